This is an optimization exercise on Yosys and OpenROAD, whose aim is small area and a short achievable clock period, not a production implementation.
RTL that was checked went through simulation tests only; none was proved equivalent to the original.
Order is by start time. A run may have started before the one above it ended, and the first run may already hold edits.
Some runs may be left out. An edit can pass the tests and still lose a function that they never use.
The RTL of run 2 was laid out without a check of its function.
Power and IR drop assume default switching activity.

==> flow/design.v <==
module ALU(
    input [31:0] a,
    input [31:0] b,
    input [3:0] func,
    output reg [31:0] res,
    output isZero
);
    assign isZero = ~|res;
    wire mmode = (func == 4'd2);
    wire dmode = (func == 4'd3) | (func == 4'd4);
    wire amode = (func == 4'd0) | (func == 4'd1) | (func == 4'd11) | (func == 4'd12);
    wire sub   = ~mmode & (func != 4'd0);
    wire [31:0] am = a & {32{mmode}};
    wire [31:0] bx = (b ^ {32{sub}}) & {32{~mmode}};
    wire [31:0] q;
    wire [31:0] x [0:32];
    wire        co0;
    assign x[32] = mmode ? 32'd0 : a;
    genvar k;
    generate
        for (k = 31; k >= 0; k = k - 1) begin : row
            localparam W = 32 - k;
            wire        hz;
            if (k == 0) begin : nz
                assign hz = 1'b1;
            end else begin : z
                assign hz = ~|b[31:W];
            end
            wire [W-1:0] y = (am[W-1:0] & {W{b[k]}}) | bx[W-1:0];
            wire [W:0]   s = {1'b0, x[k+1][31:k]} + {1'b0, y} + {{W{1'b0}}, sub};
            assign q[k] = hz & s[W];
            wire sel;
            if (k == 0) begin : lo
                assign sel = mmode | amode | (dmode & q[k]);
                assign x[k] = sel ? s[W-1:0] : x[k+1];
                assign co0 = s[W];
            end else begin : hi
                assign sel = mmode | (dmode & q[k]);
                assign x[k] = {sel ? s[W-1:0] : x[k+1][31:k], x[k+1][k-1:0]};
            end
        end
    endgenerate
    wire ltu = ~co0;
    wire lts = (a[31] ^ b[31]) ? a[31] : ltu;
    wire        bigsh = |b[31:5];
    reg  [31:0] a_rev;
    integer i;
    always @(*) for (i = 0; i < 32; i = i + 1) a_rev[i] = a[31 - i];
    wire [31:0] sh_in  = (func == 4'd9) ? a_rev : a;
    wire [31:0] sh_out = sh_in >> b[4:0];
    reg  [31:0] sh_rev;
    always @(*) for (i = 0; i < 32; i = i + 1) sh_rev[i] = sh_out[31 - i];
    always @ (*) begin
    case (func)
        4'd0: res = x[0];
        4'd1: res = x[0];
        4'd2: res = x[0];
        4'd3: res = q;
        4'd4: res = x[0];
        4'd5: res = a & b;
        4'd6: res = a | b;
        4'd7: res = a ^ b;
        4'd8: res = ~a;
        4'd9: res = bigsh ? 32'd0 : sh_rev;
        4'd10: res = bigsh ? 32'd0 : sh_out;
        4'd11: res = {31'h0, lts};
        4'd12: res = {31'h0, ltu};
        default:
            res = 32'h0;
    endcase
end
endmodule
module RegFile(
    input clk,
    input [3:0] raddr1,
    input [3:0] raddr2,
    input wen,
    input [3:0] waddr,
    input [31:0] wdata,
    output [31:0] rdata1,
    output [31:0] rdata2
);
    reg [31:0] memory [0:15];
    assign rdata1 = memory[raddr1];
    assign rdata2 = memory[raddr2];
    always @ (posedge clk) begin
        if (wen)
            memory[waddr] <= wdata;
    end
endmodule
module GPPM(
    input clk,
    input [3:0] raddr1,
    input [3:0] raddr2,
    input wen,
    input [3:0] waddr,
    input wdsrc,
    input [3:0] func,
    input [31:0] constant,
    input alusrc,
    input [31:0] aluconst,
    output [31:0] outrdata1,
    output isZero
);
    wire [31:0] rdata1;
    wire [31:0] rdata2;
    wire [31:0] wdata;
    wire [31:0] ares;
    wire [31:0] alu_op2;
    assign wdata = (wdsrc)? ares : constant;
    assign outrdata1 = rdata1;
    assign alu_op2 = alusrc? aluconst : rdata2;
    RegFile rf (
        .clk (clk),
        .raddr1 (raddr1),
        .raddr2 (raddr2),
        .wen (wen),
        .waddr (waddr),
        .wdata (wdata),
        .rdata1 (rdata1),
        .rdata2 (rdata2)
    );
    ALU alu (
        .a (rdata1),
        .b (alu_op2),
        .func (func),
        .res (ares),
        .isZero (isZero)
    );
endmodule
==> flow/run.sh <==
#!/bin/bash
# synth_recipe.tcl (not shown) runs the flow's synth.tcl, then flattens the netlist and writes it again
# the make line also repeats each setting of config.mk as NAME=value (left out here)
make -C /OpenROAD-flow-scripts/flow DESIGN_CONFIG=/design/flow/config.mk WORK_HOME=/design/flow/orfs CLKGATE_MAP_FILE= SYNTH_SCRIPT=/design/flow/synth_recipe.tcl finish
==> flow/config.mk <==
export PLATFORM = sky130hd
export DESIGN_NAME = GPPM
export DESIGN_NICKNAME = GPPM
export VERILOG_FILES = /design/flow/design.v
export SDC_FILE = /design/flow/constraint.sdc
export NUM_CORES = 4
export LEC_CHECK = 0
export CAP_MARGIN = 20
export CORE_MARGIN = 2
export CORE_UTILIZATION = 40
export SLEW_MARGIN = 20
==> flow/constraint.sdc <==
create_clock -name core_clock -period 140.0 [get_ports {clk}]
set_input_delay 28.0000 -clock core_clock [delete_from_list [all_inputs] [get_ports {clk}]]
set_output_delay 28.0000 -clock core_clock [all_outputs]
set_load 0.01 [all_outputs]
==> run summary, run 1 <==
# TYPE chip_impl_metric gauge
chip_impl_metric{name="drtPass1Iterations",unit=""} 9
chip_impl_info{name="critical_path.endpoint_type",value="output port"} 1
chip_impl_metric{name="setup_viol",unit=""} 0
chip_impl_metric{name="timing.hold.ws",unit="ns"} 2.34
chip_impl_metric{name="routed_via_count_divided_by_cell_count",unit=""} 6.33
chip_impl_metric{name="crit_arrival",unit="ns"} 109.13
chip_impl_metric{name="ys_seq_area_frac",unit=""} 0.234
chip_impl_metric{name="final_antenna_net_count",unit=""} 0
chip_impl_metric{name="first_pass_grt_wire_length",unit="mm"} 461
chip_impl_metric{name="synth_async_sr_flop_share",unit=""} 0
chip_impl_info{name="cts.root.buffer_cell",value="clkbuf_16"} 1
chip_impl_metric{name="netSwitchingPower",unit="mW"} 0.810
chip_impl_metric{name="dp_hpwl",unit="mm"} 240
chip_impl_metric{name="ioPinCount",unit=""} 117
chip_impl_metric{name="largest_register_ffs",unit=""} 512
chip_impl_metric{name="globalRoute.totalOverflow",unit=""} 0
chip_impl_info{name="outcome",value="finished clean"} 1
chip_impl_metric{name="flow.area_growth_from_synthesis",unit="%"} 34.5
chip_impl_metric{name="globalRouteMet2Util",unit=""} 0.578
chip_impl_metric{name="via_count_of_the_first_global_routing_pass",unit=""} 68900
chip_impl_metric{name="routed_wl",unit="mm"} 329
chip_impl_metric{name="post_route_cells_drive_above_1_share",unit=""} 0.339
chip_impl_info{name="top_flip_flop_cell_by_instance_count_after_synthesis",value="edfxtp_1"} 1
chip_impl_metric{name="cts.htree.levels",unit=""} 2
chip_impl_metric{name="worstMarginPinSlew",unit="ns"} 1.33
chip_impl_metric{name="required",unit="ns"} 112.00
chip_impl_metric{name="synth_edf_count",unit=""} 512
chip_impl_metric{name="max-vdd-ir-drop",unit="mV"} 0.0127
chip_impl_metric{name="clock_insertion_delay_worst_skew",unit="ns"} 0.59
chip_impl_info{name="worst_hold_path_type",value="flop to flop"} 1
chip_impl_metric{name="max_slew_margin",unit=""} 0.102
chip_impl_metric{name="cts_buffers",unit=""} 47
chip_impl_metric{name="cp_max_fo",unit=""} 8
chip_impl_metric{name="die_width",unit="um"} 410
chip_impl_metric{name="grt_util_all_layers",unit=""} 0.371
chip_impl_metric{name="route.detailed.drc",unit=""} 0
chip_impl_metric{name="netlist-cell-type-count",unit=""} 138
chip_impl_metric{name="syn_avg_cell_area",unit="um^2"} 8.76
chip_impl_metric{name="static-leakage-power",unit="nW"} 37.3
chip_impl_metric{name="comb_power_share",unit=""} 0.827
chip_impl_metric{name="switching_share",unit=""} 0.462
chip_impl_info{name="grt_busiest_layer",value="met2"} 1
chip_impl_metric{name="synth_seq_cells",unit=""} 512
chip_impl_metric{name="postCtsHoldBufs",unit=""} 0
chip_impl_metric{name="floorplan.initialDensity",unit=""} 0.403
chip_impl_info{name="clock_tree_from_tritoncts",value="built"} 1
chip_impl_metric{name="mappedNetlistArea",unit="mm^2"} 0.0658
chip_impl_metric{name="place_congestion",unit=""} 1.06
chip_impl_metric{name="clkTransAtPathRegs",unit="ns"} 0.07
chip_impl_metric{name="grt_start_max_net_pins",unit=""} 94
chip_impl_metric{name="grt_antenna_before_repair",unit=""} 27
chip_impl_metric{name="layout_min_cycle_time",unit="ns"} 137.13
chip_impl_info{name="reg.largest.list",value="rf.memory (512)"} 1
chip_impl_metric{name="floorplan.rows",unit=""} 148
chip_impl_metric{name="avgRoutedWirePerCell",unit="um"} 28.5
chip_impl_metric{name="power_frac_seq",unit=""} 0.104
chip_impl_metric{name="maxCapViolations",unit=""} 0
chip_impl_metric{name="final_slew_viol_count",unit=""} 0
chip_impl_metric{name="final-hold-violation-count",unit=""} 0
chip_impl_metric{name="tns",unit="ns"} 0
chip_impl_metric{name="detailedRoute.firstIterationViolations",unit=""} 9532
chip_impl_info{name="registers.top_by_ff_count",value="rf.memory"} 1
chip_impl_info{name="critical_setup_path_class",value="primary input to output port"} 1
chip_impl_metric{name="synthesis.instances",unit=""} 7513
chip_impl_metric{name="clk_path_buf_depth",unit=""} 3
chip_impl_metric{name="synth_nets",unit=""} 8159
chip_impl_metric{name="grtUsageMet1",unit=""} 0.494
chip_impl_metric{name="layout.core_utilization",unit=""} 0.543
chip_impl_info{name="slowest_stage",value="or4_4"} 1
chip_impl_metric{name="num-fill-cells",unit=""} 14800
chip_impl_metric{name="synth-warning-count",unit=""} 2
chip_impl_metric{name="die-height",unit="um"} 410
chip_impl_metric{name="buffer_ports.inserted",unit=""} 116
chip_impl_metric{name="p_int",unit="mW"} 0.943
chip_impl_metric{name="core_area",unit="mm^2"} 0.163
chip_impl_metric{name="clock_power_frac",unit=""} 0.069
chip_impl_metric{name="fmaxAchievable",unit="MHz"} 7.29
chip_impl_metric{name="nNetsFinal",unit=""} 9961
chip_impl_metric{name="finalCritPeriodShare",unit=""} 0.980
chip_impl_metric{name="gr-usage-met3",unit=""} 0.0715
chip_impl_info{name="worstSetupStartpointType",value="primary input"} 1
chip_impl_metric{name="worst_path_largest_cell_delay",unit="ns"} 0.60
chip_impl_metric{name="power_density",unit="mW/mm^2"} 19.8
chip_impl_metric{name="floorplan.die_area",unit="mm^2"} 0.168
chip_impl_metric{name="numClockSinks",unit=""} 512
chip_impl_metric{name="fin_skew",unit="ns"} 0.0258
chip_impl_metric{name="vias",unit=""} 73100
## layer usage
| metal | up-vias | share of wire |
|---|---|---|
| li1 | 32000 | - |
| met4 | 20 | 0.060 |
| met5 | - | 0.00041 |
| met3 | 941 | 0.12 |
| met2 | 4534 | 0.44 |
| met1 | 35600 | 0.39 |
## power groups by stage
stage	Sequential (mW)	Combinational, mW	Clock, mW
global placement	0.185	1.30	0
detailed placement	0.185	1.31	0
global route	0.182	1.55	0.127
floorplan	0.184	0.723	0
CTS	0.182	1.33	0.122
finish	0.182	1.45	0.121
## placed cells by master (no fill, tap or decap), drive strengths merged, types with 55 or more instances in the layout
master,Yosys,routed
buf,143,2050
o21ai,836,836
a21oi,732,732
nor2,658,658
nand2,583,583
edfxtp,512,512
ha,506,506
xnor2,360,360
inv,313,314
a21o,260,260
mux4,257,257
mux2i,225,225
xor2,133,133
o21bai,124,124
nor3,117,117
nand3,112,112
mux2,108,108
clkdlybuf4s50,0,105
o21a,86,86
nand2b,81,81
nor2b,67,67
a31oi,67,67
a22oi,65,65
o221ai,64,64
clkbuf,266,60
fa,56,56
and3,55,55
## synthesized netlist by cell type, types with 103 or more instances
cell | instances | area (um^2)
o21ai_0 | 767 | 3840
a21oi_1 | 723 | 3620
nor2_1 | 655 | 2460
nand2_1 | 582 | 2180
edfxtp_1 | 512 | 15400
ha_1 | 506 | 6330
xnor2_1 | 359 | 3140
inv_1 | 302 | 1130
clkbuf_1 | 262 | 983
a21o_1 | 259 | 1940
mux4_2 | 252 | 5680
mux2i_1 | 222 | 2220
xor2_1 | 132 | 1160
o21bai_1 | 124 | 931
nor3_1 | 116 | 581
nand3_1 | 110 | 551
mux2_2 | 103 | 1160
## repair_timing
item                       4_1_cts  5_1_grt
setup endpoints to repair        1        1
gates resized for setup         61      637
cloned                           0        4
buffers inserted                 5      151
pin swaps                       11      522
## cells by family (layout without fill, tap and decap cells)
kind of cell,count (synthesis),in the layout,synth area share
AO/OA/AOI/OAI,2670,2670,0.258
other,0,12,0
XOR/XNOR,499,499,0.0679
multiplexers,590,590,0.141
AND/OR/NAND/NOR,1931,1931,0.136
adder cells (fa/ha/maj),588,588,0.117
flip-flops,512,512,0.234
buffers and inverters,723,2559,0.0467
## final timing paths
path                                       start               end  slack (ns)  depth (start not counted)
worst max register to register  rf.memory[15][0]  rf.memory[1][27]       58.54                        463
worst min-delay path             rf.memory[2][2]   rf.memory[0][2]        2.34                          9
worst max-delay path                   raddr2[0]            isZero        2.87                        465
worst min register to register   rf.memory[2][2]   rf.memory[0][2]        2.34                          9
## worst max-delay path, delay by kind of cell
| family | cells | cell delay, ns |
|---|---|---|
| AO/OA/AOI/OAI | 261 | 42.74 |
| AND/OR/NAND/NOR | 105 | 16.20 |
| adder cells (fa/ha/maj) | 35 | 9.71 |
| multiplexers | 24 | 7.42 |
| buffers and inverters | 29 | 3.60 |
| XOR/XNOR | 11 | 1.33 |
## cell type report
type	count	area (um^2)	area share
Clock inverter	28	193	0.00218
Timing Repair Buffer	2162	17000	0.192
Tap cell	2175	2720	0.0307
Multi-Input combinational cell	6278	50800	0.574
Antenna cell	12	30.0	0.000339
Clock buffer	55	1230	0.0139
Inverter	314	1180	0.0133
Sequential cell	512	15400	0.174
## stage by stage
stage,power (mW),std cells,setup slack [ns],instance area (um^2)
finish,1.75,11500,2.87,88500
global placement,1.49,11300,-1.51,82800
detailed placement,1.50,11300,-2.53,82800
floorplan,0.907,7513,0.000455,66500
CTS,1.63,11400,0.00918,84500
global route,1.86,11500,-1.07,88500
==> run 2, diff against run 1 <==
==> flow/design.v (replaced) <==
module ALU(
    input [31:0] a,
    input [31:0] b,
    input [3:0] func,
    output reg [31:0] res,
    output isZero
);
    assign isZero = ~|res;
    always @ (*) begin
    case (func)
        4'd0: res = a + b;
        4'd1: res = a - b;
        4'd2: res = a * b;
        4'd3: res = (b == 32'd0) ? 32'hFFFFFFFF : a / b;
        4'd4: res = (b == 32'd0) ? a : a % b;
        4'd5: res = a & b;
        4'd6: res = a | b;
        4'd7: res = a ^ b;
        4'd8: res = ~a;
        4'd9: res = a << b;
        4'd10: res = a >> b;
        4'd11: res = {31'h0, $signed(a) < $signed(b)};
        4'd12: res = {31'h0, a < b};
        default:
            res = 32'h0;
    endcase
end
endmodule
module RegFile(
    input clk,
    input [3:0] raddr1,
    input [3:0] raddr2,
    input wen,
    input [3:0] waddr,
    input [31:0] wdata,
    output [31:0] rdata1,
    output [31:0] rdata2
);
    reg [31:0] memory [0:15];
    assign rdata1 = memory[raddr1];
    assign rdata2 = memory[raddr2];
    always @ (posedge clk) begin
        if (wen)
            memory[waddr] <= wdata;
    end
endmodule
module GPPM(
    input clk,
    input [3:0] raddr1,
    input [3:0] raddr2,
    input wen,
    input [3:0] waddr,
    input wdsrc,
    input [3:0] func,
    input [31:0] constant,
    input alusrc,
    input [31:0] aluconst,
    output [31:0] outrdata1,
    output isZero
);
    wire [31:0] rdata1;
    wire [31:0] rdata2;
    wire [31:0] wdata;
    wire [31:0] ares;
    wire [31:0] alu_op2;
    assign wdata = (wdsrc)? ares : constant;
    assign outrdata1 = rdata1;
    assign alu_op2 = alusrc? aluconst : rdata2;
    RegFile rf (
        .clk (clk),
        .raddr1 (raddr1),
        .raddr2 (raddr2),
        .wen (wen),
        .waddr (waddr),
        .wdata (wdata),
        .rdata1 (rdata1),
        .rdata2 (rdata2)
    );
    ALU alu (
        .a (rdata1),
        .b (alu_op2),
        .func (func),
        .res (ares),
        .isZero (isZero)
    );
endmodule
==> run summary, run 2 <==
# TYPE chip_impl_metric gauge
chip_impl_info{name="outcome",value="finished clean"} 1
chip_impl_metric{name="postCtsHoldBufs",unit=""} 0
chip_impl_metric{name="die-height",unit="um"} 450
chip_impl_metric{name="worst_path_largest_cell_delay",unit="ns"} 0.71
chip_impl_metric{name="layout_min_cycle_time",unit="ns"} 137.03
chip_impl_metric{name="max_slew_margin",unit=""} 0.222
chip_impl_metric{name="grt_start_max_net_pins",unit=""} 91
chip_impl_metric{name="routed_wl",unit="mm"} 440
chip_impl_metric{name="required",unit="ns"} 112.00
chip_impl_info{name="registers.top_by_ff_count",value="rf.memory"} 1
chip_impl_metric{name="netlist-cell-type-count",unit=""} 115
chip_impl_metric{name="clkTransAtPathRegs",unit="ns"} 0.06
chip_impl_metric{name="route.detailed.drc",unit=""} 0
chip_impl_metric{name="grt_util_all_layers",unit=""} 0.418
chip_impl_metric{name="first_pass_grt_wire_length",unit="mm"} 604
chip_impl_metric{name="synth_largest_type_area_fraction",unit=""} 0.194
chip_impl_metric{name="synth_edf_count",unit=""} 512
chip_impl_info{name="top_post_synthesis_cells_by_area",value="edfxtp_1 19%, ha_1 12%, fa_1 10%"} 1
chip_impl_metric{name="ioPinCount",unit=""} 117
chip_impl_metric{name="numPlacedInstances",unit=""} 12100
chip_impl_info{name="worst_hold_path_type",value="flop to flop"} 1
chip_impl_metric{name="stdcell_count",unit=""} 12200
chip_impl_metric{name="via_count_of_the_first_global_routing_pass",unit=""} 77500
chip_impl_metric{name="drtPass1Iterations",unit=""} 6
chip_impl_metric{name="routed_via_count_divided_by_cell_count",unit=""} 6.67
chip_impl_metric{name="core_area",unit="mm^2"} 0.197
chip_impl_metric{name="ys_seq_area_frac",unit=""} 0.194
chip_impl_metric{name="floorplan.rows",unit=""} 163
chip_impl_metric{name="vias",unit=""} 81300
chip_impl_metric{name="finalCritPeriodShare",unit=""} 0.979
chip_impl_info{name="worstSetupStartpointType",value="primary input"} 1
chip_impl_metric{name="final_antenna_net_count",unit=""} 0
chip_impl_info{name="critical_setup_path_class",value="primary input to output port"} 1
chip_impl_metric{name="fmaxAchievable",unit="MHz"} 7.30
chip_impl_metric{name="synthesis.instances",unit=""} 9242
chip_impl_metric{name="largest_register_ffs",unit=""} 512
chip_impl_info{name="yosys.area.top_type",value="edfxtp_1"} 1
chip_impl_info{name="reg.largest.list",value="rf.memory (512)"} 1
chip_impl_metric{name="timing.hold.worst_path_depth",unit=""} 8
chip_impl_metric{name="setup_viol",unit=""} 0
chip_impl_metric{name="synth_nets",unit=""} 10500
chip_impl_info{name="cpMostUsedCell",value="ha_1"} 1
chip_impl_metric{name="synth_seq_cells",unit=""} 512
chip_impl_metric{name="mappedNetlistArea",unit="mm^2"} 0.0794
chip_impl_info{name="yosys-top-cells-count",value="1077 x nand2_1, 884 x nor2_1, 750 x ha_1"} 1
chip_impl_metric{name="place_congestion",unit=""} 1.08
chip_impl_metric{name="avgRoutedWirePerCell",unit="um"} 36.1
chip_impl_metric{name="cts.htree.levels",unit=""} 2
chip_impl_info{name="layout.cells.most_common_list",value="1071 x nand2_1, 858 x nor2_1, 750 x ha_1, 719 x inv_1, 605 x a21oi_1"} 1
chip_impl_metric{name="crit_arrival",unit="ns"} 109.03
chip_impl_metric{name="cp_max_fo",unit=""} 24
chip_impl_metric{name="grt_antenna_before_repair",unit=""} 41
chip_impl_metric{name="clk_path_buf_depth",unit=""} 3
chip_impl_metric{name="fin_skew",unit="ns"} 0.0399
chip_impl_info{name="top_flip_flop_cell_by_instance_count_after_synthesis",value="edfxtp_1"} 1
chip_impl_metric{name="final-hold-violation-count",unit=""} 0
chip_impl_metric{name="worst_r2r_path_depth",unit=""} 328
chip_impl_info{name="clock_tree_from_tritoncts",value="built"} 1
chip_impl_metric{name="die_width",unit="um"} 450
chip_impl_metric{name="synth_async_sr_flop_share",unit=""} 0
chip_impl_metric{name="maxCapViolations",unit=""} 0
chip_impl_metric{name="nNetsFinal",unit=""} 10700
chip_impl_info{name="critical_path.endpoint_type",value="output port"} 1
chip_impl_metric{name="synth-warning-count",unit=""} 2
chip_impl_info{name="layout.cells.most_common",value="nand2_1"} 1
chip_impl_metric{name="post_route_cells_drive_above_1_share",unit=""} 0.134
chip_impl_info{name="cts.root.buffer_cell",value="clkbuf_16"} 1
chip_impl_metric{name="globalRoute.totalOverflow",unit=""} 0
chip_impl_metric{name="detailedRoute.firstIterationViolations",unit=""} 11600
chip_impl_metric{name="buffer_ports.inserted",unit=""} 116
chip_impl_metric{name="final_slew_viol_count",unit=""} 0
chip_impl_metric{name="cts_buffers",unit=""} 48
chip_impl_metric{name="floorplan.die_area",unit="mm^2"} 0.202
chip_impl_metric{name="worstMarginPinSlew",unit="ns"} 1.15
chip_impl_info{name="slowest_stage",value="a2111oi_0"} 1
chip_impl_metric{name="syn_avg_cell_area",unit="um^2"} 8.59
chip_impl_info{name="most_repeated_cell_in_the_gate_level_netlist_after_synthesis",value="nand2_1"} 1
chip_impl_metric{name="floorplan.initialDensity",unit=""} 0.402
chip_impl_metric{name="flow.area_growth_from_synthesis",unit="%"} 12.0
chip_impl_metric{name="clock_insertion_delay_worst_skew",unit="ns"} 0.60
chip_impl_metric{name="numClockSinks",unit=""} 512
chip_impl_metric{name="dp_hpwl",unit="mm"} 339
-- run 2: cell types whose count changed after synthesis, moves of 83 or more --
cell and delta:
nand3_1 +87, o21ai_0 -354, nor2_1 +229, inv_1 +425, a21oi_1 -88, nor3_1 +100
ha_1 +244, nand2_1 +495, xnor2_1 -83, fa_1 +355
-- run 2: critical path, delay by kind of cell --
family	cells	cell delay [ns]
simple gates	102	22.55
fa+ha+maj	31	9.74
compound gates	162	38.62
mux	5	1.88
buf+inv	38	7.92
-- run 2: final timing paths --
| check | startpoint | to | slack (ns) |
|---|---|---|---|
| max | alusrc | isZero | 2.97 |
| min | rf.memory[3][30] | rf.memory[8][0] | 2.49 |
| max reg2reg | rf.memory[11][28] | rf.memory[1][23] | 59.96 |
| min reg2reg | rf.memory[3][30] | rf.memory[8][0] | 2.49 |
-- run 2: area by class of cell --
cell class              count  area, um^2
inverters                 746        2800
repair buffers            657        5410
well taps                2640        3300
diodes                     13        32.5
multi-input cells        7534       60500
clock inverters            32         298
flip-flops and latches    512       15400
clock buffers              56        1230
fillers                 19700      108000
-- run 2: kinds of logic after synthesis --
family	Yosys count	synth area share
AOI/OAI and AO/OA	2409	0.203
xor gates and xnor gates	439	0.0484
adders and majority gates	1161	0.222
buffers and inverters	1197	0.0601
DFF	512	0.194
muxes	498	0.0998
and+or+nand+nor	3026	0.174
-- run 2: what timing repair did --
| action | 4_1_cts | 5_1_grt |
|---|---|---|
| setup endpoints to repair | 1 | 1 |
| cloned | 1 | 1 |
| setup buffers | 1 | 33 |
| pin swaps | 2 | 19 |
| gates resized for setup | 53 | 158 |
-- run 2: per-layer routing --
layer  vias to the layer above  global-route usage  wire length [um]
met5                         -                   0               299
met4                        38               0.258             32600
met3                      1197               0.107             50900
met2                      5378               0.609            182000
met1                     40500               0.554            174000
li1                      34200                   -                 -
-- run 2: per-stage QoR --
| stage | setup WS (ns) | util | hold WS [ns] | setup TNS [ns] | instance area (um^2) |
|---|---|---|---|---|---|
| 5_1_grt | -0.170 | 0.451 | 2.52 | -0.170 | 88900 |
| 6_report | 2.97 | 0.451 | 2.49 | 0 | 89000 |
| 3_3_place_gp | -5.21 | 0.437 | 2.38 | -5.21 | 86200 |
| 2_1_floorplan | 4.90 | - | 1.53 | 0 | 79400 |
| 3_5_place_dp | -4.50 | 0.437 | 2.32 | -4.50 | 86300 |
| 4_1_cts | 0.0291 | 0.446 | 2.35 | 0 | 88100 |
Power of run 2 is not shown: the default activity estimate is doubtful for this run.
==> run 3, diff against run 2 <==
--- a/flow/design.v
+++ b/flow/design.v
@@ -3,28 +3,135 @@
     input [31:0] b,
     input [3:0] func,
     output reg [31:0] res,
-    output isZero
+    output reg isZero
 );
-    assign isZero = ~|res;
+    wire f_add  = (func == 4'd0);
+    wire f_sub  = (func == 4'd1);
+    wire f_mul  = (func == 4'd2);
+    wire f_div  = (func == 4'd3);
+    wire f_mod  = (func == 4'd4);
+    wire f_not  = (func == 4'd8);
+    wire f_shl  = (func == 4'd9);
+    wire f_shr  = (func == 4'd10);
+    wire f_slt  = (func == 4'd11);
+    wire f_sltu = (func == 4'd12);
+    wire acc   = f_mul | f_shl | f_shr;
+    wire dmode = f_div | f_mod;
+    wire sub   = f_sub | dmode | f_slt | f_sltu;
+    reg  [31:0] a_rev;
+    integer i;
+    always @(*) for (i = 0; i < 32; i = i + 1) a_rev[i] = a[31 - i];
+    wire        bigsh = |b[31:5];
+    wire [31:0] oh = bigsh ? 32'd0 : (32'd1 << b[4:0]);
+    wire [31:0] bm = f_mul ? b : oh;
+    wire [31:0] am = acc ? (f_shr ? a_rev : a) : 32'd0;
+    wire [31:0] bx = acc ? 32'd0 : (f_not ? 32'hFFFFFFFF : (b ^ {32{sub}}));
+    wire [31:0] q;
+    wire [31:0] x [0:32];
+    wire [31:0] y0;
+    wire        co0;
+    wire        sel0;
+    assign x[32] = acc ? 32'd0 : a;
+    genvar k;
+    generate
+        for (k = 31; k >= 0; k = k - 1) begin : row
+            localparam W = 32 - k;
+            wire        hz;
+            if (k == 0) begin : nz
+                assign hz = 1'b1;
+            end else begin : z
+                assign hz = ~|b[31:W];
+            end
+            wire [W-1:0] y = (am[W-1:0] & {W{bm[k]}}) | bx[W-1:0];
+            wire [W-1:0] s;
+            wire         co;
+            addrow #(.W(W)) add (.x(x[k+1][31:k]), .y(y), .cin(sub), .s(s), .cout(co));
+            assign q[k] = hz & co;
+            wire sel;
+            if (k == 0) begin : lo
+                assign sel = acc | f_add | f_sub | (dmode & q[k]);
+                assign x[k] = sel ? s : x[k+1];
+                assign co0 = co;
+                assign sel0 = sel;
+                assign y0 = y;
+            end else begin : hi
+                assign sel = acc | (dmode & q[k]);
+                assign x[k] = {sel ? s : x[k+1][31:k], x[k+1][k-1:0]};
+            end
+        end
+    endgenerate
+    wire [31:0] x1 = x[1];
+    wire [31:0] p0 = x1 ^ y0;
+    wire [31:0] g0 = x1 & y0;
+    wire [31:0] t0 = x1 | y0;
+    wire zsum = (p0[0] == sub) & (p0[31:1] == t0[30:0]);
+    wire zx1  = ~|x1;
+    wire z0   = sel0 ? zsum : zx1;
+    reg [31:0] x0_rev;
+    always @(*) for (i = 0; i < 32; i = i + 1) x0_rev[i] = x[0][31 - i];
+    wire ltu = ~co0;
+    wire lts = (a[31] ^ b[31]) ? a[31] : ltu;
     always @ (*) begin
     case (func)
-        4'd0: res = a + b;
-        4'd1: res = a - b;
-        4'd2: res = a * b;
-        4'd3: res = (b == 32'd0) ? 32'hFFFFFFFF : a / b;
-        4'd4: res = (b == 32'd0) ? a : a % b;
-        4'd5: res = a & b;
-        4'd6: res = a | b;
-        4'd7: res = a ^ b;
-        4'd8: res = ~a;
-        4'd9: res = a << b;
-        4'd10: res = a >> b;
-        4'd11: res = {31'h0, $signed(a) < $signed(b)};
-        4'd12: res = {31'h0, a < b};
-        default:
-            res = 32'h0;
+        4'd0:  begin res = x[0];  isZero = z0; end
+        4'd1:  begin res = x[0];  isZero = z0; end
+        4'd2:  begin res = x[0];  isZero = z0; end
+        4'd3:  begin res = q;     isZero = ~|q[31:1] & ~q[0]; end
+        4'd4:  begin res = x[0];  isZero = z0; end
+        4'd5:  begin res = g0;    isZero = ~|g0; end
+        4'd6:   begin res = t0;    isZero = ~|t0; end
+        4'd7:  begin res = p0;    isZero = ~|p0; end
+        4'd8:  begin res = p0;    isZero = ~|p0; end
+        4'd9:  begin res = x[0];  isZero = z0; end
+        4'd10:  begin res = x0_rev; isZero = z0; end
+        4'd11:  begin res = {31'h0, lts};  isZero = ~lts; end
+        4'd12: begin res = {31'h0, ltu};  isZero = ~ltu; end
+        default: begin res = 32'h0; isZero = 1'b1; end
     endcase
-end
+    end
+endmodule
+module addrow #(parameter W = 8, parameter KIND = 0) (
+    input  [W-1:0] x,
+    input  [W-1:0] y,
+    input          cin,
+    output [W-1:0] s,
+    output         cout
+);
+    localparam L = (W <= 2) ? 1 : (W <= 4) ? 2 : (W <= 8) ? 3 : (W <= 16) ? 4 : 5;
+    wire [W-1:0] g0 = x & y;
+    wire [W-1:0] p0 = x ^ y;
+    wire [W-1:0] gg [0:L];
+    wire [W-1:0] pp [0:L];
+    assign gg[0] = {g0[W-1:1], g0[0] | (p0[0] & cin)};
+    assign pp[0] = p0;
+    genvar l, i;
+    generate
+        for (l = 0; l < L; l = l + 1) begin : lev
+            for (i = 0; i < W; i = i + 1) begin : bit_
+                if (KIND == 0) begin : skl
+                    if ((i >> l) & 1) begin : comb
+                        localparam J = ((i >> l) << l) - 1;
+                        assign gg[l+1][i] = gg[l][i] | (pp[l][i] & gg[l][J]);
+                        assign pp[l+1][i] = pp[l][i] & pp[l][J];
+                    end else begin : pass
+                        assign gg[l+1][i] = gg[l][i];
+                        assign pp[l+1][i] = pp[l][i];
+                    end
+                end else begin : ks
+                    if (i >= (1 << l)) begin : comb
+                        assign gg[l+1][i] = gg[l][i] | (pp[l][i] & gg[l][i - (1 << l)]);
+                        assign pp[l+1][i] = pp[l][i] & pp[l][i - (1 << l)];
+                    end else begin : pass
+                        assign gg[l+1][i] = gg[l][i];
+                        assign pp[l+1][i] = pp[l][i];
+                    end
+                end
+            end
+        end
+    endgenerate
+    wire [W:0] c = {gg[L], cin};
+    assign s = p0 ^ c[W-1:0];
+    assign cout = c[W];
 endmodule
 module RegFile(
     input clk,
--- a/flow/config.mk
+++ b/flow/config.mk
@@ -5,6 +5,7 @@
 export SDC_FILE = /design/flow/constraint.sdc
 export NUM_CORES = 4
 export LEC_CHECK = 0
+export ABC_AREA = 1
 export CAP_MARGIN = 20
 export CORE_MARGIN = 2
 export CORE_UTILIZATION = 40
==> run summary, run 3 <==
# TYPE chip_impl_metric gauge
chip_impl_metric{name="setup_viol",unit=""} 0
chip_impl_metric{name="cp_max_fo",unit=""} 61
chip_impl_metric{name="fmaxAchievable",unit="MHz"} 7.52
chip_impl_metric{name="synthesis.instances",unit=""} 8782
chip_impl_metric{name="fin_skew",unit="ns"} 0.0299
chip_impl_metric{name="mappedNetlistArea",unit="mm^2"} 0.0629
chip_impl_metric{name="detailedRoute.firstIterationViolations",unit=""} 7386
chip_impl_metric{name="cts_resized",unit=""} 0
chip_impl_metric{name="route.detailed.drc",unit=""} 0
chip_impl_metric{name="maxCapViolations",unit=""} 0
chip_impl_metric{name="core_area",unit="mm^2"} 0.156
chip_impl_metric{name="die-height",unit="um"} 400
chip_impl_metric{name="cts_buffers",unit=""} 44
chip_impl_metric{name="final_slew_viol_count",unit=""} 0
chip_impl_metric{name="layout_min_cycle_time",unit="ns"} 132.90
chip_impl_metric{name="clkTransAtPathRegs",unit="ns"} 0.07
chip_impl_metric{name="die_width",unit="um"} 400
chip_impl_metric{name="crit_arrival",unit="ns"} 104.90
chip_impl_info{name="top_flip_flop_cell_by_instance_count_after_synthesis",value="edfxtp_1"} 1
chip_impl_metric{name="avgRoutedWirePerCell",unit="um"} 25.1
chip_impl_info{name="most_repeated_cell_in_the_gate_level_netlist_after_synthesis",value="nand2_1"} 1
chip_impl_metric{name="place_congestion",unit=""} 1.05
chip_impl_metric{name="grt_start_max_net_pins",unit=""} 169
chip_impl_info{name="yosys.area.top_type",value="edfxtp_1"} 1
chip_impl_info{name="top_post_synthesis_cells_by_area",value="edfxtp_1 24%, nand2_1 13%, ha_1 9.9%"} 1
chip_impl_info{name="registers.top_by_ff_count",value="rf.memory"} 1
chip_impl_metric{name="clock_insertion_delay_worst_skew",unit="ns"} 0.60
chip_impl_metric{name="synth_async_sr_flop_share",unit=""} 0
chip_impl_metric{name="buffer_ports.inserted",unit=""} 116
chip_impl_metric{name="dp_hpwl",unit="mm"} 192
chip_impl_metric{name="worstMarginPinSlew",unit="ns"} 1.21
chip_impl_metric{name="power_density",unit="mW/mm^2"} 20.7
chip_impl_info{name="cts.root.buffer_cell",value="clkbuf_16"} 1
chip_impl_metric{name="grt_util_all_layers",unit=""} 0.322
chip_impl_info{name="critical_path.endpoint_type",value="output port"} 1
chip_impl_metric{name="tns",unit="ns"} 0
chip_impl_metric{name="routed_via_count_divided_by_cell_count",unit=""} 5.92
chip_impl_metric{name="floorplan.rows",unit=""} 145
chip_impl_metric{name="max-vdd-ir-drop",unit="mV"} 0.0119
chip_impl_info{name="grt_setup_unrepaired",value="false"} 1
chip_impl_metric{name="synth_seq_cells",unit=""} 512
chip_impl_metric{name="ys_seq_area_frac",unit=""} 0.245
chip_impl_metric{name="final-hold-violation-count",unit=""} 0
chip_impl_metric{name="cts.htree.levels",unit=""} 2
chip_impl_metric{name="totalPowerFinal",unit="mW"} 1.38
chip_impl_metric{name="worst_path_largest_cell_delay",unit="ns"} 0.67
chip_impl_info{name="slowest_stage",value="o21ai_0"} 1
chip_impl_metric{name="floorplan.die_area",unit="mm^2"} 0.160
chip_impl_metric{name="routed_wl",unit="mm"} 270
chip_impl_info{name="reg.largest.list",value="rf.memory (512)"} 1
chip_impl_metric{name="largest_register_ffs",unit=""} 512
chip_impl_metric{name="cts_setup_buffers",unit=""} 0
chip_impl_metric{name="postCtsHoldBufs",unit=""} 0
chip_impl_metric{name="finalCritPeriodShare",unit=""} 0.949
chip_impl_metric{name="netlist-cell-type-count",unit=""} 81
chip_impl_metric{name="floorplan.initialDensity",unit=""} 0.402
chip_impl_metric{name="grt_antenna_before_repair",unit=""} 23
chip_impl_metric{name="required",unit="ns"} 112.00
chip_impl_metric{name="max_slew_margin",unit=""} 0.192
chip_impl_metric{name="synth_nets",unit=""} 9494
chip_impl_info{name="layout.cells.most_common_list",value="2103 x nand2_1, 1135 x o21ai_0, 968 x inv_1, 740 x nand3_1, 512 x edfxtp_1"} 1
chip_impl_metric{name="synth_edf_count",unit=""} 512
chip_impl_metric{name="globalRoute.totalOverflow",unit=""} 0
chip_impl_info{name="yosys-top-cells-count",value="2104 x nand2_1, 1157 x o21ai_0, 987 x inv_1"} 1
chip_impl_info{name="worstSetupStartpointType",value="primary input"} 1
chip_impl_metric{name="synth_largest_type_area_fraction",unit=""} 0.245
chip_impl_metric{name="syn_avg_cell_area",unit="um^2"} 7.16
chip_impl_metric{name="clk_path_buf_depth",unit=""} 3
chip_impl_metric{name="final_antenna_net_count",unit=""} 0
chip_impl_info{name="outcome",value="finished clean"} 1
chip_impl_metric{name="nNetsFinal",unit=""} 9353
chip_impl_info{name="worst_hold_path_type",value="flop to flop"} 1
chip_impl_info{name="clock_tree_from_tritoncts",value="built"} 1
chip_impl_metric{name="drtPass1Iterations",unit=""} 6
chip_impl_metric{name="post_route_cells_drive_above_1_share",unit=""} 0.0833
chip_impl_info{name="layout.cells.most_common",value="nand2_1"} 1
chip_impl_metric{name="synth-warning-count",unit=""} 35
chip_impl_metric{name="vias",unit=""} 63500
chip_impl_metric{name="flow.area_growth_from_synthesis",unit="%"} 5.98
chip_impl_metric{name="first_pass_grt_wire_length",unit="mm"} 389
chip_impl_metric{name="via_count_of_the_first_global_routing_pass",unit=""} 59200
chip_impl_metric{name="numClockSinks",unit=""} 512
chip_impl_metric{name="ioPinCount",unit=""} 117
chip_impl_info{name="critical_setup_path_class",value="primary input to output port"} 1
chip_impl_metric{name="static-leakage-power",unit="nW"} 29.5
chip_impl_info{name="cpMostUsedCell",value="nand2_2"} 1
[run 3: changes by cell type in the layout (fill, tap and decap cells not counted), sizes merged, moves of 169 or more]
cell	delta
buf	-391
nand3	+605
fa	-279
ha	-254
inv	+261
nor3	-169
nand2	+1287
nor2	-526
o21ai	+782
mux4	-229
[run 3: metrics by stage]
step / utilization / instances / setup slack (ns) / hold WS, ns / cell area, um^2
final: 0.427 / 10700 / 7.10 / 2.23 / 66600
after global routing: 0.426 / 10700 / 0.134 / 2.34 / 66600
after CTS: 0.426 / 10700 / 3.93 / 2.23 / 66500
after detailed placement: 0.416 / 10600 / 4.24 / 2.22 / 64900
after global placement: 0.416 / 10600 / 5.93 / 2.24 / 64900
after floorplan: - / 8782 / 9.56 / 1.44 / 62900
[run 3: area by class of cell]
cell class / instances / area [um^2]
diodes: 3 / 7.51
flip-flops and latches: 512 / 15400
clock buffers: 48 / 1160
repair inverters: 3 / 20.0
fillers: 16100 / 89600
multi-input cells: 6788 / 40900
inverters: 1027 / 3940
clock inverters: 33 / 373
repair buffers: 265 / 2310
well taps: 2058 / 2570
[run 3: logic make-up (layout without fill, tap and decap cells)]
logic type	after synthesis	count (layout)	synth area share
mux	121	121	0.0193
compound gates	1989	1989	0.172
buf+inv	1482	1376	0.110
other cells	0	3	0
xor+xnor	307	307	0.0428
flops	512	512	0.245
fa+ha+maj	628	628	0.141
simple gates	3743	3743	0.271
[run 3: path summary, 6_finish.rpt]
| kind | from | to | slack (ns) | cells after the start |
|---|---|---|---|---|
| max reg2reg | rf.memory[2][31] | rf.memory[10][7] | 63.54 | 431 |
| min reg2reg | rf.memory[14][31] | rf.memory[4][0] | 2.23 | 13 |
| max | raddr2[1] | isZero | 7.10 | 438 |
| min | rf.memory[14][31] | rf.memory[4][0] | 2.23 | 13 |
[run 3: report_power, final]
part / switching, mW / internal (mW)
registers: 0.00109 / 0.183
logic: 0.698 / 0.368
clock network: 0.0588 / 0.0733
[run 3: metal layers]
metal	global-route usage	vias up	share of wire
li1	-	29300	-
met1	0.417	30100	0.39
met2	0.509	3342	0.44
met3	0.0455	757	0.096
met4	0.195	14	0.070
met5	0	-	0.00038
[run 3: worst max-delay path, delay by kind of cell]
family / cells / cell delay (ns)
compound gates: 96 / 20.07
fa+ha+maj: 36 / 13.72
buf+inv: 51 / 12.82
mux: 2 / 0.84
simple gates: 253 / 28.95
==> run 4, diff against run 3 <==
--- a/flow/config.mk
+++ b/flow/config.mk
@@ -8,5 +8,5 @@
 export ABC_AREA = 1
 export CAP_MARGIN = 20
 export CORE_MARGIN = 2
-export CORE_UTILIZATION = 40
+export CORE_UTILIZATION = 60
 export SLEW_MARGIN = 20
==> run summary, run 4 <==
# TYPE chip_impl_metric gauge
chip_impl_info{name="outcome",value="finished clean"} 1
chip_impl_info{name="yosys.area.top_type",value="edfxtp_1"} 1
chip_impl_metric{name="cts.htree.levels",unit=""} 2
chip_impl_metric{name="postLayoutSetupSlackWorst",unit="ns"} 6.82
chip_impl_metric{name="core_area",unit="mm^2"} 0.104
chip_impl_metric{name="max_slew_margin",unit=""} 0.224
chip_impl_metric{name="ioPinCount",unit=""} 117
chip_impl_metric{name="globalRoute.totalOverflow",unit=""} 0
chip_impl_metric{name="floorplan.rows",unit=""} 118
chip_impl_metric{name="dp_hpwl",unit="mm"} 182
chip_impl_metric{name="synth_largest_type_area_fraction",unit=""} 0.245
chip_impl_metric{name="mappedNetlistArea",unit="mm^2"} 0.0629
chip_impl_metric{name="layout_min_cycle_time",unit="ns"} 133.18
chip_impl_metric{name="die_width",unit="um"} 328
chip_impl_metric{name="layout.core_utilization",unit=""} 0.632
chip_impl_metric{name="pre_cts_slack",unit="ns"} 5.08
chip_impl_metric{name="vias",unit=""} 65300
chip_impl_metric{name="synthesis.instances",unit=""} 8782
chip_impl_info{name="worstSetupStartpointType",value="primary input"} 1
chip_impl_metric{name="nNetsFinal",unit=""} 9332
chip_impl_info{name="most_repeated_cell_in_the_gate_level_netlist_after_synthesis",value="nand2_1"} 1
chip_impl_info{name="layout.cells.most_common",value="nand2_1"} 1
chip_impl_metric{name="routed_wl",unit="mm"} 258
chip_impl_metric{name="required",unit="ns"} 112.00
chip_impl_metric{name="place_congestion",unit=""} 1.08
chip_impl_metric{name="numClockSinks",unit=""} 512
chip_impl_metric{name="postCtsHoldBufs",unit=""} 0
chip_impl_metric{name="grt_util_all_layers",unit=""} 0.464
chip_impl_info{name="slowest_stage",value="buf_4"} 1
chip_impl_metric{name="syn_avg_cell_area",unit="um^2"} 7.16
chip_impl_metric{name="final-hold-violation-count",unit=""} 0
chip_impl_info{name="grt_setup_unrepaired",value="false"} 1
chip_impl_metric{name="crit_arrival",unit="ns"} 105.18
chip_impl_info{name="critical_path.endpoint_type",value="output port"} 1
chip_impl_metric{name="flow.area_growth_from_synthesis",unit="%"} 4.31
chip_impl_metric{name="grt_start_max_net_pins",unit=""} 162
chip_impl_metric{name="synth_async_sr_flop_share",unit=""} 0
chip_impl_info{name="cpMostUsedCell",value="nand2_2"} 1
chip_impl_metric{name="netlist-cell-type-count",unit=""} 81
chip_impl_metric{name="finalCritPeriodShare",unit=""} 0.951
chip_impl_metric{name="synth-warning-count",unit=""} 35
chip_impl_info{name="reg.largest.list",value="rf.memory (512)"} 1
chip_impl_info{name="critical_setup_path_class",value="primary input to output port"} 1
chip_impl_metric{name="power_density",unit="mW/mm^2"} 21.1
chip_impl_metric{name="via_count_of_the_first_global_routing_pass",unit=""} 60500
chip_impl_metric{name="ys_seq_area_frac",unit=""} 0.245
chip_impl_metric{name="detailedRoute.firstIterationViolations",unit=""} 9107
chip_impl_metric{name="floorplan.die_area",unit="mm^2"} 0.107
chip_impl_metric{name="drtPass1Iterations",unit=""} 9
chip_impl_metric{name="tns",unit="ns"} 0
chip_impl_info{name="registers.top_by_ff_count",value="rf.memory"} 1
chip_impl_metric{name="clk_path_buf_depth",unit=""} 3
chip_impl_metric{name="avgRoutedWirePerCell",unit="um"} 25.7
chip_impl_metric{name="die-height",unit="um"} 328
chip_impl_info{name="top_flip_flop_cell_by_instance_count_after_synthesis",value="edfxtp_1"} 1
chip_impl_info{name="yosys-top-cells-count",value="2104 x nand2_1, 1157 x o21ai_0, 987 x inv_1"} 1
chip_impl_metric{name="fmaxAchievable",unit="MHz"} 7.51
chip_impl_metric{name="cts_buffers",unit=""} 40
chip_impl_metric{name="route.detailed.drc",unit=""} 0
chip_impl_metric{name="final_slew_viol_count",unit=""} 0
chip_impl_metric{name="maxCapViolations",unit=""} 0
chip_impl_metric{name="timing.hold.ws",unit="ns"} 2.19
chip_impl_metric{name="fin_skew",unit="ns"} 0.0178
chip_impl_metric{name="worst_path_largest_cell_delay",unit="ns"} 0.74
chip_impl_metric{name="clock_insertion_delay_worst_skew",unit="ns"} 0.57
chip_impl_metric{name="cp_max_fo",unit=""} 51
chip_impl_info{name="clock_tree_from_tritoncts",value="built"} 1
chip_impl_metric{name="largest_register_ffs",unit=""} 512
chip_impl_metric{name="clkTransAtPathRegs",unit="ns"} 0.07
chip_impl_metric{name="grt_antenna_before_repair",unit=""} 8
chip_impl_metric{name="worstMarginPinSlew",unit="ns"} 1.16
chip_impl_metric{name="first_pass_grt_wire_length",unit="mm"} 375
chip_impl_metric{name="buffer_ports.inserted",unit=""} 116
chip_impl_metric{name="setup_viol",unit=""} 0
chip_impl_metric{name="synth_seq_cells",unit=""} 512
chip_impl_metric{name="floorplan.initialDensity",unit=""} 0.606
chip_impl_info{name="layout.cells.most_common_list",value="2103 x nand2_1, 1136 x o21ai_0, 975 x inv_1, 740 x nand3_1, 512 x edfxtp_1"} 1
chip_impl_info{name="top_post_synthesis_cells_by_area",value="edfxtp_1 24%, nand2_1 13%, ha_1 9.9%"} 1
chip_impl_info{name="worst_hold_path_type",value="flop to flop"} 1
chip_impl_metric{name="max-vdd-ir-drop",unit="mV"} 0.0168
chip_impl_info{name="cts.root.buffer_cell",value="clkbuf_16"} 1
chip_impl_metric{name="post_route_cells_drive_above_1_share",unit=""} 0.0794
chip_impl_metric{name="final_antenna_net_count",unit=""} 0
chip_impl_metric{name="synth_nets",unit=""} 9494
chip_impl_metric{name="synth_edf_count",unit=""} 512
chip_impl_metric{name="stdcell_count",unit=""} 10000
chip_impl_metric{name="static-leakage-power",unit="nW"} 29.4
chip_impl_metric{name="routed_via_count_divided_by_cell_count",unit=""} 6.51
chip_impl_metric{name="numPlacedInstances",unit=""} 9953
-- run 4: cell counts after synthesis --
No cell type changed its count.
-- run 4: area by class of cell --
class / instances / area, um^2
multi-input combinational: 6788 / 40900
fill: 9367 / 38200
sequential: 512 / 15400
inverter: 1027 / 3920
timing repair buffer: 248 / 2200
tap: 1380 / 1730
clock buffer: 44 / 1040
clock inverter: 28 / 407
timing repair inverter: 3 / 20.0
antenna: 6 / 15.0
-- run 4: metrics by stage --
stage	total power [mW]	area [um^2]
6_report	1.39	65600
4_1_cts	1.35	65400
5_1_grt	1.49	65600
3_5_place_dp	1.22	64000
2_1_floorplan	0.958	62900
3_3_place_gp	1.21	64000
-- run 4: timing repair --
item                       in CTS  in global routing
gates resized for setup         0                 22
setup endpoints to repair       0                  1
buffers inserted                0                  0
-- run 4: per-layer routing --
layer,wire [um],track usage,vias to the layer above,share of wire
met1,91300,0.574,30100,0.35
met2,110000,0.708,4681,0.43
met4,23000,0.348,8,0.089
li1,-,-,29200,-
met5,58,0,-,0.00023
met3,33400,0.105,1213,0.13
-- run 4: cell families after synthesis --
group           after synthesis  synth area share
xor+xnor                    307            0.0428
compound gates             1989             0.172
buf+inv                    1482             0.110
fa+ha+maj                   628             0.141
mux                         121            0.0193
simple gates               3743             0.271
flops                       512             0.245
-- run 4: final timing paths --
path / end / depth (start not counted) / from / slack (ns)
setup / recovery: isZero / 421 / alusrc / 6.82
setup reg to reg: rf.memory[12][16] / 422 / rf.memory[8][30] / 63.10
hold / removal: rf.memory[5][1] / 13 / rf.memory[14][31] / 2.19
hold reg to reg: rf.memory[5][1] / 13 / rf.memory[14][31] / 2.19
-- run 4: worst max-delay path, delay by kind of cell --
family / cells / cell delay (ns)
AO/OA/AOI/OAI: 90 / 19.30
AND/OR/NAND/NOR: 244 / 29.46
adder cells (fa/ha/maj): 36 / 13.80
multiplexers: 2 / 0.81
buffers and inverters: 49 / 13.50
-- run 4: report_power, final --
group          total [mW]  switching (mW)  internal, mW
registers           0.184         0.00113         0.183
logic                1.07           0.705         0.370
clock network       0.127          0.0543        0.0724
total                1.39           0.760         0.625
==> run 5, diff against run 4 <==
--- a/flow/design.v
+++ b/flow/design.v
@@ -45,7 +45,30 @@
             wire [W-1:0] y = (am[W-1:0] & {W{bm[k]}}) | bx[W-1:0];
             wire [W-1:0] s;
             wire         co;
-            addrow #(.W(W)) add (.x(x[k+1][31:k]), .y(y), .cin(sub), .s(s), .cout(co));
+            localparam L = (W <= 2) ? 1 : (W <= 4) ? 2 : (W <= 8) ? 3 : (W <= 16) ? 4 : 5;
+            wire [W-1:0] xi = x[k+1][31:k];
+            wire [W-1:0] g0 = xi & y;
+            wire [W-1:0] p0 = xi ^ y;
+            wire [W-1:0] gg [0:L];
+            wire [W-1:0] pp [0:L];
+            assign gg[0] = {g0[W-1:1], g0[0] | (p0[0] & sub)};
+            assign pp[0] = p0;
+            genvar l, i;
+            for (l = 0; l < L; l = l + 1) begin : lev
+                for (i = 0; i < W; i = i + 1) begin : bit_
+                    if ((i >> l) & 1) begin : comb
+                        localparam J = ((i >> l) << l) - 1;
+                        assign gg[l+1][i] = gg[l][i] | (pp[l][i] & gg[l][J]);
+                        assign pp[l+1][i] = pp[l][i] & pp[l][J];
+                    end else begin : pass
+                        assign gg[l+1][i] = gg[l][i];
+                        assign pp[l+1][i] = pp[l][i];
+                    end
+                end
+            end
+            wire [W:0] c = {gg[L], sub};
+            assign s = p0 ^ c[W-1:0];
+            assign co = c[W];
             assign q[k] = hz & co;
             wire sel;
             if (k == 0) begin : lo
@@ -89,49 +112,6 @@
         default: begin res = 32'h0; isZero = 1'b1; end
     endcase
     end
-endmodule
-module addrow #(parameter W = 8, parameter KIND = 0) (
-    input  [W-1:0] x,
-    input  [W-1:0] y,
-    input          cin,
-    output [W-1:0] s,
-    output         cout
-);
-    localparam L = (W <= 2) ? 1 : (W <= 4) ? 2 : (W <= 8) ? 3 : (W <= 16) ? 4 : 5;
-    wire [W-1:0] g0 = x & y;
-    wire [W-1:0] p0 = x ^ y;
-    wire [W-1:0] gg [0:L];
-    wire [W-1:0] pp [0:L];
-    assign gg[0] = {g0[W-1:1], g0[0] | (p0[0] & cin)};
-    assign pp[0] = p0;
-    genvar l, i;
-    generate
-        for (l = 0; l < L; l = l + 1) begin : lev
-            for (i = 0; i < W; i = i + 1) begin : bit_
-                if (KIND == 0) begin : skl
-                    if ((i >> l) & 1) begin : comb
-                        localparam J = ((i >> l) << l) - 1;
-                        assign gg[l+1][i] = gg[l][i] | (pp[l][i] & gg[l][J]);
-                        assign pp[l+1][i] = pp[l][i] & pp[l][J];
-                    end else begin : pass
-                        assign gg[l+1][i] = gg[l][i];
-                        assign pp[l+1][i] = pp[l][i];
-                    end
-                end else begin : ks
-                    if (i >= (1 << l)) begin : comb
-                        assign gg[l+1][i] = gg[l][i] | (pp[l][i] & gg[l][i - (1 << l)]);
-                        assign pp[l+1][i] = pp[l][i] & pp[l][i - (1 << l)];
-                    end else begin : pass
-                        assign gg[l+1][i] = gg[l][i];
-                        assign pp[l+1][i] = pp[l][i];
-                    end
-                end
-            end
-        end
-    endgenerate
-    wire [W:0] c = {gg[L], cin};
-    assign s = p0 ^ c[W-1:0];
-    assign cout = c[W];
 endmodule
 module RegFile(
     input clk,
--- a/flow/config.mk
+++ b/flow/config.mk
@@ -8,5 +8,5 @@
 export ABC_AREA = 1
 export CAP_MARGIN = 20
 export CORE_MARGIN = 2
-export CORE_UTILIZATION = 60
+export CORE_UTILIZATION = 65
 export SLEW_MARGIN = 20
==> run summary, run 5 <==
# TYPE chip_impl_metric gauge
chip_impl_metric{name="grt_util_all_layers",unit=""} 0.507
chip_impl_metric{name="cts_buffers",unit=""} 39
chip_impl_metric{name="power_density",unit="mW/mm^2"} 21.4
chip_impl_metric{name="final-hold-violation-count",unit=""} 0
chip_impl_info{name="reg.largest.list",value="rf.memory (512)"} 1
chip_impl_info{name="critical_path.endpoint_type",value="output port"} 1
chip_impl_metric{name="dr_wl_met3",unit="mm"} 39.4
chip_impl_metric{name="largest_register_ffs",unit=""} 512
chip_impl_info{name="yosys-top-cells-count",value="2090 x nand2_1, 1169 x o21ai_0, 979 x inv_1"} 1
chip_impl_metric{name="tns",unit="ns"} 0
chip_impl_metric{name="ioPinCount",unit=""} 117
chip_impl_metric{name="avgRoutedWirePerCell",unit="um"} 26.0
chip_impl_info{name="clock_tree_from_tritoncts",value="built"} 1
chip_impl_metric{name="final_slew_viol_count",unit=""} 0
chip_impl_metric{name="route.detailed.drc",unit=""} 0
chip_impl_info{name="outcome",value="finished clean"} 1
chip_impl_metric{name="routed_wl",unit="mm"} 257
chip_impl_metric{name="clk_path_buf_depth",unit=""} 3
chip_impl_metric{name="clock_power_frac",unit=""} 0.090
chip_impl_metric{name="comb_power_share",unit=""} 0.777
chip_impl_metric{name="synth_largest_type_area_fraction",unit=""} 0.248
chip_impl_metric{name="switching_share",unit=""} 0.553
chip_impl_info{name="top_layer_used",value="met5"} 1
chip_impl_metric{name="buffer_ports.inserted",unit=""} 116
chip_impl_metric{name="via_count_of_the_first_global_routing_pass",unit=""} 62000
chip_impl_info{name="layout.cells.most_common_list",value="2090 x nand2_1, 1150 x o21ai_0, 969 x inv_1, 731 x nand3_1, 512 x edfxtp_1"} 1
chip_impl_info{name="registers.top_by_ff_count",value="rf.memory"} 1
chip_impl_metric{name="synth_edf_count",unit=""} 512
chip_impl_info{name="most_repeated_cell_in_the_gate_level_netlist_after_synthesis",value="nand2_1"} 1
chip_impl_metric{name="final_antenna_net_count",unit=""} 0
chip_impl_metric{name="met2_length",unit="mm"} 105
chip_impl_metric{name="layout.core_utilization",unit=""} 0.685
chip_impl_info{name="critical_path.startpoint",value="raddr2[2]"} 1
chip_impl_metric{name="max_slew_margin",unit=""} 0.175
chip_impl_metric{name="finalCritPeriodShare",unit=""} 0.951
chip_impl_info{name="timing.rr.start",value="rf.memory[3][31]"} 1
chip_impl_metric{name="die-height",unit="um"} 313
chip_impl_metric{name="timing.hold.ws",unit="ns"} 2.00
chip_impl_metric{name="p_int",unit="mW"} 0.620
chip_impl_metric{name="post_route_cells_drive_above_1_share",unit=""} 0.0716
chip_impl_info{name="yosys.area.top_type",value="edfxtp_1"} 1
chip_impl_metric{name="floorplan.die_area",unit="mm^2"} 0.0980
chip_impl_metric{name="first_pass_grt_wire_length",unit="mm"} 377
chip_impl_metric{name="worst_path_largest_cell_delay",unit="ns"} 0.72
chip_impl_info{name="critical_setup_path_class",value="primary input to output port"} 1
chip_impl_metric{name="cts.htree.levels",unit=""} 2
chip_impl_metric{name="netlist-cell-type-count",unit=""} 77
chip_impl_info{name="top_flip_flop_cell_by_instance_count_after_synthesis",value="edfxtp_1"} 1
chip_impl_info{name="layout.cells.most_common",value="nand2_1"} 1
chip_impl_info{name="cpMostUsedCell",value="nand2_2"} 1
chip_impl_metric{name="nNetsFinal",unit=""} 9284
chip_impl_metric{name="worstMarginPinSlew",unit="ns"} 1.24
chip_impl_metric{name="power_frac_seq",unit=""} 0.133
chip_impl_metric{name="syn_avg_cell_area",unit="um^2"} 7.11
chip_impl_info{name="cts.root.buffer_cell",value="clkbuf_16"} 1
chip_impl_metric{name="ys_seq_area_frac",unit=""} 0.248
chip_impl_metric{name="worst_r2r_path_depth",unit=""} 412
chip_impl_metric{name="die_width",unit="um"} 313
chip_impl_metric{name="cp_max_fo",unit=""} 47
chip_impl_metric{name="max-vdd-ir-drop",unit="mV"} 0.0148
chip_impl_metric{name="fmaxAchievable",unit="MHz"} 7.51
chip_impl_metric{name="r2r_slack",unit="ns"} 63.22
chip_impl_metric{name="floorplan.initialDensity",unit=""} 0.654
chip_impl_metric{name="netSwitchingPower",unit="mW"} 0.768
chip_impl_metric{name="setup_viol",unit=""} 0
chip_impl_metric{name="dpl-instance-area",unit="mm^2"} 0.0635
chip_impl_metric{name="drtPass1Iterations",unit=""} 9
chip_impl_metric{name="vias",unit=""} 66300
chip_impl_metric{name="required",unit="ns"} 112.00
chip_impl_metric{name="synthesis.instances",unit=""} 8729
chip_impl_metric{name="crit_arrival",unit="ns"} 105.20
chip_impl_info{name="critPathCapture",value="isZero"} 1
chip_impl_metric{name="routed_via_count_divided_by_cell_count",unit=""} 6.71
chip_impl_metric{name="synth_async_sr_flop_share",unit=""} 0
chip_impl_metric{name="static-leakage-power",unit="nW"} 29.2
chip_impl_metric{name="met1_length",unit="mm"} 86.8
chip_impl_metric{name="synth-warning-count",unit=""} 3
chip_impl_info{name="slowest_stage",value="o21ai_0"} 1
chip_impl_metric{name="num-fill-cells",unit=""} 7950
chip_impl_info{name="worstSetupStartpointType",value="primary input"} 1
chip_impl_info{name="top_post_synthesis_cells_by_area",value="edfxtp_1 25%, nand2_1 13%, ha_1 10%"} 1
chip_impl_metric{name="globalRoute.totalOverflow",unit=""} 0
chip_impl_metric{name="grt_antenna_before_repair",unit=""} 12
chip_impl_info{name="worst_hold_path_type",value="flop to flop"} 1
chip_impl_metric{name="grt_start_max_net_pins",unit=""} 152
chip_impl_metric{name="mappedNetlistArea",unit="mm^2"} 0.0621
chip_impl_metric{name="maxCapViolations",unit=""} 0
chip_impl_metric{name="core_area",unit="mm^2"} 0.0949
chip_impl_metric{name="flow.area_growth_from_synthesis",unit="%"} 4.67
chip_impl_metric{name="clock_insertion_delay_worst_skew",unit="ns"} 0.57
chip_impl_metric{name="detailedRoute.firstIterationViolations",unit=""} 11300
chip_impl_metric{name="synth_seq_cells",unit=""} 512
chip_impl_metric{name="layout_min_cycle_time",unit="ns"} 133.20
chip_impl_info{name="end_of_the_worst_register_to_register_path",value="rf.memory[3][9]"} 1
chip_impl_metric{name="place_congestion",unit=""} 1.11
chip_impl_metric{name="clkTransAtPathRegs",unit="ns"} 0.08
chip_impl_metric{name="dp_hpwl",unit="mm"} 177
chip_impl_metric{name="post_layout_inst_area",unit="mm^2"} 0.0650
chip_impl_metric{name="totalPowerFinal",unit="mW"} 1.39
chip_impl_metric{name="synth_nets",unit=""} 9441
chip_impl_metric{name="numClockSinks",unit=""} 512
chip_impl_metric{name="fin_skew",unit="ns"} 0.0279
chip_impl_metric{name="floorplan.rows",unit=""} 113
chip_impl_info{name="grt_setup_unrepaired",value="false"} 1
-- run 5: layout make-up --
cell class	instances	area (um^2)	area share
diodes	8	20.0	0.000308
clock buffers	45	998	0.0154
clock inverters	25	394	0.00607
inverters	1011	3850	0.0592
multi-input cells	6747	40500	0.623
flip-flops and latches	512	15400	0.237
well taps	1265	1580	0.0244
repair buffers	259	2260	0.0347
repair inverters	2	12.5	0.000193
-- run 5: per-layer routing --
metal | vias to the layer above | GRT usage
met2 | 5536 | 0.749
met4 | 6 | 0.405
met5 | - | 0
met3 | 1509 | 0.145
met1 | 30100 | 0.620
li1 | 29100 | -
-- run 5: logic make-up after synthesis --
group / count (synthesis) / synth area share
flops: 512 / 0.248
compound gates: 2037 / 0.178
buf+inv: 1470 / 0.104
fa+ha+maj: 628 / 0.143
simple gates: 3650 / 0.264
xor+xnor: 310 / 0.0442
mux: 122 / 0.0197
-- run 5: through the flow --
stage               worst slack [ns]  instances
floorplan                       9.47       8729
finish                          6.80       9874
global route                  0.0237       9866
global placement                8.81       9793
detailed placement              6.54       9794
CTS                             6.15       9864
-- run 5: power by group through the flow --
stage / Combinational [mW] / Sequential, mW / Clock [mW]
after detailed placement: 1.03 / 0.188 / 0
after global routing: 1.18 / 0.185 / 0.128
after floorplan: 0.764 / 0.187 / 0
final: 1.08 / 0.185 / 0.125
after global placement: 1.02 / 0.188 / 0
after CTS: 1.04 / 0.185 / 0.123
-- run 5: worst min path at each step --
| stage | from | to | slack [ns] | cells past startpoint |
|---|---|---|---|---|
| detailed placement | rf.memory[0][31] | rf.memory[5][0] | 1.93 | 13 |
| global placement | rf.memory[0][31] | rf.memory[15][0] | 1.85 | 13 |
| CTS | rf.memory[0][31] | rf.memory[4][0] | 1.96 | 13 |
| global route | rf.memory[0][31] | rf.memory[5][0] | 2.11 | 13 |
| finish | rf.memory[0][31] | rf.memory[5][0] | 2.00 | 13 |
| floorplan | rf.memory[0][31] | rf.memory[0][1] | 1.45 | 13 |
-- run 5: worst max-delay path: cells and delay by family --
family                     cells  cell delay [ns]
and+or+nand+nor              242            28.16
buffers and inverters         44            13.61
adders and majority gates     36            13.62
muxes                          1             0.38
AOI/OAI and AO/OA             91            21.02
-- run 5: timing repair --
action | 4_1_cts | 5_1_grt
resized for setup | 0 | 17
endpoints found under the hold margin | 0 | 0
setup endpoints to repair | 0 | 1
buffers inserted | 0 | 0
hold buffers | 0 | 0
==> run 6, diff against run 5 <==
==> flow/flow/run.sh (new file) <==
#!/bin/bash
# The standard synthesis and layout, with one change to the layout: the port buffers are
# buf_2 (every input and output still gets its own buffer).
set -euo pipefail
here=$(pwd)
bash standard.sh synth > "$here/synth.log" 2>&1
bash standard.sh BUFFER_PORTS_ARGS="-buffer_cell sky130_fd_sc_hd__buf_2" > "$here/layout.log" 2>&1
==> flow/standard.sh (new file) <==
#!/bin/bash
# synth_recipe.tcl (not shown) runs the flow's synth.tcl, then flattens the netlist and writes it again
# the make line also repeats each setting of config.mk as NAME=value (left out here)
make -C /OpenROAD-flow-scripts/flow DESIGN_CONFIG=/design/flow/config.mk WORK_HOME=/design/flow/orfs CLKGATE_MAP_FILE= SYNTH_SCRIPT=/design/flow/synth_recipe.tcl "${@:-finish}"
removed: flow/run.sh
==> run summary, run 6 <==
# TYPE chip_impl_metric gauge
chip_impl_info{name="outcome",value="finished clean"} 1
chip_impl_info{name="critical_path.endpoint_type",value="output port"} 1
chip_impl_info{name="registers.top_by_ff_count",value="rf.memory"} 1
chip_impl_metric{name="core_area",unit="mm^2"} 0.0949
chip_impl_info{name="layout.cells.most_common_list",value="2089 x nand2_1, 1152 x o21ai_0, 969 x inv_1, 731 x nand3_1, 512 x edfxtp_1"} 1
chip_impl_metric{name="required",unit="ns"} 112.00
chip_impl_metric{name="fin_skew",unit="ns"} 0.0301
chip_impl_metric{name="ys_seq_area_frac",unit=""} 0.248
chip_impl_metric{name="synth_async_sr_flop_share",unit=""} 0
chip_impl_metric{name="ioPinCount",unit=""} 117
chip_impl_metric{name="max-vdd-ir-drop",unit="mV"} 0.0167
chip_impl_info{name="slowest_stage",value="o21ai_1"} 1
chip_impl_metric{name="avgRoutedWirePerCell",unit="um"} 26.6
chip_impl_info{name="cts.root.buffer_cell",value="clkbuf_16"} 1
chip_impl_info{name="cpMostUsedCell",value="nand2_2"} 1
chip_impl_metric{name="layout_min_cycle_time",unit="ns"} 133.17
chip_impl_info{name="layout.cells.most_common",value="nand2_1"} 1
chip_impl_metric{name="power_density",unit="mW/mm^2"} 21.4
chip_impl_metric{name="synth_largest_type_area_fraction",unit=""} 0.248
chip_impl_metric{name="fmaxAchievable",unit="MHz"} 7.51
chip_impl_metric{name="clk_path_buf_depth",unit=""} 3
chip_impl_info{name="dominant_combinational_cell_family_by_area_after_synthesis",value="simple AND/OR/NAND/NOR gates"} 1
chip_impl_metric{name="final_slew_viol_count",unit=""} 0
chip_impl_metric{name="final-hold-violation-count",unit=""} 0
chip_impl_metric{name="place_congestion",unit=""} 1.08
chip_impl_metric{name="mappedNetlistArea",unit="mm^2"} 0.0621
chip_impl_metric{name="flow.area_growth_from_synthesis",unit="%"} 3.72
chip_impl_metric{name="setup_viol",unit=""} 0
chip_impl_metric{name="detailedRoute.firstIterationViolations",unit=""} 11600
chip_impl_metric{name="grt_antenna_before_repair",unit=""} 17
chip_impl_metric{name="numClockSinks",unit=""} 512
chip_impl_metric{name="routed_wl",unit="mm"} 263
chip_impl_info{name="top_post_synthesis_cells_by_area",value="edfxtp_1 25%, nand2_1 13%, ha_1 10%"} 1
chip_impl_metric{name="max_slew_margin",unit=""} 0.0920
chip_impl_info{name="most_repeated_cell_in_the_gate_level_netlist_after_synthesis",value="nand2_1"} 1
chip_impl_info{name="top_flip_flop_cell_by_instance_count_after_synthesis",value="edfxtp_1"} 1
chip_impl_metric{name="synth_seq_cells",unit=""} 512
chip_impl_metric{name="routed_via_count_divided_by_cell_count",unit=""} 6.82
chip_impl_metric{name="nNetsFinal",unit=""} 9290
chip_impl_metric{name="totalPowerFinal",unit="mW"} 1.38
chip_impl_metric{name="floorplan.die_area",unit="mm^2"} 0.0980
chip_impl_metric{name="final_antenna_net_count",unit=""} 0
chip_impl_info{name="yosys.area.top_type",value="edfxtp_1"} 1
chip_impl_metric{name="synthesis.instances",unit=""} 8729
chip_impl_info{name="yosys-top-cells-count",value="2090 x nand2_1, 1169 x o21ai_0, 979 x inv_1"} 1
chip_impl_metric{name="netlist-cell-type-count",unit=""} 77
chip_impl_info{name="worst_hold_path_type",value="flop to flop"} 1
chip_impl_metric{name="via_count_of_the_first_global_routing_pass",unit=""} 63200
chip_impl_metric{name="drtPass1Iterations",unit=""} 10
chip_impl_metric{name="post_route_cells_drive_above_1_share",unit=""} 0.0849
chip_impl_metric{name="syn_avg_cell_area",unit="um^2"} 7.11
chip_impl_metric{name="grt_util_all_layers",unit=""} 0.520
chip_impl_metric{name="synth_edf_count",unit=""} 512
chip_impl_metric{name="muxShareOfSynthArea",unit=""} 0.0197
chip_impl_metric{name="static-leakage-power",unit="nW"} 29.2
chip_impl_metric{name="globalRoute.totalOverflow",unit=""} 0
chip_impl_metric{name="vias",unit=""} 67500
chip_impl_metric{name="floorplan.initialDensity",unit=""} 0.654
chip_impl_metric{name="synth_compound_area_frac",unit=""} 0.178
chip_impl_metric{name="die-height",unit="um"} 313
chip_impl_metric{name="dp_hpwl",unit="mm"} 182
chip_impl_info{name="critical_setup_path_class",value="primary input to output port"} 1
chip_impl_metric{name="die_width",unit="um"} 313
chip_impl_metric{name="clock_insertion_delay_worst_skew",unit="ns"} 0.58
chip_impl_metric{name="synth_area_in_adders",unit=""} 0.143
chip_impl_metric{name="cp_max_fo",unit=""} 75
chip_impl_info{name="clock_tree_from_tritoncts",value="built"} 1
chip_impl_metric{name="maxCapViolations",unit=""} 0
chip_impl_metric{name="route.detailed.drc",unit=""} 0
chip_impl_info{name="worstSetupStartpointType",value="primary input"} 1
chip_impl_metric{name="synth-warning-count",unit=""} 3
chip_impl_metric{name="pre_cts_slack",unit="ns"} 6.93
chip_impl_metric{name="worstMarginPinSlew",unit="ns"} 1.36
chip_impl_metric{name="grt_start_max_net_pins",unit=""} 125
chip_impl_metric{name="crit_arrival",unit="ns"} 105.17
chip_impl_metric{name="clkTransAtPathRegs",unit="ns"} 0.09
chip_impl_metric{name="buffer_ports.inserted",unit=""} 116
chip_impl_metric{name="post_layout_inst_area",unit="mm^2"} 0.0644
chip_impl_metric{name="layout.core_utilization",unit=""} 0.679
chip_impl_metric{name="num-fill-cells",unit=""} 7942
chip_impl_metric{name="tns",unit="ns"} 0
chip_impl_metric{name="largest_register_ffs",unit=""} 512
chip_impl_metric{name="cts_setup_buffers",unit=""} 0
chip_impl_metric{name="cts.htree.levels",unit=""} 2
chip_impl_metric{name="dpl-instance-area",unit="mm^2"} 0.0630
chip_impl_metric{name="worst_path_largest_cell_delay",unit="ns"} 0.80
chip_impl_info{name="grt_setup_unrepaired",value="false"} 1
chip_impl_info{name="reg.largest.list",value="rf.memory (512)"} 1
chip_impl_metric{name="synth_nets",unit=""} 9441
chip_impl_metric{name="cts_buffers",unit=""} 38
chip_impl_metric{name="first_pass_grt_wire_length",unit="mm"} 385
chip_impl_metric{name="floorplan.rows",unit=""} 113
chip_impl_metric{name="synth-simple-area-share",unit=""} 0.264
chip_impl_metric{name="finalCritPeriodShare",unit=""} 0.951
chip_impl_metric{name="postLayoutSetupSlackWorst",unit="ns"} 6.83
chip_impl_metric{name="yosys.area_share.xor_xnor",unit=""} 0.0442
[run 6: cell types whose count changed in the layout (fill, tap and decap cells not counted), moves of 3 or more]
cell             before  now
bufinv_16            10    5
clkinv_1             15   18
buf_4               141  149
diode_2               8   20
clkbuf_1              6    2
clkdlybuf4s50_1     108    0
buf_2                 3  111
[run 6: timing repair]
action | in CTS | in global routing
setup endpoints to repair | 0 | 1
hold buffers | 0 | 0
endpoints found under the hold margin | 0 | 0
gates resized for setup | 0 | 11
[run 6: final timing paths]
path | start | endpoint | slack [ns] | cells past startpoint
max | raddr2[1] | isZero | 6.83 | 414
min | rf.memory[11][31] | rf.memory[15][0] | 1.90 | 13
max reg2reg | rf.memory[9][5] | rf.memory[10][7] | 62.71 | 413
min reg2reg | rf.memory[11][31] | rf.memory[15][0] | 1.90 | 13
[run 6: metal layers]
metal  track usage  vias up  share of wire
met1         0.617    30500           0.33
met5             0        -        0.00052
li1              -    29200              -
met3         0.160     1812           0.15
met4         0.437       18           0.11
met2         0.771     5970           0.41
[run 6: metrics by stage]
step | hold WS, ns | cells
5_1_grt | 2.06 | 9872
4_1_cts | 1.87 | 9869
3_5_place_dp | 1.86 | 9800
6_report | 1.90 | 9892
3_3_place_gp | 1.82 | 9798
2_1_floorplan | 1.45 | 8729
[run 6: worst max-delay path, delay by kind of cell]
| kind | cells | cell delay (ns) |
|---|---|---|
| compound gates | 97 | 21.78 |
| mux | 1 | 0.41 |
| simple gates | 230 | 27.57 |
| buf+inv | 50 | 13.75 |
| fa+ha+maj | 36 | 13.26 |
[run 6: report_power, final]
group	leakage, nW	switching, mW	internal (mW)
registers	4.78	0.00131	0.183
clock network	0.622	0.0552	0.0602
logic	23.8	0.713	0.365
[run 6: layout make-up]
type	count	area [um^2]	area share
clock inverters	29	315	0.00490
multi-input cells	6747	40500	0.629
diodes	20	50.0	0.000777
flip-flops and latches	512	15400	0.239
repair buffers	267	1760	0.0273
inverters	1011	3840	0.0597
repair inverters	1	5.00	0.0000777
clock buffers	40	958	0.0149
well taps	1265	1580	0.0246
[run 6: cells by family after synthesis]
group	Yosys count
adders and majority gates	628
buffers and inverters	1470
DFF	512
muxes	122
xor gates and xnor gates	310
AOI/OAI and AO/OA	2037
and+or+nand+nor	3650

==> what the ideal ports hide <==
Ports are ideal in the flow. The routed layouts listed here were re-timed in OpenROAD.
Step 1: set_driving_cell puts a clkbuf_16 on clk and a buf_2 on each other input, an assumption about the parent block.
Step 2, shift: input delay + t, output delay - t, t = (earliest + latest rising clock arrival at the registers) / 2. This alone moves slack from input paths to output paths.
Three values: ideal, step 1, step 2; two values: the first two.
run	shift t [ns]	slack for setup (ns)	worst data-port slew with drivers (ns)
run 1	0.639	2.866 / 2.744 / 2.744	0.12
run 2	0.647	2.966 / 2.838 / 2.838	0.19
run 3	0.643	7.096 / 7.071 / 7.071	0.08
run 4	0.623	6.817 / 6.791 / 6.791	0.06
run 5	0.610	6.796 / 6.772 / 6.772	0.11
run 6	0.631	6.827 / 6.775 / 6.775	0.11
After both steps every run listed still meets setup and hold. For run 2, which loses most, drivers alone change the setup slack by -0.128 ns; drivers and shift together by -0.128 ns.
